From an optimization exercise on the open Yosys and OpenROAD flow, aimed at small area; shortcuts taken in it are not production practice. The RTL was checked by simulation tests, not by an equivalence proof against the original design. Order is by start time. A run may have started before the one above it ended, and the first run may already hold edits. The series may have gaps, and a smaller design here may also do less where the tests do not look. Power is estimated from default activity; no workload was simulated.

--- flow/design.v ---
localparam XLEN = 32;
localparam REG_ADDR_LEN = 5;
localparam PC_SEL_LEN   = 3,
           PC_PLUS_FOUR = 3'd0,
           PC_BRANCH    = 3'd1,
           PC_JAL       = 3'd2,
           PC_JALR      = 3'd3;
localparam ALU_OP_LEN = 4,
           ALU_ADD    = 4'd0,
           ALU_SLL    = 4'd1,
           ALU_XOR    = 4'd2,
           ALU_OR     = 4'd3,
           ALU_AND    = 4'd4,
           ALU_SRL    = 4'd5,
           ALU_SEQ    = 4'd6,
           ALU_SNE    = 4'd7,
           ALU_SUB    = 4'd8,
           ALU_SRA    = 4'd9,
           ALU_SLT    = 4'd10,
           ALU_SGE    = 4'd11,
           ALU_SLTU   = 4'd12,
           ALU_SGEU   = 4'd13;
localparam SRCA_SEL_LEN = 2,
           SRCA_RS1     = 2'd0,
           SRCA_PC      = 2'd1,
           SRCA_ZERO    = 2'd2;
localparam SRCB_SEL_LEN = 3,
           SRCB_RS2     = 3'd0,
           SRCB_IMM_I   = 3'd1,
           SRCB_IMM_S   = 3'd2,
           SRCB_IMM_U   = 3'd3,
           SRCB_IMM_J   = 3'd4,
           SRCB_FOUR    = 3'd5,
           SRCB_ZERO    = 3'd6;
localparam MEM_TYPE_LEN = 3,
           MEM_B        = 3'b000,
           MEM_H        = 3'b001,
           MEM_W        = 3'b010,
           MEM_D        = 3'b011,
           MEM_BU       = 3'b100,
           MEM_HU       = 3'b101,
           MEM_WU       = 3'b110;
localparam WB_SEL_LEN = 2,
           WB_ALU     = 2'd0,
           WB_MEM     = 2'd1,
           WB_CSR     = 2'd2;
localparam RV_NOP     = 32'b0010011,
           RV_INVALID = 32'b0;
localparam CSR_SEL_LEN     = 1,
           CSR_SEL_RS1     = 1'd0,
           CSR_SEL_IMM     = 1'd1;
localparam CSR_COUNTER_LEN   = 64,
           CSR_ADDR_LEN      = 12,
           CSR_ADDR_CYCLE    = 12'hC00,
           CSR_ADDR_TIME     = 12'hC01,
           CSR_ADDR_INSTRET  = 12'hC02,
           CSR_ADDR_CYCLEH   = 12'hC80,
           CSR_ADDR_TIMEH    = 12'hC81,
           CSR_ADDR_INSTRETH = 12'hC82;
localparam CSR_CMD_LEN = 2,
           CSR_READ    = 2'd0,
           CSR_WRITE   = 2'd1,
           CSR_SET     = 2'd2,
           CSR_CLEAR   = 2'd3;
localparam RV_LOAD     = 7'b0000011,
           RV_STORE    = 7'b0100011,
           RV_MADD     = 7'b1000011,
           RV_BRANCH   = 7'b1100011,
           RV_LOAD_FP  = 7'b0000111,
           RV_STORE_FP = 7'b0100111,
           RV_MSUB     = 7'b1000111,
           RV_JALR     = 7'b1100111,
           RV_CUSTOM_0 = 7'b0001011,
           RV_CUSTOM_1 = 7'b0101011,
           RV_NMSUB    = 7'b1001011,
           RV_MISC_MEM = 7'b0001111,
           RV_AMO      = 7'b0101111,
           RV_NMADD    = 7'b1001111,
           RV_JAL      = 7'b1101111,
           RV_OP_IMM   = 7'b0010011,
           RV_OP       = 7'b0110011,
           RV_OP_FP    = 7'b1010011,
           RV_SYSTEM   = 7'b1110011,
           RV_AUIPC    = 7'b0010111,
           RV_LUI      = 7'b0110111,
           RV_CUSTOM_2 = 7'b1011011,
           RV_CUSTOM_3 = 7'b1111011;
localparam RV_FUNCT3_ADD_SUB = 0,
           RV_FUNCT3_SLL = 1,
           RV_FUNCT3_SLT = 2,
           RV_FUNCT3_SLTU = 3,
           RV_FUNCT3_XOR = 4,
           RV_FUNCT3_SRA_SRL = 5,
           RV_FUNCT3_OR = 6,
           RV_FUNCT3_AND = 7;
localparam RV_FUNCT3_BEQ = 0,
           RV_FUNCT3_BNE = 1,
           RV_FUNCT3_BLT = 4,
           RV_FUNCT3_BGE = 5,
           RV_FUNCT3_BLTU = 6,
           RV_FUNCT3_BGEU = 7;
localparam RV_FUNCT3_FENCE = 0,
           RV_FUNCT3_FENCE_I = 1;
localparam RV_FUNCT3_PRIV = 0,
           RV_FUNCT3_CSRRW = 1,
           RV_FUNCT3_CSRRS = 2,
           RV_FUNCT3_CSRRC = 3,
           RV_FUNCT3_CSRRWI = 5,
           RV_FUNCT3_CSRRSI = 6,
           RV_FUNCT3_CSRRCI = 7;
localparam RV_FUNCT12_ECALL = 12'b000000000000,
           RV_FUNCT12_EBREAK = 12'b000000000001,
           RV_FUNCT12_ERET = 12'b000100000000,
           RV_FUNCT12_WFI = 12'b000100000010;
localparam RV_FUNCT7_MUL_DIV = 7'd1,
           RV_FUNCT3_MUL = 3'd0,
           RV_FUNCT3_MULH = 3'd1,
           RV_FUNCT3_MULHSU = 3'd2,
           RV_FUNCT3_MULHU = 3'd3,
           RV_FUNCT3_DIV = 3'd4,
           RV_FUNCT3_DIVU = 3'd5,
           RV_FUNCT3_REM = 3'd6,
           RV_FUNCT3_REMU = 3'd7;
module control (
  input reset,
  input [XLEN-1:0] inst,
  output reg [ALU_OP_LEN-1:0] alu_op,
  output reg [SRCA_SEL_LEN-1:0] alu_srca,
  output reg [SRCB_SEL_LEN-1:0] alu_srcb,
  output wire [MEM_TYPE_LEN-1:0] dmem_type,
  output reg dmem_we,
  output reg reg_we,
  output reg [WB_SEL_LEN-1:0] wb_sel,
  output reg [CSR_CMD_LEN-1:0] csr_cmd,
  output reg [CSR_SEL_LEN-1:0] csr_sel,
  output reg [PC_SEL_LEN-1:0] pc_sel,
  output reg error
);
localparam XLEN = 32;
localparam REG_ADDR_LEN = 5;
localparam PC_SEL_LEN   = 3,
           PC_PLUS_FOUR = 3'd0,
           PC_BRANCH    = 3'd1,
           PC_JAL       = 3'd2,
           PC_JALR      = 3'd3;
localparam ALU_OP_LEN = 4,
           ALU_ADD    = 4'd0,
           ALU_SLL    = 4'd1,
           ALU_XOR    = 4'd2,
           ALU_OR     = 4'd3,
           ALU_AND    = 4'd4,
           ALU_SRL    = 4'd5,
           ALU_SEQ    = 4'd6,
           ALU_SNE    = 4'd7,
           ALU_SUB    = 4'd8,
           ALU_SRA    = 4'd9,
           ALU_SLT    = 4'd10,
           ALU_SGE    = 4'd11,
           ALU_SLTU   = 4'd12,
           ALU_SGEU   = 4'd13;
localparam SRCA_SEL_LEN = 2,
           SRCA_RS1     = 2'd0,
           SRCA_PC      = 2'd1,
           SRCA_ZERO    = 2'd2;
localparam SRCB_SEL_LEN = 3,
           SRCB_RS2     = 3'd0,
           SRCB_IMM_I   = 3'd1,
           SRCB_IMM_S   = 3'd2,
           SRCB_IMM_U   = 3'd3,
           SRCB_IMM_J   = 3'd4,
           SRCB_FOUR    = 3'd5,
           SRCB_ZERO    = 3'd6;
localparam MEM_TYPE_LEN = 3,
           MEM_B        = 3'b000,
           MEM_H        = 3'b001,
           MEM_W        = 3'b010,
           MEM_D        = 3'b011,
           MEM_BU       = 3'b100,
           MEM_HU       = 3'b101,
           MEM_WU       = 3'b110;
localparam WB_SEL_LEN = 2,
           WB_ALU     = 2'd0,
           WB_MEM     = 2'd1,
           WB_CSR     = 2'd2;
localparam RV_NOP     = 32'b0010011,
           RV_INVALID = 32'b0;
localparam CSR_SEL_LEN     = 1,
           CSR_SEL_RS1     = 1'd0,
           CSR_SEL_IMM     = 1'd1;
localparam CSR_COUNTER_LEN   = 64,
           CSR_ADDR_LEN      = 12,
           CSR_ADDR_CYCLE    = 12'hC00,
           CSR_ADDR_TIME     = 12'hC01,
           CSR_ADDR_INSTRET  = 12'hC02,
           CSR_ADDR_CYCLEH   = 12'hC80,
           CSR_ADDR_TIMEH    = 12'hC81,
           CSR_ADDR_INSTRETH = 12'hC82;
localparam CSR_CMD_LEN = 2,
           CSR_READ    = 2'd0,
           CSR_WRITE   = 2'd1,
           CSR_SET     = 2'd2,
           CSR_CLEAR   = 2'd3;
localparam RV_LOAD     = 7'b0000011,
           RV_STORE    = 7'b0100011,
           RV_MADD     = 7'b1000011,
           RV_BRANCH   = 7'b1100011,
           RV_LOAD_FP  = 7'b0000111,
           RV_STORE_FP = 7'b0100111,
           RV_MSUB     = 7'b1000111,
           RV_JALR     = 7'b1100111,
           RV_CUSTOM_0 = 7'b0001011,
           RV_CUSTOM_1 = 7'b0101011,
           RV_NMSUB    = 7'b1001011,
           RV_MISC_MEM = 7'b0001111,
           RV_AMO      = 7'b0101111,
           RV_NMADD    = 7'b1001111,
           RV_JAL      = 7'b1101111,
           RV_OP_IMM   = 7'b0010011,
           RV_OP       = 7'b0110011,
           RV_OP_FP    = 7'b1010011,
           RV_SYSTEM   = 7'b1110011,
           RV_AUIPC    = 7'b0010111,
           RV_LUI      = 7'b0110111,
           RV_CUSTOM_2 = 7'b1011011,
           RV_CUSTOM_3 = 7'b1111011;
localparam RV_FUNCT3_ADD_SUB = 0,
           RV_FUNCT3_SLL = 1,
           RV_FUNCT3_SLT = 2,
           RV_FUNCT3_SLTU = 3,
           RV_FUNCT3_XOR = 4,
           RV_FUNCT3_SRA_SRL = 5,
           RV_FUNCT3_OR = 6,
           RV_FUNCT3_AND = 7;
localparam RV_FUNCT3_BEQ = 0,
           RV_FUNCT3_BNE = 1,
           RV_FUNCT3_BLT = 4,
           RV_FUNCT3_BGE = 5,
           RV_FUNCT3_BLTU = 6,
           RV_FUNCT3_BGEU = 7;
localparam RV_FUNCT3_FENCE = 0,
           RV_FUNCT3_FENCE_I = 1;
localparam RV_FUNCT3_PRIV = 0,
           RV_FUNCT3_CSRRW = 1,
           RV_FUNCT3_CSRRS = 2,
           RV_FUNCT3_CSRRC = 3,
           RV_FUNCT3_CSRRWI = 5,
           RV_FUNCT3_CSRRSI = 6,
           RV_FUNCT3_CSRRCI = 7;
localparam RV_FUNCT12_ECALL = 12'b000000000000,
           RV_FUNCT12_EBREAK = 12'b000000000001,
           RV_FUNCT12_ERET = 12'b000100000000,
           RV_FUNCT12_WFI = 12'b000100000010;
localparam RV_FUNCT7_MUL_DIV = 7'd1,
           RV_FUNCT3_MUL = 3'd0,
           RV_FUNCT3_MULH = 3'd1,
           RV_FUNCT3_MULHSU = 3'd2,
           RV_FUNCT3_MULHU = 3'd3,
           RV_FUNCT3_DIV = 3'd4,
           RV_FUNCT3_DIVU = 3'd5,
           RV_FUNCT3_REM = 3'd6,
           RV_FUNCT3_REMU = 3'd7;
  wire [6:0] opcode = inst[6:0];
  wire [2:0] funct3 = inst[14:12];
  wire [6:0] funct7 = inst[31:25];
  wire [REG_ADDR_LEN-1:0] rs1_addr = inst[19:15];
  reg [ALU_OP_LEN-1:0] alu_op_arith;
  always @(*) begin
    alu_op = ALU_ADD;
    alu_srca = SRCA_RS1;
    alu_srcb = SRCB_IMM_I;
    dmem_we = 1'b0;
    reg_we = 1'b0;
    wb_sel = WB_ALU;
    csr_sel = CSR_SEL_RS1;
    csr_cmd = CSR_READ;
    pc_sel = PC_PLUS_FOUR;
    error = 1'b0;
    case (opcode)
      RV_LOAD: begin
        reg_we = 1'b1;
        wb_sel = WB_MEM;
      end
      RV_STORE: begin
        alu_srcb = SRCB_IMM_S;
        dmem_we = 1'b1;
      end
      RV_BRANCH: begin
        alu_srcb = SRCB_RS2;
        pc_sel = PC_BRANCH;
        case (funct3)
          RV_FUNCT3_BEQ: alu_op = ALU_SEQ;
          RV_FUNCT3_BNE: alu_op = ALU_SNE;
          RV_FUNCT3_BLT: alu_op = ALU_SLT;
          RV_FUNCT3_BLTU: alu_op = ALU_SLTU;
          RV_FUNCT3_BGE: alu_op = ALU_SGE;
          RV_FUNCT3_BGEU: alu_op = ALU_SGEU;
          default: begin
            error = 1'b1;
          end
        endcase
      end
      RV_JAL: begin
        pc_sel = PC_JAL;
        alu_srca = SRCA_PC;
        alu_srcb = SRCB_FOUR;
        reg_we = 1'b1;
      end
      RV_JALR: begin
        if (funct3 != 0) begin
          error = 1'b1;
        end
        pc_sel = PC_JALR;
        alu_srca = SRCA_PC;
        alu_srcb = SRCB_FOUR;
        reg_we = 1'b1;
      end
      RV_OP_IMM: begin
        alu_op = alu_op_arith;
        reg_we = 1'b1;
      end
      RV_OP: begin
        alu_op = alu_op_arith;
        alu_srcb = SRCB_RS2;
        reg_we = 1'b1;
      end
      RV_SYSTEM: begin
        wb_sel = WB_CSR;
        reg_we = 1'b1;
        case (funct3)
          RV_FUNCT3_CSRRW: begin
            csr_cmd = CSR_WRITE;
          end
          RV_FUNCT3_CSRRS: begin
            csr_cmd = CSR_SET;
          end
          RV_FUNCT3_CSRRC: begin
            csr_cmd = CSR_CLEAR;
          end
          RV_FUNCT3_CSRRWI: begin
            csr_cmd = CSR_WRITE;
            csr_sel = CSR_SEL_IMM;
          end
          RV_FUNCT3_CSRRSI: begin
            csr_cmd = CSR_SET;
            csr_sel = CSR_SEL_IMM;
          end
          RV_FUNCT3_CSRRCI: begin
            csr_cmd = CSR_CLEAR;
            csr_sel = CSR_SEL_IMM;
          end
          default: error = 1'b1;
        endcase
        if (rs1_addr == 0) csr_cmd = CSR_READ;
      end
      RV_AUIPC: begin
        alu_srca = SRCA_PC;
        alu_srcb = SRCB_IMM_U;
        reg_we = 1'b1;
      end
      RV_LUI: begin
        alu_srca = SRCA_ZERO;
        alu_srcb = SRCB_IMM_U;
        reg_we = 1'b1;
      end
      default: begin
        error = 1'b1;
      end
    endcase
  end
  always @(*) begin
    case (funct3)
      RV_FUNCT3_ADD_SUB: begin
        if ((opcode == RV_OP) && (funct7[5] != 0)) begin
          alu_op_arith = ALU_SUB;
        end else begin
          alu_op_arith = ALU_ADD;
        end
      end
      RV_FUNCT3_SLL: alu_op_arith = ALU_SLL;
      RV_FUNCT3_SLT: alu_op_arith = ALU_SLT;
      RV_FUNCT3_SLTU: alu_op_arith = ALU_SLTU;
      RV_FUNCT3_XOR: alu_op_arith = ALU_XOR;
      RV_FUNCT3_OR: alu_op_arith = ALU_OR;
      RV_FUNCT3_AND: alu_op_arith = ALU_AND;
      RV_FUNCT3_SRA_SRL: begin
        if (funct7[5] != 0) alu_op_arith = ALU_SRA;
        else alu_op_arith = ALU_SRL;
      end
      default: alu_op_arith = ALU_ADD;
    endcase
  end
  assign dmem_type = funct3;
endmodule
module alu (
  input [ALU_OP_LEN-1:0] op,
  input [XLEN-1:0] srca,
  input [XLEN-1:0] srcb,
  output reg [XLEN-1:0] out
);
localparam XLEN = 32;
localparam REG_ADDR_LEN = 5;
localparam PC_SEL_LEN   = 3,
           PC_PLUS_FOUR = 3'd0,
           PC_BRANCH    = 3'd1,
           PC_JAL       = 3'd2,
           PC_JALR      = 3'd3;
localparam ALU_OP_LEN = 4,
           ALU_ADD    = 4'd0,
           ALU_SLL    = 4'd1,
           ALU_XOR    = 4'd2,
           ALU_OR     = 4'd3,
           ALU_AND    = 4'd4,
           ALU_SRL    = 4'd5,
           ALU_SEQ    = 4'd6,
           ALU_SNE    = 4'd7,
           ALU_SUB    = 4'd8,
           ALU_SRA    = 4'd9,
           ALU_SLT    = 4'd10,
           ALU_SGE    = 4'd11,
           ALU_SLTU   = 4'd12,
           ALU_SGEU   = 4'd13;
localparam SRCA_SEL_LEN = 2,
           SRCA_RS1     = 2'd0,
           SRCA_PC      = 2'd1,
           SRCA_ZERO    = 2'd2;
localparam SRCB_SEL_LEN = 3,
           SRCB_RS2     = 3'd0,
           SRCB_IMM_I   = 3'd1,
           SRCB_IMM_S   = 3'd2,
           SRCB_IMM_U   = 3'd3,
           SRCB_IMM_J   = 3'd4,
           SRCB_FOUR    = 3'd5,
           SRCB_ZERO    = 3'd6;
localparam MEM_TYPE_LEN = 3,
           MEM_B        = 3'b000,
           MEM_H        = 3'b001,
           MEM_W        = 3'b010,
           MEM_D        = 3'b011,
           MEM_BU       = 3'b100,
           MEM_HU       = 3'b101,
           MEM_WU       = 3'b110;
localparam WB_SEL_LEN = 2,
           WB_ALU     = 2'd0,
           WB_MEM     = 2'd1,
           WB_CSR     = 2'd2;
localparam RV_NOP     = 32'b0010011,
           RV_INVALID = 32'b0;
localparam CSR_SEL_LEN     = 1,
           CSR_SEL_RS1     = 1'd0,
           CSR_SEL_IMM     = 1'd1;
localparam CSR_COUNTER_LEN   = 64,
           CSR_ADDR_LEN      = 12,
           CSR_ADDR_CYCLE    = 12'hC00,
           CSR_ADDR_TIME     = 12'hC01,
           CSR_ADDR_INSTRET  = 12'hC02,
           CSR_ADDR_CYCLEH   = 12'hC80,
           CSR_ADDR_TIMEH    = 12'hC81,
           CSR_ADDR_INSTRETH = 12'hC82;
localparam CSR_CMD_LEN = 2,
           CSR_READ    = 2'd0,
           CSR_WRITE   = 2'd1,
           CSR_SET     = 2'd2,
           CSR_CLEAR   = 2'd3;
  localparam SHAMT_WIDTH = 5;
  wire [SHAMT_WIDTH-1:0] shamt;
  assign shamt = srcb[SHAMT_WIDTH-1:0];
  always @(*) begin
    case (op)
      ALU_ADD : out = srca + srcb;
      ALU_SLL : out = srca << shamt;
      ALU_XOR : out = srca ^ srcb;
      ALU_OR : out = srca | srcb;
      ALU_AND : out = srca & srcb;
      ALU_SRL : out = srca >> shamt;
      ALU_SEQ : out = {31'b0, srca == srcb};
      ALU_SNE : out = {31'b0, srca != srcb};
      ALU_SUB : out = srca - srcb;
      ALU_SRA : out = $signed(srca) >>> shamt;
      ALU_SLT : out = {31'b0, $signed(srca) < $signed(srcb)};
      ALU_SGE : out = {31'b0, $signed(srca) >= $signed(srcb)};
      ALU_SLTU : out = {31'b0, srca < srcb};
      ALU_SGEU : out = {31'b0, srca >= srcb};
      default : out = 0;
    endcase
  end
endmodule
module alu_src_mux (
  input [SRCA_SEL_LEN-1:0] srca_sel,
  input [SRCB_SEL_LEN-1:0] srcb_sel,
  input [XLEN-1:0] rs1,
  input [XLEN-1:0] rs2,
  input [XLEN-1:0] pc,
  input [XLEN-1:0] imm_i,
  input [XLEN-1:0] imm_s,
  input [XLEN-1:0] imm_u,
  input [XLEN-1:0] imm_j,
  output reg [XLEN-1:0] srca,
  output reg [XLEN-1:0] srcb
);
localparam XLEN = 32;
localparam REG_ADDR_LEN = 5;
localparam PC_SEL_LEN   = 3,
           PC_PLUS_FOUR = 3'd0,
           PC_BRANCH    = 3'd1,
           PC_JAL       = 3'd2,
           PC_JALR      = 3'd3;
localparam ALU_OP_LEN = 4,
           ALU_ADD    = 4'd0,
           ALU_SLL    = 4'd1,
           ALU_XOR    = 4'd2,
           ALU_OR     = 4'd3,
           ALU_AND    = 4'd4,
           ALU_SRL    = 4'd5,
           ALU_SEQ    = 4'd6,
           ALU_SNE    = 4'd7,
           ALU_SUB    = 4'd8,
           ALU_SRA    = 4'd9,
           ALU_SLT    = 4'd10,
           ALU_SGE    = 4'd11,
           ALU_SLTU   = 4'd12,
           ALU_SGEU   = 4'd13;
localparam SRCA_SEL_LEN = 2,
           SRCA_RS1     = 2'd0,
           SRCA_PC      = 2'd1,
           SRCA_ZERO    = 2'd2;
localparam SRCB_SEL_LEN = 3,
           SRCB_RS2     = 3'd0,
           SRCB_IMM_I   = 3'd1,
           SRCB_IMM_S   = 3'd2,
           SRCB_IMM_U   = 3'd3,
           SRCB_IMM_J   = 3'd4,
           SRCB_FOUR    = 3'd5,
           SRCB_ZERO    = 3'd6;
localparam MEM_TYPE_LEN = 3,
           MEM_B        = 3'b000,
           MEM_H        = 3'b001,
           MEM_W        = 3'b010,
           MEM_D        = 3'b011,
           MEM_BU       = 3'b100,
           MEM_HU       = 3'b101,
           MEM_WU       = 3'b110;
localparam WB_SEL_LEN = 2,
           WB_ALU     = 2'd0,
           WB_MEM     = 2'd1,
           WB_CSR     = 2'd2;
localparam RV_NOP     = 32'b0010011,
           RV_INVALID = 32'b0;
localparam CSR_SEL_LEN     = 1,
           CSR_SEL_RS1     = 1'd0,
           CSR_SEL_IMM     = 1'd1;
localparam CSR_COUNTER_LEN   = 64,
           CSR_ADDR_LEN      = 12,
           CSR_ADDR_CYCLE    = 12'hC00,
           CSR_ADDR_TIME     = 12'hC01,
           CSR_ADDR_INSTRET  = 12'hC02,
           CSR_ADDR_CYCLEH   = 12'hC80,
           CSR_ADDR_TIMEH    = 12'hC81,
           CSR_ADDR_INSTRETH = 12'hC82;
localparam CSR_CMD_LEN = 2,
           CSR_READ    = 2'd0,
           CSR_WRITE   = 2'd1,
           CSR_SET     = 2'd2,
           CSR_CLEAR   = 2'd3;
  always @(*) begin
    case (srca_sel)
      SRCA_RS1: srca = rs1;
      SRCA_PC: srca = pc;
      default: srca = 0;
    endcase
  end
  always @(*) begin
    case (srcb_sel)
      SRCB_RS2: srcb = rs2;
      SRCB_IMM_I: srcb = imm_i;
      SRCB_IMM_S: srcb = imm_s;
      SRCB_IMM_U: srcb = imm_u;
      SRCB_IMM_J: srcb = imm_j;
      SRCB_FOUR: srcb = 4;
      default: srcb = 0;
    endcase
  end
endmodule
module csr (
  input clk,
  input reset,
  input [CSR_CMD_LEN-1:0] cmd,
  input [CSR_ADDR_LEN-1:0] addr,
  input [XLEN-1:0] wdata,
  output reg [XLEN-1:0] rdata
);
localparam XLEN = 32;
localparam REG_ADDR_LEN = 5;
localparam PC_SEL_LEN   = 3,
           PC_PLUS_FOUR = 3'd0,
           PC_BRANCH    = 3'd1,
           PC_JAL       = 3'd2,
           PC_JALR      = 3'd3;
localparam ALU_OP_LEN = 4,
           ALU_ADD    = 4'd0,
           ALU_SLL    = 4'd1,
           ALU_XOR    = 4'd2,
           ALU_OR     = 4'd3,
           ALU_AND    = 4'd4,
           ALU_SRL    = 4'd5,
           ALU_SEQ    = 4'd6,
           ALU_SNE    = 4'd7,
           ALU_SUB    = 4'd8,
           ALU_SRA    = 4'd9,
           ALU_SLT    = 4'd10,
           ALU_SGE    = 4'd11,
           ALU_SLTU   = 4'd12,
           ALU_SGEU   = 4'd13;
localparam SRCA_SEL_LEN = 2,
           SRCA_RS1     = 2'd0,
           SRCA_PC      = 2'd1,
           SRCA_ZERO    = 2'd2;
localparam SRCB_SEL_LEN = 3,
           SRCB_RS2     = 3'd0,
           SRCB_IMM_I   = 3'd1,
           SRCB_IMM_S   = 3'd2,
           SRCB_IMM_U   = 3'd3,
           SRCB_IMM_J   = 3'd4,
           SRCB_FOUR    = 3'd5,
           SRCB_ZERO    = 3'd6;
localparam MEM_TYPE_LEN = 3,
           MEM_B        = 3'b000,
           MEM_H        = 3'b001,
           MEM_W        = 3'b010,
           MEM_D        = 3'b011,
           MEM_BU       = 3'b100,
           MEM_HU       = 3'b101,
           MEM_WU       = 3'b110;
localparam WB_SEL_LEN = 2,
           WB_ALU     = 2'd0,
           WB_MEM     = 2'd1,
           WB_CSR     = 2'd2;
localparam RV_NOP     = 32'b0010011,
           RV_INVALID = 32'b0;
localparam CSR_SEL_LEN     = 1,
           CSR_SEL_RS1     = 1'd0,
           CSR_SEL_IMM     = 1'd1;
localparam CSR_COUNTER_LEN   = 64,
           CSR_ADDR_LEN      = 12,
           CSR_ADDR_CYCLE    = 12'hC00,
           CSR_ADDR_TIME     = 12'hC01,
           CSR_ADDR_INSTRET  = 12'hC02,
           CSR_ADDR_CYCLEH   = 12'hC80,
           CSR_ADDR_TIMEH    = 12'hC81,
           CSR_ADDR_INSTRETH = 12'hC82;
localparam CSR_CMD_LEN = 2,
           CSR_READ    = 2'd0,
           CSR_WRITE   = 2'd1,
           CSR_SET     = 2'd2,
           CSR_CLEAR   = 2'd3;
  reg [CSR_COUNTER_LEN-1:0] cycle_cnt;
  reg [CSR_COUNTER_LEN-1:0] time_cnt;
  reg [CSR_COUNTER_LEN-1:0] instret;
  reg [XLEN-1:0] to_write;
  reg we;
  always @(*) begin
    case (cmd)
      CSR_WRITE: begin
        we = 1'b1;
        to_write = wdata;
      end
      CSR_SET: begin
        we = 1'b1;
        to_write = rdata | wdata;
      end
      CSR_CLEAR: begin
        we = 1'b1;
        to_write = rdata & ~wdata;
      end
      default: begin
        we = 1'b0;
        to_write = wdata;
      end
    endcase
  end
  always @(*) begin
    case (addr)
      CSR_ADDR_CYCLE: rdata = cycle_cnt[0 +: XLEN];
      CSR_ADDR_TIME: rdata = time_cnt[0 +: XLEN];
      CSR_ADDR_INSTRET: rdata = instret[0 +: XLEN];
      CSR_ADDR_CYCLEH: rdata = cycle_cnt[XLEN +: XLEN];
      CSR_ADDR_TIMEH: rdata = time_cnt[XLEN +: XLEN];
      CSR_ADDR_INSTRETH: rdata = instret[XLEN +: XLEN];
      default: rdata = 0;
    endcase
  end
  always @(posedge clk) begin
    if (reset) begin
      cycle_cnt <= 0;
      time_cnt <= 0;
      instret <= 0;
    end else begin
      cycle_cnt <= cycle_cnt + 1;
      time_cnt <= time_cnt + 1;
      instret <= instret + 1;
      if (we) begin
        case (addr)
          CSR_ADDR_CYCLE: cycle_cnt[0 +: XLEN] <= to_write;
          CSR_ADDR_TIME: time_cnt[0 +: XLEN] <= to_write;
          CSR_ADDR_INSTRET: instret[0 +: XLEN] <= to_write;
          CSR_ADDR_CYCLEH: cycle_cnt[XLEN +: XLEN] <= to_write;
          CSR_ADDR_TIMEH: time_cnt[XLEN +: XLEN] <= to_write;
          CSR_ADDR_INSTRETH: instret[XLEN +: XLEN] <= to_write;
          default: ;
        endcase
      end  
    end  
  end  
endmodule
module mem_load (
  input [XLEN-1:0] addr,
  input [XLEN-1:0] data,
  input [MEM_TYPE_LEN-1:0] load_type,
  output reg [XLEN-1:0] to_load
);
localparam XLEN = 32;
localparam REG_ADDR_LEN = 5;
localparam PC_SEL_LEN   = 3,
           PC_PLUS_FOUR = 3'd0,
           PC_BRANCH    = 3'd1,
           PC_JAL       = 3'd2,
           PC_JALR      = 3'd3;
localparam ALU_OP_LEN = 4,
           ALU_ADD    = 4'd0,
           ALU_SLL    = 4'd1,
           ALU_XOR    = 4'd2,
           ALU_OR     = 4'd3,
           ALU_AND    = 4'd4,
           ALU_SRL    = 4'd5,
           ALU_SEQ    = 4'd6,
           ALU_SNE    = 4'd7,
           ALU_SUB    = 4'd8,
           ALU_SRA    = 4'd9,
           ALU_SLT    = 4'd10,
           ALU_SGE    = 4'd11,
           ALU_SLTU   = 4'd12,
           ALU_SGEU   = 4'd13;
localparam SRCA_SEL_LEN = 2,
           SRCA_RS1     = 2'd0,
           SRCA_PC      = 2'd1,
           SRCA_ZERO    = 2'd2;
localparam SRCB_SEL_LEN = 3,
           SRCB_RS2     = 3'd0,
           SRCB_IMM_I   = 3'd1,
           SRCB_IMM_S   = 3'd2,
           SRCB_IMM_U   = 3'd3,
           SRCB_IMM_J   = 3'd4,
           SRCB_FOUR    = 3'd5,
           SRCB_ZERO    = 3'd6;
localparam MEM_TYPE_LEN = 3,
           MEM_B        = 3'b000,
           MEM_H        = 3'b001,
           MEM_W        = 3'b010,
           MEM_D        = 3'b011,
           MEM_BU       = 3'b100,
           MEM_HU       = 3'b101,
           MEM_WU       = 3'b110;
localparam WB_SEL_LEN = 2,
           WB_ALU     = 2'd0,
           WB_MEM     = 2'd1,
           WB_CSR     = 2'd2;
localparam RV_NOP     = 32'b0010011,
           RV_INVALID = 32'b0;
localparam CSR_SEL_LEN     = 1,
           CSR_SEL_RS1     = 1'd0,
           CSR_SEL_IMM     = 1'd1;
localparam CSR_COUNTER_LEN   = 64,
           CSR_ADDR_LEN      = 12,
           CSR_ADDR_CYCLE    = 12'hC00,
           CSR_ADDR_TIME     = 12'hC01,
           CSR_ADDR_INSTRET  = 12'hC02,
           CSR_ADDR_CYCLEH   = 12'hC80,
           CSR_ADDR_TIMEH    = 12'hC81,
           CSR_ADDR_INSTRETH = 12'hC82;
localparam CSR_CMD_LEN = 2,
           CSR_READ    = 2'd0,
           CSR_WRITE   = 2'd1,
           CSR_SET     = 2'd2,
           CSR_CLEAR   = 2'd3;
  wire [XLEN-1:0] shifted_data = data >> {addr[1:0], 3'b0};
  wire [XLEN-1:0] b_data = (shifted_data & 32'hFF);
  wire [XLEN-1:0] h_data = (shifted_data & 32'hFFFF);
  wire [XLEN-1:0] b_extend = ({{32{shifted_data[7]}}} & ~(32'hFF));
  wire [XLEN-1:0] h_extend = ({{32{shifted_data[15]}}} & ~(32'hFFFF));
  always @(*) begin
    case (load_type)
      MEM_B: to_load = b_data | b_extend;
      MEM_H: to_load = h_data | h_extend;
      MEM_BU: to_load = b_data;
      MEM_HU: to_load = h_data;
      default : to_load = shifted_data;
    endcase
  end
endmodule
module pc_mux (
  input [XLEN-1:0] pc_in,
  input [PC_SEL_LEN-1:0] sel,
  input branch,
  input [XLEN-1:0] imm_i,
  input [XLEN-1:0] imm_b,
  input [XLEN-1:0] imm_j,
  input [XLEN-1:0] rs1_data,
  output [XLEN-1:0] pc_out
);
localparam XLEN = 32;
localparam REG_ADDR_LEN = 5;
localparam PC_SEL_LEN   = 3,
           PC_PLUS_FOUR = 3'd0,
           PC_BRANCH    = 3'd1,
           PC_JAL       = 3'd2,
           PC_JALR      = 3'd3;
localparam ALU_OP_LEN = 4,
           ALU_ADD    = 4'd0,
           ALU_SLL    = 4'd1,
           ALU_XOR    = 4'd2,
           ALU_OR     = 4'd3,
           ALU_AND    = 4'd4,
           ALU_SRL    = 4'd5,
           ALU_SEQ    = 4'd6,
           ALU_SNE    = 4'd7,
           ALU_SUB    = 4'd8,
           ALU_SRA    = 4'd9,
           ALU_SLT    = 4'd10,
           ALU_SGE    = 4'd11,
           ALU_SLTU   = 4'd12,
           ALU_SGEU   = 4'd13;
localparam SRCA_SEL_LEN = 2,
           SRCA_RS1     = 2'd0,
           SRCA_PC      = 2'd1,
           SRCA_ZERO    = 2'd2;
localparam SRCB_SEL_LEN = 3,
           SRCB_RS2     = 3'd0,
           SRCB_IMM_I   = 3'd1,
           SRCB_IMM_S   = 3'd2,
           SRCB_IMM_U   = 3'd3,
           SRCB_IMM_J   = 3'd4,
           SRCB_FOUR    = 3'd5,
           SRCB_ZERO    = 3'd6;
localparam MEM_TYPE_LEN = 3,
           MEM_B        = 3'b000,
           MEM_H        = 3'b001,
           MEM_W        = 3'b010,
           MEM_D        = 3'b011,
           MEM_BU       = 3'b100,
           MEM_HU       = 3'b101,
           MEM_WU       = 3'b110;
localparam WB_SEL_LEN = 2,
           WB_ALU     = 2'd0,
           WB_MEM     = 2'd1,
           WB_CSR     = 2'd2;
localparam RV_NOP     = 32'b0010011,
           RV_INVALID = 32'b0;
localparam CSR_SEL_LEN     = 1,
           CSR_SEL_RS1     = 1'd0,
           CSR_SEL_IMM     = 1'd1;
localparam CSR_COUNTER_LEN   = 64,
           CSR_ADDR_LEN      = 12,
           CSR_ADDR_CYCLE    = 12'hC00,
           CSR_ADDR_TIME     = 12'hC01,
           CSR_ADDR_INSTRET  = 12'hC02,
           CSR_ADDR_CYCLEH   = 12'hC80,
           CSR_ADDR_TIMEH    = 12'hC81,
           CSR_ADDR_INSTRETH = 12'hC82;
localparam CSR_CMD_LEN = 2,
           CSR_READ    = 2'd0,
           CSR_WRITE   = 2'd1,
           CSR_SET     = 2'd2,
           CSR_CLEAR   = 2'd3;
  reg [XLEN-1:0] base;
  reg [XLEN-1:0] offset;
  always @(*) begin
    base = pc_in;
    offset = 32'h4;
    case (sel)
      PC_JAL: begin
        base = pc_in;
        offset = imm_j;
      end
      PC_JALR: begin
        base = rs1_data;
        offset = imm_i & ~(32'b1);
      end
      PC_BRANCH: begin
        if (branch) begin
          base = pc_in;
          offset = imm_b;
        end
      end
    endcase
  end
  assign pc_out = base + offset;
endmodule
module regfile #(
  parameter STACK_ADDR = ~(32'h0)
)(
  input clk,
  input reset,
  input[REG_ADDR_LEN-1:0] ra1, ra2, wa,
  input we,
  input [XLEN-1:0] wdata,
  output[XLEN-1:0] rd1,
  output[XLEN-1:0] rd2
);
localparam XLEN = 32;
localparam REG_ADDR_LEN = 5;
localparam PC_SEL_LEN   = 3,
           PC_PLUS_FOUR = 3'd0,
           PC_BRANCH    = 3'd1,
           PC_JAL       = 3'd2,
           PC_JALR      = 3'd3;
localparam ALU_OP_LEN = 4,
           ALU_ADD    = 4'd0,
           ALU_SLL    = 4'd1,
           ALU_XOR    = 4'd2,
           ALU_OR     = 4'd3,
           ALU_AND    = 4'd4,
           ALU_SRL    = 4'd5,
           ALU_SEQ    = 4'd6,
           ALU_SNE    = 4'd7,
           ALU_SUB    = 4'd8,
           ALU_SRA    = 4'd9,
           ALU_SLT    = 4'd10,
           ALU_SGE    = 4'd11,
           ALU_SLTU   = 4'd12,
           ALU_SGEU   = 4'd13;
localparam SRCA_SEL_LEN = 2,
           SRCA_RS1     = 2'd0,
           SRCA_PC      = 2'd1,
           SRCA_ZERO    = 2'd2;
localparam SRCB_SEL_LEN = 3,
           SRCB_RS2     = 3'd0,
           SRCB_IMM_I   = 3'd1,
           SRCB_IMM_S   = 3'd2,
           SRCB_IMM_U   = 3'd3,
           SRCB_IMM_J   = 3'd4,
           SRCB_FOUR    = 3'd5,
           SRCB_ZERO    = 3'd6;
localparam MEM_TYPE_LEN = 3,
           MEM_B        = 3'b000,
           MEM_H        = 3'b001,
           MEM_W        = 3'b010,
           MEM_D        = 3'b011,
           MEM_BU       = 3'b100,
           MEM_HU       = 3'b101,
           MEM_WU       = 3'b110;
localparam WB_SEL_LEN = 2,
           WB_ALU     = 2'd0,
           WB_MEM     = 2'd1,
           WB_CSR     = 2'd2;
localparam RV_NOP     = 32'b0010011,
           RV_INVALID = 32'b0;
localparam CSR_SEL_LEN     = 1,
           CSR_SEL_RS1     = 1'd0,
           CSR_SEL_IMM     = 1'd1;
localparam CSR_COUNTER_LEN   = 64,
           CSR_ADDR_LEN      = 12,
           CSR_ADDR_CYCLE    = 12'hC00,
           CSR_ADDR_TIME     = 12'hC01,
           CSR_ADDR_INSTRET  = 12'hC02,
           CSR_ADDR_CYCLEH   = 12'hC80,
           CSR_ADDR_TIMEH    = 12'hC81,
           CSR_ADDR_INSTRETH = 12'hC82;
localparam CSR_CMD_LEN = 2,
           CSR_READ    = 2'd0,
           CSR_WRITE   = 2'd1,
           CSR_SET     = 2'd2,
           CSR_CLEAR   = 2'd3;
  localparam REG_RA = 2;
  reg [XLEN-1:0] regs[XLEN-1:0];
  assign rd1 = (ra1 != 0) ? regs[ra1] : 0;
  assign rd2 = (ra2 != 0) ? regs[ra2] : 0;
  always @(posedge clk) begin
    if (reset) begin
      regs[REG_RA] <= STACK_ADDR;
    end else if (we && wa != 0) begin
      regs[wa] <= wdata;
    end
  end
endmodule
module datapath #(
  parameter ENABLE_COUNTERS = 1,
  parameter PC_START        = 32'h0,
  parameter STACK_ADDR      = ~(32'h0)
)(
  input clk,
  input reset,
  input [XLEN-1:0] imem_rdata,
  input [XLEN-1:0] dmem_rdata,
  output [XLEN-1:0] imem_addr,
  output [XLEN-1:0] dmem_addr,
  output [XLEN-1:0] dmem_wdata,
  output reg [XLEN-1:0] dmem_wmask,
  output dmem_we,
  output error
);
localparam XLEN = 32;
localparam REG_ADDR_LEN = 5;
localparam PC_SEL_LEN   = 3,
           PC_PLUS_FOUR = 3'd0,
           PC_BRANCH    = 3'd1,
           PC_JAL       = 3'd2,
           PC_JALR      = 3'd3;
localparam ALU_OP_LEN = 4,
           ALU_ADD    = 4'd0,
           ALU_SLL    = 4'd1,
           ALU_XOR    = 4'd2,
           ALU_OR     = 4'd3,
           ALU_AND    = 4'd4,
           ALU_SRL    = 4'd5,
           ALU_SEQ    = 4'd6,
           ALU_SNE    = 4'd7,
           ALU_SUB    = 4'd8,
           ALU_SRA    = 4'd9,
           ALU_SLT    = 4'd10,
           ALU_SGE    = 4'd11,
           ALU_SLTU   = 4'd12,
           ALU_SGEU   = 4'd13;
localparam SRCA_SEL_LEN = 2,
           SRCA_RS1     = 2'd0,
           SRCA_PC      = 2'd1,
           SRCA_ZERO    = 2'd2;
localparam SRCB_SEL_LEN = 3,
           SRCB_RS2     = 3'd0,
           SRCB_IMM_I   = 3'd1,
           SRCB_IMM_S   = 3'd2,
           SRCB_IMM_U   = 3'd3,
           SRCB_IMM_J   = 3'd4,
           SRCB_FOUR    = 3'd5,
           SRCB_ZERO    = 3'd6;
localparam MEM_TYPE_LEN = 3,
           MEM_B        = 3'b000,
           MEM_H        = 3'b001,
           MEM_W        = 3'b010,
           MEM_D        = 3'b011,
           MEM_BU       = 3'b100,
           MEM_HU       = 3'b101,
           MEM_WU       = 3'b110;
localparam WB_SEL_LEN = 2,
           WB_ALU     = 2'd0,
           WB_MEM     = 2'd1,
           WB_CSR     = 2'd2;
localparam RV_NOP     = 32'b0010011,
           RV_INVALID = 32'b0;
localparam CSR_SEL_LEN     = 1,
           CSR_SEL_RS1     = 1'd0,
           CSR_SEL_IMM     = 1'd1;
localparam CSR_COUNTER_LEN   = 64,
           CSR_ADDR_LEN      = 12,
           CSR_ADDR_CYCLE    = 12'hC00,
           CSR_ADDR_TIME     = 12'hC01,
           CSR_ADDR_INSTRET  = 12'hC02,
           CSR_ADDR_CYCLEH   = 12'hC80,
           CSR_ADDR_TIMEH    = 12'hC81,
           CSR_ADDR_INSTRETH = 12'hC82;
localparam CSR_CMD_LEN = 2,
           CSR_READ    = 2'd0,
           CSR_WRITE   = 2'd1,
           CSR_SET     = 2'd2,
           CSR_CLEAR   = 2'd3;
  wire branch;
  wire [PC_SEL_LEN-1:0] pc_sel;
  wire [XLEN-1:0] pc_next;
  reg [XLEN-1:0] pc;
  reg [XLEN-1:0] inst;
  wire [XLEN-1:0] imm_i = {{21{inst[31]}}, inst[30:20]};
  wire [XLEN-1:0] imm_s = {{21{inst[31]}}, inst[30:25], inst[11:7]};
  wire [XLEN-1:0] imm_b = {{20{inst[31]}}, inst[7], inst[30:25], inst[11:8], 1'b0};
  wire [XLEN-1:0] imm_u = {inst[31:12], 12'b0};
  wire [XLEN-1:0] imm_j = {{12{inst[31]}}, inst[19:12], inst[20], inst[30:21], 1'b0};
  wire [XLEN-1:0] rs1_data;
  wire [XLEN-1:0] rs2_data;
  wire [ALU_OP_LEN-1:0] alu_op;
  wire [SRCA_SEL_LEN-1:0] srca_sel;
  wire [SRCB_SEL_LEN-1:0] srcb_sel;
  wire [MEM_TYPE_LEN-1:0] dmem_type;
  wire reg_we;
  wire [WB_SEL_LEN-1:0] wb_sel;
  reg [XLEN-1:0] reg_wdata;
  wire [CSR_CMD_LEN-1:0] csr_cmd;
  wire [CSR_SEL_LEN-1:0] csr_sel;
  wire [XLEN-1:0] csr_rdata;
  control control (
    .reset(reset),
    .inst(inst),
    .alu_op(alu_op),
    .alu_srca(srca_sel),
    .alu_srcb(srcb_sel),
    .dmem_type(dmem_type),
    .dmem_we(dmem_we),
    .reg_we(reg_we),
    .wb_sel(wb_sel),
    .csr_cmd(csr_cmd),
    .csr_sel(csr_sel),
    .pc_sel(pc_sel),
    .error()
  );
  pc_mux pc_mux (
    .pc_in(pc),
    .sel(pc_sel),
    .branch(branch),
    .imm_i(imm_i),
    .imm_b(imm_b),
    .imm_j(imm_j),
    .rs1_data(rs1_data),
    .pc_out(pc_next)
  );
  assign imem_addr = pc;
  wire [XLEN-1:0] inst_raw = reset ? RV_NOP : imem_rdata;
  wire dec_error;
  reg error_q;
  control decode_check (
    .reset(reset),
    .inst(inst_raw),
    .alu_op(),
    .alu_srca(),
    .alu_srcb(),
    .dmem_type(),
    .dmem_we(),
    .reg_we(),
    .wb_sel(),
    .csr_cmd(),
    .csr_sel(),
    .pc_sel(),
    .error(dec_error)
  );
  assign error = ~reset & (error_q | dec_error);
  always @(posedge clk) begin
    if (reset) error_q <= 1'b0;
    else error_q <= error;
  end
  always @(*) begin
    if (reset) inst = RV_NOP;
    else if (error) inst = RV_INVALID;
    else inst = imem_rdata;
  end
  always @(posedge clk) begin
    if (reset) pc <= PC_START;
    else if (~error) pc <= pc_next;
  end
  wire [REG_ADDR_LEN-1:0] rs1_addr = inst[19:15];
  wire [REG_ADDR_LEN-1:0] rs2_addr = inst[24:20];
  wire [REG_ADDR_LEN-1:0] rd_addr = inst[11:7];
  regfile #(
    .STACK_ADDR(STACK_ADDR)
  ) regfile (
    .clk(clk),
    .reset(reset),
    .ra1(rs1_addr),
    .ra2(rs2_addr),
    .wa(rd_addr),
    .we(reg_we),
    .wdata(reg_wdata),
    .rd1(rs1_data),
    .rd2(rs2_data)
  );
  wire [XLEN-1:0] alu_srca;
  wire [XLEN-1:0] alu_srcb;
  alu_src_mux alu_src_mux (
    .srca_sel(srca_sel),
    .srcb_sel(srcb_sel),
    .rs1(rs1_data),
    .rs2(rs2_data),
    .pc(pc),
    .imm_i(imm_i),
    .imm_s(imm_s),
    .imm_u(imm_u),
    .imm_j(imm_j),
    .srca(alu_srca),
    .srcb(alu_srcb)
  );
  wire [XLEN-1:0] alu_out;
  assign branch = alu_out[0];
  alu alu (
    .op(alu_op),
    .srca(alu_srca),
    .srcb(alu_srcb),
    .out(alu_out)
  );
  wire [XLEN-1:0] load_data;
  mem_load mem_load (
    .addr(alu_out),
    .data(dmem_rdata),
    .load_type(dmem_type),
    .to_load(load_data)
  );
  assign dmem_addr = alu_out;
  assign dmem_wdata = rs2_data;
  always @(*) begin
    case (dmem_type)
      MEM_B:   dmem_wmask = 32'hFF;
      MEM_H:   dmem_wmask = 32'hFFFF;
      default: dmem_wmask = ~(32'h0);
    endcase
  end
  always @(*) begin
    case (wb_sel)
      WB_MEM: reg_wdata = load_data;
      WB_CSR: reg_wdata = csr_rdata;
      default: reg_wdata = alu_out;
    endcase
  end
  generate
  if (ENABLE_COUNTERS) begin
    wire [CSR_ADDR_LEN-1:0] csr_addr = inst[31:20];
    wire [XLEN-1:0] csr_imm = {{(XLEN - 5){1'b0}}, inst[19:15]};
    wire [XLEN-1:0] csr_wdata = (csr_sel == CSR_SEL_IMM) ? csr_imm : rs1_data;
    csr csr (
      .clk(clk),
      .reset(reset),
      .cmd(csr_cmd),
      .addr(csr_addr),
      .wdata(csr_wdata),
      .rdata(csr_rdata)
    );
  end else begin
    assign csr_rdata = 0;
  end
  endgenerate
endmodule
--- flow/run.sh ---
#!/bin/bash
# synth_recipe.tcl (not shown) runs the flow's synth.tcl, then flattens the netlist and writes it again
# the make line also repeats each setting of config.mk as NAME=value (left out here)
make -C /OpenROAD-flow-scripts/flow DESIGN_CONFIG=/design/flow/config.mk WORK_HOME=/design/flow/orfs CLKGATE_MAP_FILE= SYNTH_SCRIPT=/design/flow/synth_recipe.tcl finish
--- flow/config.mk ---
export PLATFORM = sky130hd
export DESIGN_NAME = datapath
export DESIGN_NICKNAME = datapath
export VERILOG_FILES = /design/flow/design.v
export SDC_FILE = /design/flow/constraint.sdc
export NUM_CORES = 4
export LEC_CHECK = 0
export CAP_MARGIN = 20
export CORE_MARGIN = 2
export CORE_UTILIZATION = 45
export PLACE_DENSITY = 0.6
export SLEW_MARGIN = 20
--- flow/constraint.sdc ---
create_clock -name core_clock -period 13.0 [get_ports {clk}]
set_input_delay 2.6000 -clock core_clock [delete_from_list [all_inputs] [get_ports {clk}]]
set_output_delay 2.6000 -clock core_clock [all_outputs]
set_load 0.01 [all_outputs]
==> impl_metrics.env, run 1 <==
export IMPL_worstSetupEndpointType="output port"
export IMPL_crit_slowest_cell="clkdlybuf4s50_1"
export IMPL_r2r_end="pc[31]"
export IMPL_hold_violations=0
export IMPL_period_share_pct=98.2
export IMPL_clk_path_buf_depth=3
export IMPL_rr_worst_depth=43
export IMPL_finalNonFillerCells=11065
export IMPL_p_leak_nw=35.3
export IMPL_synth_edf_count=1001
export IMPL_antenna_found_initial=41
export IMPL_cts_buffers=139
export IMPL_hpwlAfterDp_um=300000
export IMPL_dr_pass1_iters=9
export IMPL_maxCapViolCount=0
export IMPL_first_global_vias=72286
export IMPL_met2_length_um=174000
export IMPL_grt_max_degree=88
export IMPL_path_common_cell="buf_4"
export IMPL_worstSetupStartpointType="primary input"
export IMPL_worst_pin_slew_ns=1.18
export IMPL_critPathKind="primary input to output port"
export IMPL_netlist_instances=7837
export IMPL_netlist_area_um2=74500
export IMPL_htreeDepth=4
export IMPL_hold_path_class="flip-flop to flip-flop"
export IMPL_ys_ff_latch=1226
export IMPL_met1_length_um=152000
export IMPL_port_buffers=187
export IMPL_p_total_mw=9.59
export IMPL_grt_pass1_wl_um=579000
export IMPL_min_period_ns=12.77
export IMPL_status="timing/DRC/antenna clean"
export IMPL_synth_area_per_cell_um2=9.51
export IMPL_route_met3_wl_um=63000
export IMPL_die_width_um=411
export IMPL_antenna_left=0
export IMPL_seq_area_frac_synth_pct=46.4
export IMPL_layout_drive_gt1_share_pct=20.1
export IMPL_cp_max_fo=10
export IMPL_endpoint="dmem_addr[27]"
export IMPL_critPathLaunch="imem_rdata[14]"
export IMPL_reg2reg_from="error_q"
export IMPL_synth_ff_type="edfxtp_1"
export IMPL_rsz0062_at_grt="true"
export IMPL_fin_skew_ns=0.0397
export IMPL_placed_cells=10777
export IMPL_cts_root_buf="clkbuf_16"
export IMPL_routabilityCongestion=1.11
export IMPL_die_area_um2=169000
export IMPL_async_reset_ff_share_pct=0
export IMPL_slew_headroom_pct=21.2
export IMPL_clk_latency_ns=0.84
export IMPL_p_per_area_nw_per_um2=104
export IMPL_synth_distinct_cells=119
export IMPL_post_drt_wl_per_cell_um=38.6
export IMPL_yosys_warnings=8
export IMPL_cts_tree="built"
export IMPL_area_delta_synth_final_pct=23.9
export IMPL_clkTransAtPathRegs_ns=0.06
export IMPL_cts_sinks=1226
export IMPL_num_io_pins=196
export IMPL_max_stage_delay_ns=0.49
export IMPL_fillers=14684
export IMPL_grt_overflow_total=0
export IMPL_dr_total_vias=78585
export IMPL_r2r_slack_ns=2.66
export IMPL_routed_top_layer="met5"
export IMPL_via_per_inst=7.10
export IMPL_slew_violations=0
export IMPL_max_freq_mhz=78.3
export IMPL_die_h_um=411
export IMPL_worstPathRequired_ns=10.40
export IMPL_initial_core_util_pct=45.2
export IMPL_drcViolationCount=0
export IMPL_wirelength_um=428000
export IMPL_core_rowCount=149
export IMPL_core_um2=165000
export IMPL_nets=8942
export IMPL_gr_usage_all_layers_pct=49.1
export IMPL_setup_violations=0
export IMPL_drtIter0Drc=14059
export IMPL_peakVddDrop_uv=158
export IMPL_arrival_ns=10.17
## worst max-delay path, delay by kind of cell
kind	cells	cell delay [ns]
AOI/OAI and AO/OA	12	3.01
adders and majority gates	1	0.34
buffers and inverters	12	2.94
and+or+nand+nor	8	1.25
## where the power goes
| group | switching, mW | internal, mW | leakage (nW) |
|---|---|---|---|
| clock network | 1.73 | 2.39 | 2.27 |
| logic | 0.835 | 0.415 | 19.8 |
| registers | 0.00936 | 4.21 | 13.2 |
## routing by layer
| layer | GRT usage (%) | vias to the layer above |
|---|---|---|
| met1 | 61.6 | 38065 |
| met5 | 0 | - |
| li1 | - | 31583 |
| met4 | 35.4 | 34 |
| met2 | 69.6 | 7076 |
| met3 | 17.6 | 1827 |
## layout make-up
cell class	instances	area, µm²	share of cell area [%]
Inverter	141	534	0.579
Sequential cell	1226	34600	37.4
Clock inverter	74	877	0.950
Antenna cell	24	60.1	0.0651
Timing Repair Buffer	1378	12100	13.1
Clock buffer	179	3790	4.11
Tap cell	2189	2740	2.97
Multi-Input combinational cell	5854	37700	40.8
## registers in the layout, indices dropped and copies added (netlist names)
signal,flops
regfile.regs,1001
genblk1.csr.cycle_cnt,64
genblk1.csr.instret,64
genblk1.csr.time_cnt,64
pc,32
error_q,1
## cells in the mapped netlist, drive strengths merged, types with 60 or more instances
master	count	area share, %
o22ai	133	1.1
xor2	79	0.93
nor2	891	4.5
dfxtp	225	6.0
o221ai	103	1.2
mux2	85	1.3
buf	222	1.6
edfxtp	1001	40
o21ai	456	3.1
and3	82	0.69
mux2i	273	3.7
clkbuf	409	2.1
nor3	157	1.1
nand2	932	4.7
ha	133	2.2
o211ai	118	1.2
a221oi	100	1.2
xnor2	144	1.7
nand4	60	0.52
a21oi	510	3.4
nand3	313	2.1
a211oi	261	2.7
inv	138	0.70
a22oi	111	1.1
## worst min-delay path by stage
stage           start     end  slack (ns)  cells after the start
2_1_floorplan  pc[21]  pc[21]        0.50                      2
3_3_place_gp   pc[11]  pc[11]        0.52                      2
4_1_cts        pc[11]  pc[11]        0.54                      2
6_report       pc[11]  pc[11]        0.55                      2
3_5_place_dp   pc[11]  pc[11]        0.53                      2
5_1_grt        pc[11]  pc[11]        0.58                      2
## per-stage QoR
stage	setup TNS (ns)	worst slack (ns)	instance area, µm²	util, %	hold slack (ns)
2_1_floorplan	0	0.578	74600	-	0.496
3_3_place_gp	-3.20	-0.733	87200	52.9	0.521
3_5_place_dp	-3.18	-0.600	87200	52.9	0.530
4_1_cts	0	0.00663	91900	55.8	0.538
5_1_grt	-0.0512	-0.0512	92300	56.0	0.576
6_report	0	0.230	92300	56.0	0.551
## placed cells by master, fill, tap and decap left out, drive strengths merged, types with 36 or more instances in the layout
master         instances
a211oi               261
a21o                  44
a21oi                510
a221oi               100
a22oi                111
a311oi                38
a31oi                 55
and3                  82
buf                 1197
clkbuf               179
clkdlybuf4s50        170
clkinv                53
dfxtp                225
edfxtp              1001
ha                   133
inv                  143
mux2                  85
mux2i                273
mux4                  45
nand2                932
nand3                313
nand4                 60
nor2                 891
nor2b                 42
nor3                 157
o211ai               118
o21ai                456
o221ai               103
o22ai                133
o31ai                 36
or3                   54
xnor2                144
xor2                  79
## kinds of logic after synthesis
group	synth area share, %
multiplexers	6.32
flip-flops	46.4
XOR/XNOR	2.62
other	0.0101
AO/OA/AOI/OAI	22.2
buffers and inverters	4.36
AND/OR/NAND/NOR	15.8
adder cells (fa/ha/maj)	2.31
## what timing repair did
| action | 4_1_cts | 5_1_grt |
|---|---|---|
| gates resized for setup | 27 | 68 |
| pin swaps | 7 | 24 |
| endpoints found under the hold margin | 0 | 0 |
| endpoints found under the setup margin | 9 | 13 |
| setup buffers | 0 | 11 |
| hold buffers | 0 | 0 |
==> inputs of run 2 (changes only) <==
==> flow/design.v (replaced) <==
module csr (
  input clk,
  input reset,
  input [11:0] addr,
  input we,                
  input [1:0] op,          
  input [31:0] wdata,
  output [31:0] rdata
);
  reg [63:0] cnt0, cnt1, cnt2;
  wire base = (addr[11:8] == 4'hC) && (addr[6:2] == 5'b0);
  wire hi = addr[7];
  wire [5:0] s;
  assign s[0] = base & (addr[1:0] == 2'd0) & ~hi;
  assign s[1] = base & (addr[1:0] == 2'd0) &  hi;
  assign s[2] = base & (addr[1:0] == 2'd1) & ~hi;
  assign s[3] = base & (addr[1:0] == 2'd1) &  hi;
  assign s[4] = base & (addr[1:0] == 2'd2) & ~hi;
  assign s[5] = base & (addr[1:0] == 2'd2) &  hi;
  genvar i;
  generate
    for (i = 0; i < 32; i = i + 1) begin : rd
      wire nl, nh;
      aoi222 ul (.a0(cnt0[i]), .s0(s[0]), .a1(cnt1[i]), .s1(s[2]),
                 .a2(cnt2[i]), .s2(s[4]), .y(nl));
      aoi222 uh (.a0(cnt0[32 + i]), .s0(s[1]), .a1(cnt1[32 + i]), .s1(s[3]),
                 .a2(cnt2[32 + i]), .s2(s[5]), .y(nh));
      assign rdata[i] = ~(nl & nh);
    end
  endgenerate
  wire op_wr = (op == 2'd1);
  wire op_set = (op == 2'd2);
  wire op_clr = (op == 2'd3);
  wire [31:0] tw = ({32{op_wr}} & wdata) | ({32{op_set}} & (rdata | wdata))
                 | ({32{op_clr}} & rdata & ~wdata);
  wire [31:0] tw_r = tw & {32{~reset}};
  wire [5:0] ld = {6{reset}} | ({6{we}} & s);
  wire [63:0] inc0, inc1, inc2;
  cnt_inc i0 (.q(cnt0), .s(inc0));
  cnt_inc i1 (.q(cnt1), .s(inc1));
  cnt_inc i2 (.q(cnt2), .s(inc2));
  wire [63:0] d0, d1, d2;
  wire [5:0] nld = ~ld;
  generate
    for (i = 0; i < 32; i = i + 1) begin : m
      ao22 l0 (.a0(inc0[i]), .s0(nld[0]), .a1(tw_r[i]), .s1(ld[0]), .y(d0[i]));
      ao22 h0 (.a0(inc0[32 + i]), .s0(nld[1]), .a1(tw_r[i]), .s1(ld[1]), .y(d0[32 + i]));
      ao22 l1 (.a0(inc1[i]), .s0(nld[2]), .a1(tw_r[i]), .s1(ld[2]), .y(d1[i]));
      ao22 h1 (.a0(inc1[32 + i]), .s0(nld[3]), .a1(tw_r[i]), .s1(ld[3]), .y(d1[32 + i]));
      ao22 l2 (.a0(inc2[i]), .s0(nld[4]), .a1(tw_r[i]), .s1(ld[4]), .y(d2[i]));
      ao22 h2 (.a0(inc2[32 + i]), .s0(nld[5]), .a1(tw_r[i]), .s1(ld[5]), .y(d2[32 + i]));
    end
  endgenerate
  always @(posedge clk) begin
    cnt0 <= d0;
    cnt1 <= d1;
    cnt2 <= d2;
  end
endmodule
module cnt_inc (
  input [63:0] q,
  output [63:0] s
);
  wire [64:0] c;
  assign c[0] = 1'b1;
  assign c[32] = &q[31:0];
  genvar i;
  generate
    for (i = 0; i < 64; i = i + 1) begin : b
      assign s[i] = q[i] ^ c[i];
      if (i != 31) assign c[i + 1] = q[i] & c[i];
    end
  endgenerate
endmodule
module ao22 (
  input a0,
  input s0,
  input a1,
  input s1,
  output y
);
  assign y = (a0 & s0) | (a1 & s1);
endmodule
module regfile (
  input clk,
  input reset,
  input [4:0] ra1,
  input [4:0] ra2,
  input [31:0] wsel,       
  input [31:0] wdata,
  output [31:0] rd1,
  output [31:0] rd2
);
  wire [32*32-1:0] q;
  assign q[31:0] = 32'b0;
  genvar i;
  generate
    for (i = 1; i < 32; i = i + 1) begin : r
      reg [31:0] x;
      if (i == 2) begin : sp
        always @(posedge clk)
          if (reset) x <= 32'hFFFFFFFF;
          else if (wsel[i]) x <= wdata;
      end else begin : gp
        always @(posedge clk)
          if (wsel[i]) x <= wdata;
      end
      assign q[32*i +: 32] = x;
    end
  endgenerate
  wire [31:0] s1, s2;
  generate
    for (i = 0; i < 32; i = i + 1) begin : dec
      assign s1[i] = (i != 0) && (ra1 == i);
      assign s2[i] = (i != 0) && (ra2 == i);
    end
  endgenerate
  rf_read p1 (.q(q), .s(s1), .y(rd1));
  rf_read p2 (.q(q), .s(s2), .y(rd2));
endmodule
module rf_read (
  input [32*32-1:0] q,
  input [31:0] s,
  output [31:0] y
);
  genvar b, g;
  generate
    for (b = 0; b < 32; b = b + 1) begin : bt
      wire [10:0] n;
      for (g = 0; g < 10; g = g + 1) begin : grp
        aoi222 u (.a0(q[32*(3*g+1)+b]), .s0(s[3*g+1]),
                  .a1(q[32*(3*g+2)+b]), .s1(s[3*g+2]),
                  .a2(q[32*(3*g+3)+b]), .s2(s[3*g+3]), .y(n[g]));
      end
      assign n[10] = ~(q[32*31+b] & s[31]);
      assign y[b] = ~(n[0] & n[1] & n[2] & n[3]) | ~(n[4] & n[5] & n[6] & n[7]) |
                    ~(n[8] & n[9] & n[10]);
    end
  endgenerate
endmodule
module aoi222 (
  input a0, s0, a1, s1, a2, s2,
  output y
);
  assign y = ~((a0 & s0) | (a1 & s1) | (a2 & s2));
endmodule
module datapath (
  input clk,
  input reset,
  input [31:0] imem_rdata,
  input [31:0] dmem_rdata,
  output [31:0] imem_addr,
  output [31:0] dmem_addr,
  output [31:0] dmem_wdata,
  output [31:0] dmem_wmask,
  output dmem_we,
  output error
);
  wire [31:0] inst = imem_rdata;
  wire [4:0] o = inst[6:2];
  wire [2:0] f3 = inst[14:12];
  wire opc_ok = (inst[1:0] == 2'b11) && (
                (o == 5'b00000) || (o == 5'b01000) || (o == 5'b11000) ||
                (o == 5'b11011) || (o == 5'b11001) || (o == 5'b00100) ||
                (o == 5'b01100) || (o == 5'b11100) || (o == 5'b00101) ||
                (o == 5'b01101));
  wire illegal = ~opc_ok
               | ((o == 5'b11000) & (f3[2:1] == 2'b01))
               | ((o == 5'b11001) & (f3 != 3'd0))
               | ((o == 5'b11100) & (f3[1:0] == 2'b00));
  reg error_q;
  assign error = ~reset & (error_q | illegal);
  always @(posedge clk) begin
    if (reset) error_q <= 1'b0;
    else error_q <= error;
  end
  wire valid = ~reset & ~error_q & ~illegal;
  wire d_branch = o[4] & ~o[2] & ~o[0];
  wire d_jal    = o[4] & o[1];
  wire d_jalr   = o[4] & ~o[1] & o[0];
  wire d_system = o[4] & o[2];
  wire d_load   = ~o[4] & ~o[2] & ~o[3];
  wire d_store  = ~o[4] & ~o[2] & o[3];
  wire d_op     = ~o[4] & o[2] & ~o[0] & o[3];
  wire d_auipc  = ~o[4] & o[0] & ~o[3];
  wire d_lui    = ~o[4] & o[0] & o[3];
  wire d_arith  = ~o[4] & o[2] & ~o[0];        
  wire d_jump   = o[4] & o[0];                 
  wire [4:0] rs1 = inst[19:15];
  wire [4:0] rs2 = inst[24:20];
  wire [4:0] rd  = inst[11:7];
  wire rd_we = valid & ~d_branch & ~d_store;
  wire [31:0] wsel;
  genvar gi;
  generate
    for (gi = 0; gi < 32; gi = gi + 1) begin : wdec
      assign wsel[gi] = (gi != 0) && rd_we && (rd == gi);
    end
  endgenerate
  wire [31:0] rs1_data, rs2_data;
  wire [31:0] wb;
  regfile regfile (
    .clk(clk), .reset(reset),
    .ra1(rs1), .ra2(rs2),
    .wsel(wsel), .wdata(wb),
    .rd1(rs1_data), .rd2(rs2_data)
  );
  reg [31:0] pc;
  assign imem_addr = pc;
  wire a_pc = d_auipc | d_jal;
  wire a_rs1 = ~a_pc;
  wire sign = inst[31];
  wire imm_u = d_auipc | d_lui;
  wire [31:0] imm;
  assign imm[31:20] = imm_u ? inst[31:20] : {12{sign}};
  assign imm[19:12] = (imm_u | d_jal) ? inst[19:12] : {8{sign}};
  assign imm[11]    = imm_u ? 1'b0 : (d_jal ? inst[20] : sign);
  assign imm[10:5]  = imm_u ? 6'b0 : inst[30:25];
  assign imm[4:1]   = imm_u ? 4'b0 : (d_store ? inst[11:8] : inst[24:21]);
  assign imm[0]     = (imm_u | d_jal | d_jalr) ? 1'b0 : (d_store ? inst[7] : inst[20]);
  wire b_rs2 = d_op | d_branch;
  wire b_imm = ~b_rs2;
  wire [31:0] a, b;
  generate
    for (gi = 0; gi < 32; gi = gi + 1) begin : opnd
      ao22 ua (.a0(rs1_data[gi]), .s0(a_rs1), .a1(pc[gi]), .s1(a_pc), .y(a[gi]));
      ao22 ub (.a0(rs2_data[gi]), .s0(b_rs2), .a1(imm[gi]), .s1(b_imm), .y(b[gi]));
    end
  endgenerate
  wire sub = d_branch | (d_arith & (f3[2:1] == 2'b01)) | (d_op & (f3 == 3'd0) & inst[30]);
  wire [31:0] sum, p, g;
  wire cout;
  alu_add alu_add (.a(a), .b(b), .sub(sub), .sum(sum), .cout(cout), .p(p), .g(g));
  wire ltu = ~cout;
  wire lts = (a[31] ^ b[31]) ? a[31] : ltu;
  wire eq = &p;
  wire [31:0] sh_r, sh_l;
  shifter shifter (.a(a), .shamt(b[4:0]), .left(~f3[2]), .arith(inst[30]),
                   .r(sh_r), .l(sh_l));
  wire cond = f3[2] ? (f3[1] ? ltu : lts) : eq;
  wire taken = d_branch & (cond ^ f3[0]);
  wire [31:0] pc4, target;
  pc_inc pc_inc (.pc(pc), .y(pc4));
  br_target br_target (.pc(pc), .off({inst[31], inst[7], inst[30:25], inst[11:8]}), .y(target));
  wire s_j = d_jump;
  wire s_t = ~d_jump & taken;
  wire s_4 = ~d_jump & ~taken;
  wire [31:0] pc_d;
  generate
    for (gi = 0; gi < 32; gi = gi + 1) begin : npc
      wire n;
      aoi222 u (.a0(sum[gi]), .s0(s_j), .a1(target[gi]), .s1(s_t), .a2(pc4[gi]), .s2(s_4), .y(n));
      assign pc_d[gi] = ~(n | reset);
    end
  endgenerate
  always @(posedge clk) begin
    if (reset | valid) pc <= pc_d;
  end
  assign dmem_addr = sum;
  assign dmem_wdata = rs2_data;
  assign dmem_we = valid & d_store;
  assign dmem_wmask = {{16{f3[1] | f3[2]}}, {8{f3[1] | f3[2] | f3[0]}}, 8'hFF};
  wire [31:0] ld;
  ld_align ld_align (.d(dmem_rdata), .ba(sum[1:0]), .f3(f3), .y(ld));
  wire [31:0] csr_rdata;
  csr csr (
    .clk(clk), .reset(reset),
    .addr(inst[31:20]),
    .we(valid & d_system & (rs1 != 5'd0)),
    .op(f3[1:0]),
    .wdata(f3[2] ? {27'b0, rs1} : rs1_data),
    .rdata(csr_rdata)
  );
  wire w_sum  = d_auipc | (d_arith & (f3 == 3'd0));
  wire w_imm  = d_lui;
  wire w_p    = d_arith & ((f3 == 3'd4) | (f3 == 3'd6));    
  wire w_g    = d_arith & ((f3 == 3'd7) | (f3 == 3'd6));    
  wire w_shr  = d_arith & (f3 == 3'd5);
  wire w_shl  = d_arith & (f3 == 3'd1);
  wire w_link = d_jump;
  wire w_ld   = d_load;
  wire w_csr  = d_system;
  wire slt    = (f3 == 3'd2) ? lts : (f3 == 3'd3) ? ltu : 1'b0;
  generate
    for (gi = 0; gi < 32; gi = gi + 1) begin : wbm
      wire n0, n1, n2;
      aoi222 u0 (.a0(sum[gi]), .s0(w_sum), .a1(p[gi]), .s1(w_p), .a2(g[gi]), .s2(w_g), .y(n0));
      aoi222 u1 (.a0(sh_r[gi]), .s0(w_shr), .a1(sh_l[gi]), .s1(w_shl), .a2(pc4[gi]), .s2(w_link), .y(n1));
      if (gi == 0) begin : b0
        aoi222 u2 (.a0(ld[gi]), .s0(w_ld), .a1(csr_rdata[gi]), .s1(w_csr), .a2(slt), .s2(d_arith), .y(n2));
      end else begin : bn
        aoi222 u2 (.a0(ld[gi]), .s0(w_ld), .a1(csr_rdata[gi]), .s1(w_csr), .a2(b[gi]), .s2(w_imm), .y(n2));
      end
      assign wb[gi] = ~(n0 & n1 & n2);
    end
  endgenerate
endmodule
module alu_add (
  input [31:0] a,
  input [31:0] b,
  input sub,
  output [31:0] sum,
  output cout,
  output [31:0] p,
  output [31:0] g
);
  wire [31:0] bx = b ^ {32{sub}};
  assign p = a ^ bx;
  assign g = a & bx;
  wire [31:0] G [0:9];
  wire [31:0] P [0:9];
  assign G[0] = {g[31:1], g[0] | (p[0] & sub)};
  assign P[0] = p;
  genvar l, i;
  generate
    for (l = 1; l <= 5; l = l + 1) begin : up
      for (i = 0; i < 32; i = i + 1) begin : n
        if (((i + 1) % (1 << l)) == 0) begin : c
          assign G[l][i] = G[l-1][i] | (P[l-1][i] & G[l-1][i - (1 << (l-1))]);
          assign P[l][i] = P[l-1][i] & P[l-1][i - (1 << (l-1))];
        end else begin : t
          assign G[l][i] = G[l-1][i];
          assign P[l][i] = P[l-1][i];
        end
      end
    end
    for (l = 4; l >= 1; l = l - 1) begin : dn
      for (i = 0; i < 32; i = i + 1) begin : n
        if ((((i + 1) % (1 << l)) == (1 << (l-1))) && (i >= (1 << l))) begin : c
          assign G[10-l][i] = G[9-l][i] | (P[9-l][i] & G[9-l][i - (1 << (l-1))]);
          assign P[10-l][i] = P[9-l][i] & P[9-l][i - (1 << (l-1))];
        end else begin : t
          assign G[10-l][i] = G[9-l][i];
          assign P[10-l][i] = P[9-l][i];
        end
      end
    end
  endgenerate
  wire [31:0] c = {G[9][30:0], sub};
  assign sum = p ^ c;
  assign cout = G[9][31];
endmodule
module pc_inc (
  input [31:0] pc,
  output [31:0] y
);
  wire [32:0] c;
  assign c[2] = 1'b1;
  assign y[1:0] = pc[1:0];
  genvar i;
  generate
    for (i = 2; i < 32; i = i + 1) begin : b
      assign y[i] = pc[i] ^ c[i];
      assign c[i + 1] = pc[i] & c[i];
    end
  endgenerate
endmodule
module br_target (
  input [31:0] pc,
  input [11:0] off,
  output [31:0] y
);
  wire s = off[11];
  wire [13:0] c;
  assign c[1] = 1'b0;
  assign y[0] = pc[0];
  genvar i;
  generate
    for (i = 1; i <= 12; i = i + 1) begin : lo
      wire x = pc[i] ^ off[i - 1];
      assign y[i] = x ^ c[i];
      assign c[i + 1] = (pc[i] & off[i - 1]) | (x & c[i]);
    end
  endgenerate
  wire up = c[13] & ~s;
  wire dn = ~c[13] & s;
  wire [19:0] im, dm;
  assign im[0] = 1'b1;
  assign dm[0] = 1'b1;
  generate
    for (i = 0; i < 19; i = i + 1) begin : hi
      assign y[13 + i] = pc[13 + i] ^ ((up & im[i]) | (dn & dm[i]));
      assign im[i + 1] = im[i] & pc[13 + i];
      assign dm[i + 1] = dm[i] & ~pc[13 + i];
    end
  endgenerate
endmodule
module shifter (
  input [31:0] a,
  input [4:0] shamt,
  input left,
  input arith,
  output [31:0] r,
  output [31:0] l
);
  wire fill = ~left & arith & a[31];
  wire [31:0] s0, s1, s2, s3, s4, s5;
  genvar i;
  generate
    for (i = 0; i < 32; i = i + 1) begin : lv
      mxi m0 (.a(a[i]), .b(a[31 - i]), .s(left), .y(s0[i]));
      if (i < 16) begin : g1
        mxi m1 (.a(s0[i]), .b(s0[i + 16]), .s(shamt[4]), .y(s1[i]));
      end else begin : f1
        mxi m1 (.a(s0[i]), .b(~fill), .s(shamt[4]), .y(s1[i]));
      end
      if (i < 24) begin : g2
        mxi m2 (.a(s1[i]), .b(s1[i + 8]), .s(shamt[3]), .y(s2[i]));
      end else begin : f2
        mxi m2 (.a(s1[i]), .b(fill), .s(shamt[3]), .y(s2[i]));
      end
      if (i < 28) begin : g3
        mxi m3 (.a(s2[i]), .b(s2[i + 4]), .s(shamt[2]), .y(s3[i]));
      end else begin : f3
        mxi m3 (.a(s2[i]), .b(~fill), .s(shamt[2]), .y(s3[i]));
      end
      if (i < 30) begin : g4
        mxi m4 (.a(s3[i]), .b(s3[i + 2]), .s(shamt[1]), .y(s4[i]));
      end else begin : f4
        mxi m4 (.a(s3[i]), .b(fill), .s(shamt[1]), .y(s4[i]));
      end
      if (i < 31) begin : g5
        mxi m5 (.a(s4[i]), .b(s4[i + 1]), .s(shamt[0]), .y(s5[i]));
      end else begin : f5
        mxi m5 (.a(s4[i]), .b(~fill), .s(shamt[0]), .y(s5[i]));
      end
      assign l[i] = s5[31 - i];
    end
  endgenerate
  assign r = s5;
endmodule
module mxi (
  input a,
  input b,
  input s,
  output y
);
  assign y = ~(s ? b : a);
endmodule
module ld_align (
  input [31:0] d,
  input [1:0] ba,
  input [2:0] f3,
  output [31:0] y
);
  wire [31:0] sh = d >> {ba, 3'b0};
  wire ld_b = (f3[1:0] == 2'b00);
  wire ld_h = (f3[1:0] == 2'b01);
  wire ld_s = ~f3[2];
  assign y[7:0] = sh[7:0];
  assign y[15:8] = ld_b ? {8{ld_s & sh[7]}} : sh[15:8];
  assign y[31:16] = ld_b ? {16{ld_s & sh[7]}} :
                    ld_h ? {16{ld_s & sh[15]}} : sh[31:16];
endmodule
==> flow/flow/run.sh (new file) <==
#!/bin/bash
# Standard ORFS layout (standard.sh, standard synthesis unchanged) with
# small port buffers and no CTS dummy loads. Full tool output goes to
# flow_make.log here; ORFS's per-step logs stay under orfs/logs.
set -euo pipefail
export BUFFER_PORTS_ARGS="-buffer_cell sky130_fd_sc_hd__buf_2"
export CTS_ARGS="-sink_clustering_enable -repair_clock_nets -dont_use_dummy_load -sink_clustering_size 16 -sink_clustering_max_diameter 50 -buf_list sky130_fd_sc_hd__clkbuf_8"
bash standard.sh > flow_make.log 2>&1
==> flow/standard.sh (new file) <==
#!/bin/bash
# synth_recipe.tcl (not shown) runs the flow's synth.tcl, then flattens the netlist and writes it again
# the make line also repeats each setting of config.mk as NAME=value (left out here)
make -C /OpenROAD-flow-scripts/flow DESIGN_CONFIG=/design/flow/config.mk WORK_HOME=/design/flow/orfs CLKGATE_MAP_FILE= SYNTH_SCRIPT=/design/flow/synth_recipe.tcl "${@:-finish}"
--- a/flow/config.mk
+++ b/flow/config.mk
@@ -6,7 +6,14 @@
 export NUM_CORES = 4
 export LEC_CHECK = 0
 export CAP_MARGIN = 20
+export CELL_PAD_IN_SITES_DETAIL_PLACEMENT = 1
+export CELL_PAD_IN_SITES_GLOBAL_PLACEMENT = 1
 export CORE_MARGIN = 2
-export CORE_UTILIZATION = 45
-export PLACE_DENSITY = 0.6
+export CORE_UTILIZATION = 50
+export CTS_BUF_LIST = sky130_fd_sc_hd__clkbuf_8
+export CTS_CLUSTER_DIAMETER = 50
+export CTS_CLUSTER_SIZE = 16
+export PLACE_DENSITY = 0.62
 export SLEW_MARGIN = 20
+export SYNTH_HIERARCHICAL = 1
+export SYNTH_MINIMUM_KEEP_SIZE = 0
removed: flow/run.sh
==> run 2 against run 1 <==
Against the previous run:
- still clean on timing, DRC and antenna
- cell count down 46%
- combinational power grew 63%
- die area decreased by 28%
- highest routed layer unchanged
==> impl_metrics.env, run 2 <==
export IMPL_status="timing/DRC/antenna clean"
export IMPL_via_per_inst=7.98
export IMPL_cts_tree="built"
export IMPL_worstSetupEndpointType="output port"
export IMPL_min_period_ns=11.81
export IMPL_cts_buffers=117
export IMPL_cts_repair_resized=0
export IMPL_gr_max_usage_layer="met2"
export IMPL_num_io_pins=196
export IMPL_port_buffers=187
export IMPL_first_global_vias=46485
export IMPL_min_from="csr.cnt1[0]"
export IMPL_drtIter0Drc=10443
export IMPL_max_freq_mhz=84.7
export IMPL_antenna_found_initial=11
export IMPL_path_cells="buf_2 -> nand2b_1 -> nor2_4 -> buf_4 -> a222oi_1 -> nand4_1 -> a2111o_1 -> a22o_2 -> mux2i_1 -> fa_1 -> nand2b_1 -> a21oi_2 -> o2111ai_2 -> o22ai_2 -> a21oi_2 -> o21a_1 -> fa_1 -> xnor2_1 -> buf_2"
export IMPL_seq_power_share_pct=52.5
export IMPL_crit_slowest_cell="nand2b_1"
export IMPL_dr_pass1_iters=14
export IMPL_grt_overflow_total=0
export IMPL_worstPathRequired_ns=10.40
export IMPL_area_delta_synth_final_pct=9.20
export IMPL_met1_usage_pct=52.8
export IMPL_reg2reg_from="csr.cnt2[0]"
export IMPL_grt_use_met2_pct=63.2
export IMPL_yosys_warnings=10
export IMPL_cp_max_fo=34
export IMPL_core_um2=118000
export IMPL_gr_usage_all_layers_pct=41.2
export IMPL_die_width_um=348
export IMPL_netlist_area_um2=59300
export IMPL_gr_usage_met3_pct=9.66
export IMPL_cts_sinks=1217
export IMPL_pre_cts_ws_ns=1.37
export IMPL_die_h_um=348
export IMPL_final_area_um2=64800
export IMPL_nets=4803
export IMPL_hold_violations=0
export IMPL_finalWorstSetupSlack_ns=1.19
export IMPL_max_stage_delay_ns=0.76
export IMPL_clk_latency_ns=0.88
export IMPL_largest_reg_flops=992
export IMPL_layout_common_cells="edfxtp_1 (992), a222oi_1 (832), a22o_1 (252), ha_1 (247), dfxtp_1 (225)"
export IMPL_rsz0062_at_grt="false"
export IMPL_grt_pass1_wl_um=356000
export IMPL_top_register="regfile.r.x"
export IMPL_final_common_cell="edfxtp_1"
export IMPL_p_sw_mw=2.80
export IMPL_period_share_pct=90.8
export IMPL_critPathLaunch="imem_rdata[21]"
export IMPL_clk_path_buf_depth=3
export IMPL_clkTransAtPathRegs_ns=0.07
export IMPL_p_total_mw=8.61
export IMPL_critPathKind="primary input to output port"
export IMPL_netlist_instances=4154
export IMPL_arrival_ns=9.21
export IMPL_slew_violations=0
export IMPL_hold_path_class="flip-flop to flip-flop"
export IMPL_dr_total_vias=47942
export IMPL_antenna_left=0
export IMPL_core_rowCount=126
export IMPL_wirelength_um=258000
export IMPL_initial_core_util_pct=50.3
export IMPL_r2r_end="csr.cnt2[63]"
export IMPL_worst_pin_slew_ns=1.24
export IMPL_endpoint="dmem_addr[31]"
export IMPL_grt_max_degree=78
export IMPL_min_path_cells=2
export IMPL_cts_root_buf="clkbuf_8"
export IMPL_worstSetupStartpointType="primary input"
export IMPL_utilization_pct=54.9
export IMPL_pwr_share_comb_pct=23.7
export IMPL_drcViolationCount=0
export IMPL_p_per_area_nw_per_um2=133
export IMPL_layout_drive_gt1_share_pct=15.0
export IMPL_setup_tns_ns=0
export IMPL_routabilityCongestion=1.02
export IMPL_maxCapViolCount=0
export IMPL_hpwlAfterDp_um=173000
export IMPL_setup_violations=0
export IMPL_r2r_slack_ns=4.78
export IMPL_synth_area_per_cell_um2=14.3
export IMPL_p_sw_share_pct=32.5
export IMPL_p_clk_share_pct=23.7
export IMPL_post_drt_wl_per_cell_um=42.9
export IMPL_slew_headroom_pct=17.2
export IMPL_rr_worst_depth=37
export IMPL_fin_skew_ns=0.137
export IMPL_placed_cell_area_um2=63100
export IMPL_ctsHoldBuffers=0
export IMPL_p_int_mw=5.81
export IMPL_post_cts_buffers=0
export IMPL_htreeDepth=3
export IMPL_peakVddDrop_uv=103
export IMPL_p_leak_nw=23.5
export IMPL_die_area_um2=121000
## run 2: changes by cell type in the layout (fill, tap and decap cells not counted), moves of 170 or more
| cell | change |
|---|---|
| a21oi_1 | -426 |
| a22o_1 | +223 |
| nand3_1 | -284 |
| buf_4 | -937 |
| nand2_1 | -741 |
| buf_2 | +183 |
| nor2_1 | -776 |
| a222oi_1 | +832 |
| a211oi_1 | -236 |
| o21ai_0 | -388 |
| clkdlybuf4s50_1 | -170 |
## run 2: layer usage
metal / wire (µm) / share of wire (%)
met1: 93200 / 36
met2: 114000 / 44
met3: 32000 / 12
met4: 18400 / 7.2
met5: 47 / 0.018
## run 2: worst max-delay path, delay by kind of cell
kind	cells	cell delay [ns]
mux	1	0.24
simple gates	4	1.52
compound gates	8	2.86
fa+ha+maj	2	0.83
xor+xnor	1	0.34
buf+inv	3	0.81
## run 2: how the worst min path moves through the flow
| stage | to |
|---|---|
| floorplan | csr.cnt1[0] |
| global placement | csr.cnt1[0] |
| detailed placement | csr.cnt1[0] |
| CTS | csr.cnt1[0] |
| global route | csr.cnt0[0] |
| finish | csr.cnt1[0] |
## run 2: through the flow
stage                     hold slack, ns  std cells
final                              0.529       6010
after global routing               0.560       6006
after CTS                          0.533       5995
after detailed placement           0.514       5878
after global placement             0.507       5878
after floorplan                    0.491       4161
## run 2: power groups by stage
stage	registers [mW]	clock network (mW)	logic, mW
global route	4.53	2.19	2.09
floorplan	4.59	0	1.09
global placement	4.61	0	1.92
CTS	4.52	2.07	1.95
finish	4.53	2.05	2.04
detailed placement	4.61	0	1.95
## run 2: layout make-up
cell class	instances	area [µm²]
Fill cell	11421	53100
Tap cell	1536	1920
Clock buffer	117	1610
Inverter	40	150
Multi-Input combinational cell	2751	24700
Sequential cell	1217	34300
Antenna cell	13	32.5
Timing Repair Buffer	336	2100
==> inputs of run 3 (changes only) <==
==> flow/run.sh (new file) <==
#!/bin/bash
# synth_recipe.tcl (not shown) runs the flow's synth.tcl, then flattens the netlist and writes it again
# the make line also repeats each setting of config.mk as NAME=value (left out here)
make -C /OpenROAD-flow-scripts/flow DESIGN_CONFIG=/design/flow/config.mk WORK_HOME=/design/flow/orfs CLKGATE_MAP_FILE= SYNTH_SCRIPT=/design/flow/synth_recipe.tcl finish
removed: flow/flow/run.sh
removed: flow/standard.sh
==> run 3 against run 2 <==
Against the previous run:
- synthesized area unchanged
- critical path type unchanged
- cell count is 2.4% higher
- highest routed layer unchanged
- die area is the same
- sequential power about the same
- largest cell class unchanged
- combinational power rose by 6%
- global-route usage is 0.25 points higher
- first-iteration DRC count down 1.3%
- critical endpoint is now dmem_addr[13]
- clock skew decreased by 0.065 ns
- register-to-register slack better by 0.06 ns
- setup slack got worse by 0.68 ns
==> impl_metrics.env, run 3 <==
export IMPL_status="timing/DRC/antenna clean"
export IMPL_core_um2=118000
export IMPL_utilization_pct=57.0
export IMPL_wirelength_um=259000
export IMPL_yosys_warnings=10
export IMPL_grt_max_degree=78
export IMPL_routabilityCongestion=1.04
export IMPL_cts_root_buf="clkbuf_8"
export IMPL_min_period_ns=12.49
export IMPL_pwr_share_comb_pct=23.1
export IMPL_p_leak_nw=24.3
export IMPL_synth_area_per_cell_um2=14.3
export IMPL_p_sw_share_pct=32.7
export IMPL_clk_path_buf_depth=3
export IMPL_initial_core_util_pct=50.3
export IMPL_antenna_left=0
export IMPL_worst_pin_slew_ns=1.26
export IMPL_hpwlAfterDp_um=174000
export IMPL_clkTransAtPathRegs_ns=0.09
export IMPL_fin_skew_ns=0.0724
export IMPL_cts_buffers=120
export IMPL_setup_tns_ns=0
export IMPL_layout_common_cells="edfxtp_1 (992), a222oi_1 (832), a22o_1 (252), ha_1 (247), dfxtp_1 (225)"
export IMPL_final_common_cell="edfxtp_1"
export IMPL_port_buffers=187
export IMPL_crit_slowest_cell="clkdlybuf4s50_1"
export IMPL_hold_violations=0
export IMPL_post_cts_buffers=0
export IMPL_hold_path_class="flip-flop to flip-flop"
export IMPL_p_per_area_nw_per_um2=140
export IMPL_drtIter0Drc=10305
export IMPL_num_io_pins=196
export IMPL_p_sw_mw=3.08
export IMPL_die_h_um=348
export IMPL_nets=4852
export IMPL_area_delta_synth_final_pct=13.2
export IMPL_antenna_found_initial=10
export IMPL_via_per_inst=7.91
export IMPL_gr_usage_all_layers_pct=41.4
export IMPL_worstPathRequired_ns=10.40
export IMPL_dr_total_vias=48683
export IMPL_period_share_pct=96.1
export IMPL_post_drt_wl_per_cell_um=42.1
export IMPL_rsz0062_at_grt="false"
export IMPL_worstSetupStartpointType="primary input"
export IMPL_cts_sinks=1217
export IMPL_dr_pass1_iters=15
export IMPL_p_int_mw=6.34
export IMPL_arrival_ns=9.89
export IMPL_first_global_vias=47330
export IMPL_setup_violations=0
export IMPL_grt_pass1_wl_um=358000
export IMPL_layout_drive_gt1_share_pct=13.1
export IMPL_worstSetupEndpointType="output port"
export IMPL_clk_latency_ns=0.91
export IMPL_htreeDepth=3
export IMPL_grt_overflow_total=0
export IMPL_peakVddDrop_uv=134
export IMPL_slew_headroom_pct=15.7
export IMPL_path_cells="clkdlybuf4s50_1 -> or3b_1 -> nor2_4 -> buf_4 -> a222oi_1 -> nand4_1 -> a2111o_1 -> a22o_2 -> xor2_1 -> ha_1 -> nand2b_1 -> a21oi_2 -> o2111ai_2 -> a21oi_1 -> nor2b_1 -> fa_1 -> xnor2_1 -> clkdlybuf4s50_1"
export IMPL_die_width_um=348
export IMPL_path_common_cell="clkdlybuf4s50_1"
export IMPL_largest_reg_flops=992
export IMPL_critPathKind="primary input to output port"
export IMPL_max_stage_delay_ns=1.05
export IMPL_drcViolationCount=0
export IMPL_seq_power_share_pct=48.1
export IMPL_p_clk_share_pct=28.9
export IMPL_max_freq_mhz=80.0
export IMPL_slew_violations=0
export IMPL_cts_repair_resized=0
export IMPL_ctsHoldBuffers=0
export IMPL_cp_max_fo=22
export IMPL_die_area_um2=121000
export IMPL_top_register="regfile.r.x"
export IMPL_cts_tree="built"
export IMPL_core_rowCount=126
export IMPL_netlist_instances=4154
export IMPL_fillers=11319
export IMPL_maxCapViolCount=0
export IMPL_netlist_area_um2=59300
==> run 3: final cells by class <==
type | count | area (µm²) | share of cell area [%]
diodes | 8 | 20.0 | 0.0298
repair buffers | 382 | 3450 | 5.13
flip-flops and latches | 1217 | 34300 | 51.0
inverters | 40 | 150 | 0.223
clock buffers | 126 | 1730 | 2.58
clock inverters | 97 | 992 | 1.48
well taps | 1536 | 1920 | 2.86
multi-input cells | 2751 | 24600 | 36.7
==> run 3: through the flow <==
| stage | hold slack, ns | cell area, µm² | std cells | total power [mW] | setup WS [ns] |
|---|---|---|---|---|---|
| finish | 0.545 | 67200 | 6157 | 9.41 | 0.507 |
| detailed placement | 0.513 | 64300 | 5922 | 6.69 | 0.895 |
| global placement | 0.509 | 64300 | 5922 | 6.66 | 0.975 |
| CTS | 0.535 | 67100 | 6145 | 9.35 | 0.833 |
| global route | 0.570 | 67200 | 6154 | 9.62 | 0.585 |
| floorplan | 0.491 | 59400 | 4161 | 5.68 | 2.20 |
==> run 3: critical path: cells and delay by family <==
kind / cells / cell delay [ns]
compound gates: 6 / 1.43
xor+xnor: 2 / 1.14
buf+inv: 3 / 2.13
simple gates: 5 / 1.95
fa+ha+maj: 2 / 0.62
==> run 3: worst paths after layout <==
check / start / endpoint / slack [ns] / cells after the start
hold reg to reg: csr.cnt2[0] / csr.cnt2[0] / 0.54 / 2
setup reg to reg: csr.cnt2[0] / csr.cnt2[63] / 4.84 / 37
hold / removal: csr.cnt2[0] / csr.cnt2[0] / 0.54 / 2
setup / recovery: imem_rdata[20] / dmem_addr[13] / 0.51 / 18
==> run 3: layer usage <==
metal  GRT usage (%)  part of all wire [%]  vias up
li1                -                     -    19593
met1            53.0                    36    24557
met2            62.9                    44     3758
met3            10.0                    12      769
met4            26.7                   7.8        6
met5            1.16                 0.076        -
==> run 3: power groups by stage <==
stage	combinational (mW)	sequential [mW]	clock (mW)
6_report	2.17	4.53	2.72
3_5_place_dp	2.08	4.61	0
2_1_floorplan	1.09	4.59	0
3_3_place_gp	2.05	4.61	0
4_1_cts	2.08	4.52	2.75
5_1_grt	2.22	4.53	2.87
==> inputs of run 4 (changes only) <==
--- a/flow/design.v
+++ b/flow/design.v
@@ -28,12 +28,14 @@
       assign rdata[i] = ~(nl & nh);
     end
   endgenerate
-  wire op_wr = (op == 2'd1);
-  wire op_set = (op == 2'd2);
-  wire op_clr = (op == 2'd3);
-  wire [31:0] tw = ({32{op_wr}} & wdata) | ({32{op_set}} & (rdata | wdata))
-                 | ({32{op_clr}} & rdata & ~wdata);
-  wire [31:0] tw_r = tw & {32{~reset}};
+  wire ne_w = reset | ~(op == 2'd1 | op == 2'd2);
+  wire e_r = ~reset & op[1];
+  wire [31:0] tw_r;
+  generate
+    for (i = 0; i < 32; i = i + 1) begin : t
+      mxi u (.a(~(rdata[i] & e_r)), .b(ne_w), .s(wdata[i]), .y(tw_r[i]));
+    end
+  endgenerate
   wire [5:0] ld = {6{reset}} | ({6{we}} & s);
   wire [63:0] inc0, inc1, inc2;
   cnt_inc i0 (.q(cnt0), .s(inc0));
@@ -443,12 +445,34 @@
   input [2:0] f3,
   output [31:0] y
 );
-  wire [31:0] sh = d >> {ba, 3'b0};
-  wire ld_b = (f3[1:0] == 2'b00);
-  wire ld_h = (f3[1:0] == 2'b01);
-  wire ld_s = ~f3[2];
-  assign y[7:0] = sh[7:0];
-  assign y[15:8] = ld_b ? {8{ld_s & sh[7]}} : sh[15:8];
-  assign y[31:16] = ld_b ? {16{ld_s & sh[7]}} :
-                    ld_h ? {16{ld_s & sh[15]}} : sh[31:16];
+  wire lb = (f3[1:0] == 2'b00);
+  wire lh = (f3[1:0] == 2'b01);
+  wire [3:0] o;                           
+  assign o[0] = (ba == 2'd0);
+  assign o[1] = (ba == 2'd1);
+  assign o[2] = (ba == 2'd2);
+  assign o[3] = (ba == 2'd3);
+  wire bsign = (o[0] & d[7]) | (o[1] & d[15]) | (o[2] & d[23]) | (o[3] & d[31]);
+  wire hsign = (o[0] & d[15]) | (o[1] & d[23]) | (o[2] & d[31]);
+  wire ext = ~f3[2] & (lb ? bsign : hsign);
+  wire x1 = lb;                           
+  wire x2 = lb | lh;                      
+  wire [2:0] m1 = o[2:0] & {3{~x1}};
+  wire [1:0] m2 = o[1:0] & {2{~x2}};
+  wire m3 = o[0] & ~x2;
+  wire e1 = ext & x1;
+  wire e2 = ext & x2;
+  genvar i;
+  generate
+    for (i = 0; i < 8; i = i + 1) begin : b
+      wire n0, n1, n2, n3;
+      aoi222 u0 (.a0(d[i]), .s0(o[0]), .a1(d[i + 8]), .s1(o[1]), .a2(d[i + 16]), .s2(o[2]), .y(n0));
+      assign y[i] = ~(n0 & ~(d[i + 24] & o[3]));
+      aoi222 u1 (.a0(d[i + 8]), .s0(m1[0]), .a1(d[i + 16]), .s1(m1[1]), .a2(d[i + 24]), .s2(m1[2]), .y(n1));
+      assign y[i + 8] = ~(n1 & ~e1);
+      aoi222 u2 (.a0(d[i + 16]), .s0(m2[0]), .a1(d[i + 24]), .s1(m2[1]), .a2(ext), .s2(x2), .y(n2));
+      assign y[i + 16] = ~n2;
+      assign y[i + 24] = (d[i + 24] & m3) | e2;
+    end
+  endgenerate
 endmodule
==> flow/flow/run.sh (new file) <==
#!/bin/bash
# Standard ORFS layout (standard.sh, standard synthesis unchanged) with
# small port buffers and no CTS dummy loads. Full tool output goes to
# flow_make.log here; ORFS's per-step logs stay under orfs/logs.
set -euo pipefail
export BUFFER_PORTS_ARGS="-buffer_cell sky130_fd_sc_hd__buf_1"
export CTS_ARGS="-sink_clustering_enable -repair_clock_nets -dont_use_dummy_load -sink_clustering_size 16 -sink_clustering_max_diameter 50 -buf_list sky130_fd_sc_hd__clkbuf_8"
bash standard.sh > flow_make.log 2>&1
==> flow/standard.sh (new file) <==
#!/bin/bash
# synth_recipe.tcl (not shown) runs the flow's synth.tcl, then flattens the netlist and writes it again
# the make line also repeats each setting of config.mk as NAME=value (left out here)
make -C /OpenROAD-flow-scripts/flow DESIGN_CONFIG=/design/flow/config.mk WORK_HOME=/design/flow/orfs CLKGATE_MAP_FILE= SYNTH_SCRIPT=/design/flow/synth_recipe.tcl "${@:-finish}"
removed: flow/run.sh
==> run 4 against run 3 <==
Against the previous run:
- sequential power hardly changed
- via count fell by 0.55%
- synthesized area shrank 0.69%
- register-to-register slack got worse by 0.09 ns
- clock power is 19% lower
- critical path depth rose by 1
- synthesized cell count shrank 2.2%
- cell area down 3.8%
- fmax rose by 1.8%
- cell count down 3.0%
- sequential share of layout area is 2.0 points higher
- routed wire length down 1.3%
==> impl_metrics.env, run 4 <==
export IMPL_path_buf_inv=3
export IMPL_num_io_pins=196
export IMPL_setup_tns_ns=0
export IMPL_cts_buffers=132
export IMPL_path_delay_family="compound AO/OA/AOI/OAI gates"
export IMPL_routabilityCongestion=1.06
export IMPL_layout_drive_gt1_share_pct=11.1
export IMPL_first_global_vias=46783
export IMPL_cts_repair_resized=0
export IMPL_grt_pass1_wl_um=356000
export IMPL_utilization_pct=55.5
export IMPL_worstSetupStartpointType="primary input"
export IMPL_min_from="csr.cnt2[0]"
export IMPL_netlist_instances=4063
export IMPL_via_per_inst=8.11
export IMPL_top_register="regfile.r.x"
export IMPL_final_common_cell="edfxtp_1"
export IMPL_critPathKind="primary input to output port"
export IMPL_wirelength_um=256000
export IMPL_p_leak_nw=23.2
export IMPL_fin_skew_ns=0.109
export IMPL_drtIter0Drc=11247
export IMPL_drcViolationCount=0
export IMPL_r2r_slack_ns=4.75
export IMPL_grt_overflow_total=0
export IMPL_hold_violations=0
export IMPL_dr_pass1_iters=15
export IMPL_rsz0062_at_grt="false"
export IMPL_area_delta_synth_final_pct=9.70
export IMPL_clk_path_buf_depth=3
export IMPL_ctsHoldBuffers=0
export IMPL_grt_max_degree=65
export IMPL_largest_reg_flops=992
export IMPL_yosys_warnings=10
export IMPL_slew_violations=0
export IMPL_antenna_found_initial=25
export IMPL_min_period_ns=12.27
export IMPL_cts_sinks=1217
export IMPL_dr_total_vias=48414
export IMPL_max_freq_mhz=81.5
export IMPL_min_path_cells=2
export IMPL_worst_pin_slew_ns=1.34
export IMPL_die_h_um=347
export IMPL_antenna_left=0
export IMPL_p_per_area_nw_per_um2=134
export IMPL_worstPathRequired_ns=10.40
export IMPL_rr_worst_depth=36
export IMPL_clkTransAtPathRegs_ns=0.08
export IMPL_peakVddDrop_uv=104
export IMPL_clk_latency_ns=0.91
export IMPL_path_cells="buf_1 -> nand2b_1 -> nor2_4 -> a222oi_1 -> nand4_1 -> a2111o_1 -> a22o_2 -> xor2_1 -> inv_1 -> fa_1 -> nand2b_1 -> a21oi_4 -> o2111ai_4 -> o41ai_4 -> a2bb2oi_2 -> a31oi_1 -> fa_1 -> xnor2_1 -> buf_1"
export IMPL_netlist_area_um2=58900
export IMPL_slew_headroom_pct=10.8
export IMPL_hold_path_class="flip-flop to flip-flop"
export IMPL_htreeDepth=4
export IMPL_max_stage_delay_ns=1.14
export IMPL_period_share_pct=94.4
export IMPL_crit_slowest_cell="nor2_4"
export IMPL_core_rowCount=125
export IMPL_status="timing/DRC/antenna clean"
export IMPL_reg2reg_from="csr.cnt2[0]"
export IMPL_hpwlAfterDp_um=176000
export IMPL_synth_area_per_cell_um2=14.5
export IMPL_port_buffers=187
export IMPL_nets=4773
export IMPL_post_drt_wl_per_cell_um=42.8
export IMPL_post_cts_buffers=0
export IMPL_die_width_um=347
export IMPL_r2r_end="csr.cnt2[63]"
export IMPL_cts_tree="built"
export IMPL_worstSetupEndpointType="output port"
export IMPL_min_to="csr.cnt2[0]"
export IMPL_layout_common_cells="edfxtp_1 (992), a222oi_1 (856), a22o_1 (252), ha_1 (247), mux2i_1 (231)"
export IMPL_core_um2=117000
export IMPL_arrival_ns=9.67
export IMPL_cts_root_buf="clkbuf_8"
export IMPL_cp_max_fo=34
export IMPL_setup_violations=0
export IMPL_fillers=11210
export IMPL_maxCapViolCount=0
export IMPL_die_area_um2=121000
export IMPL_gr_usage_all_layers_pct=41.3
export IMPL_initial_core_util_pct=50.6
run 4: metal layers:
layer  vias up  GRT usage, %  share of wire [%]
met5         -         0.440              0.093
met4        28          23.6                6.4
met3       692          11.4                 14
met1     24561          56.2                 38
met2      3902          59.2                 42
li1      19231             -                  -
run 4: layout make-up:
| class | instances | area [µm²] | area share, % |
|---|---|---|---|
| diodes | 15 | 37.5 | 0.0581 |
| well taps | 1524 | 1910 | 2.95 |
| flip-flops and latches | 1217 | 34300 | 53.0 |
| multi-input cells | 2668 | 24300 | 37.6 |
| inverters | 49 | 184 | 0.285 |
| clock buffers | 132 | 1820 | 2.81 |
| repair buffers | 365 | 2080 | 3.21 |
run 4: worst register-to-register path, delay by kind of cell, from the launching register on:
kind	cells	cell delay, ns
fa+ha+maj	32	7.13
flops	1	0.34
simple gates	2	0.25
xor+xnor	1	0.16
compound gates	1	0.22
run 4: worst max-delay path by stage:
| stage | startpoint | end | slack, ns | cells past startpoint |
|---|---|---|---|---|
| 2_1_floorplan | imem_rdata[20] | dmem_addr[31] | 2.06 | 17 |
| 3_3_place_gp | imem_rdata[20] | dmem_addr[23] | 1.14 | 19 |
| 3_5_place_dp | imem_rdata[24] | dmem_addr[23] | 0.98 | 19 |
| 4_1_cts | imem_rdata[24] | dmem_addr[23] | 0.96 | 19 |
| 5_1_grt | imem_rdata[24] | dmem_addr[23] | 0.65 | 19 |
| 6_report | imem_rdata[24] | dmem_addr[23] | 0.73 | 19 |
run 4: power breakdown:
part,total [mW],internal (mW),switching (mW)
clock network,2.19,0.901,1.29
logic,1.97,0.531,1.44
registers,4.52,4.45,0.0706
run 4: stage by stage:
stage	hold WS (ns)	power, mW	worst slack [ns]	instances	cell area, µm²
2_1_floorplan	0.491	5.64	2.06	4070	59000
3_3_place_gp	0.512	6.46	1.14	5821	62700
3_5_place_dp	0.521	6.48	0.976	5821	62700
4_1_cts	0.546	8.63	0.959	5953	64600
5_1_grt	0.569	8.88	0.645	5956	64600
6_report	0.543	8.68	0.732	5970	64600
==> inputs of run 5 (changes only) <==
--- a/flow/config.mk
+++ b/flow/config.mk
@@ -5,7 +5,7 @@
 export SDC_FILE = /design/flow/constraint.sdc
 export NUM_CORES = 4
 export LEC_CHECK = 0
-export CAP_MARGIN = 20
+export CAP_MARGIN = 10
 export CELL_PAD_IN_SITES_DETAIL_PLACEMENT = 1
 export CELL_PAD_IN_SITES_GLOBAL_PLACEMENT = 1
 export CORE_MARGIN = 2
@@ -14,6 +14,6 @@
 export CTS_CLUSTER_DIAMETER = 50
 export CTS_CLUSTER_SIZE = 16
 export PLACE_DENSITY = 0.62
-export SLEW_MARGIN = 20
+export SLEW_MARGIN = 10
 export SYNTH_HIERARCHICAL = 1
 export SYNTH_MINIMUM_KEEP_SIZE = 0
==> run 5 against run 4 <==
Against the previous run:
- clock power is essentially flat
- worst hold slack got worse by 0.0026 ns
- critical path depth unchanged
- largest power group unchanged
- cell area about the same
- die area is the same
- still clean
- fmax barely moved
- clock skew fell by 0.0048 ns
- register-to-register slack barely moved
==> impl_metrics.env, run 5 <==
export IMPL_maxCapViolCount=0
export IMPL_clkTransAtPathRegs_ns=0.09
export IMPL_post_cts_buffers=0
export IMPL_via_per_inst=8.11
export IMPL_die_h_um=347
export IMPL_min_to="csr.cnt1[0]"
export IMPL_drcViolationCount=0
export IMPL_hpwlAfterDp_um=176000
export IMPL_slew_violations=0
export IMPL_setup_tns_ns=0
export IMPL_grt_max_degree=65
export IMPL_max_freq_mhz=81.4
export IMPL_ctsHoldBuffers=0
export IMPL_die_area_um2=121000
export IMPL_first_global_vias=46844
export IMPL_pre_cts_ws_ns=0.976
export IMPL_rsz0062_at_grt="false"
export IMPL_cp_max_fo=34
export IMPL_post_drt_wl_per_cell_um=42.9
export IMPL_worstSetupEndpointType="output port"
export IMPL_htreeDepth=4
export IMPL_cts_buffers=132
export IMPL_slew_headroom_pct=10.6
export IMPL_core_rowCount=125
export IMPL_path_buf_inv=3
export IMPL_grt_pass1_wl_um=356000
export IMPL_rr_worst_depth=36
export IMPL_largest_reg_flops=992
export IMPL_setup_violations=0
export IMPL_worst_pin_slew_ns=1.34
export IMPL_hold_violations=0
export IMPL_nets=4772
export IMPL_path_cells="buf_1 -> nand2b_1 -> nor2_4 -> a222oi_1 -> nand4_1 -> a2111o_1 -> a22o_2 -> xor2_1 -> inv_1 -> fa_1 -> nand2b_1 -> a21oi_4 -> o2111ai_4 -> o41ai_4 -> a2bb2oi_2 -> a31oi_1 -> fa_1 -> xnor2_1 -> buf_1"
export IMPL_critPathLaunch="imem_rdata[24]"
export IMPL_dr_total_vias=48384
export IMPL_core_um2=117000
export IMPL_hold_path_class="flip-flop to flip-flop"
export IMPL_initial_core_util_pct=50.6
export IMPL_min_from="csr.cnt1[0]"
export IMPL_die_width_um=347
export IMPL_clk_path_buf_depth=3
export IMPL_area_delta_synth_final_pct=9.63
export IMPL_yosys_warnings=10
export IMPL_r2r_slack_ns=4.74
export IMPL_layout_common_cells="edfxtp_1 (992), a222oi_1 (856), a22o_1 (252), ha_1 (247), mux2i_1 (231)"
export IMPL_wirelength_um=256000
export IMPL_finalNonFillerCells=5966
export IMPL_p_per_area_nw_per_um2=134
export IMPL_num_io_pins=196
export IMPL_netlist_instances=4063
export IMPL_period_share_pct=94.5
export IMPL_r2r_end="csr.cnt2[63]"
export IMPL_fin_skew_ns=0.104
export IMPL_top_register="regfile.r.x"
export IMPL_final_common_cell="edfxtp_1"
export IMPL_arrival_ns=9.68
export IMPL_critPathKind="primary input to output port"
export IMPL_antenna_left=0
export IMPL_peakVddDrop_uv=104
export IMPL_netlist_area_um2=58900
export IMPL_path_delay_family="compound AO/OA/AOI/OAI gates"
export IMPL_cts_tree="built"
export IMPL_holdWs_ns=0.540
export IMPL_routabilityCongestion=1.06
export IMPL_min_period_ns=12.28
export IMPL_cts_repair_resized=0
export IMPL_status="timing/DRC/antenna clean"
export IMPL_clk_latency_ns=0.91
export IMPL_synth_area_per_cell_um2=14.5
export IMPL_antenna_found_initial=29
export IMPL_port_buffers=187
export IMPL_drtIter0Drc=11199
export IMPL_p_leak_nw=23.2
export IMPL_cts_sinks=1217
export IMPL_max_stage_delay_ns=1.12
export IMPL_min_path_cells=2
export IMPL_finalWorstSetupSlack_ns=0.720
export IMPL_dr_pass1_iters=15
export IMPL_placed_cells=5821
export IMPL_gr_usage_all_layers_pct=41.3
export IMPL_crit_slowest_cell="nor2_4"
export IMPL_layout_drive_gt1_share_pct=11.0
export IMPL_worstSetupStartpointType="primary input"
export IMPL_worstPathRequired_ns=10.40
export IMPL_reg2reg_from="csr.cnt2[0]"
export IMPL_grt_overflow_total=0
export IMPL_cts_root_buf="clkbuf_8"
## run 5: stage by stage
| step | util (%) | area [µm²] | power [mW] |
|---|---|---|---|
| final | 55.4 | 64600 | 8.69 |
| after global routing | 55.4 | 64600 | 8.89 |
| after CTS | 55.4 | 64500 | 8.63 |
| after detailed placement | 53.8 | 62700 | 6.49 |
| after global placement | 53.8 | 62700 | 6.46 |
| after floorplan | - | 59000 | 5.64 |
## run 5: area by class of cell
cell class | instances | area [µm²]
timing repair buffer | 364 | 2060
inverter | 49 | 184
tap | 1524 | 1910
sequential | 1217 | 34300
clock buffer | 132 | 1820
fill | 11209 | 51900
multi-input combinational | 2668 | 24300
antenna | 12 | 30.0
## run 5: worst reg2reg max path: cells and delay by family (launching register included)
kind | cells | cell delay (ns)
adder cells (fa/ha/maj) | 32 | 7.13
AO/OA/AOI/OAI | 1 | 0.22
flip-flops | 1 | 0.34
XOR/XNOR | 1 | 0.16
AND/OR/NAND/NOR | 2 | 0.25
## run 5: worst max path at each step
stage	cells past startpoint	to	slack, ns
after floorplan	17	dmem_addr[31]	2.06
after global placement	19	dmem_addr[23]	1.14
after detailed placement	19	dmem_addr[23]	0.98
after CTS	19	dmem_addr[23]	0.96
after global routing	19	dmem_addr[23]	0.63
final	19	dmem_addr[23]	0.72
## run 5: power by group
part	internal [mW]	leakage, nW	switching (mW)	total [mW]
logic	0.532	11.3	1.44	1.97
clock network	0.901	0.949	1.30	2.20
registers	4.45	11.0	0.0704	4.52
total	5.88	23.2	2.80	8.69
## run 5: routing by layer
metal / vias to the layer above / routed length [µm] / track usage, %
li1: 19211 / - / -
met1: 24582 / 95600 / 55.7
met2: 3853 / 108000 / 59.2
met3: 696 / 35300 / 12.0
met4: 42 / 16700 / 24.3
met5: - / 319 / 0.440
==> inputs of run 6 (changes only) <==
--- a/flow/config.mk
+++ b/flow/config.mk
@@ -5,7 +5,7 @@
 export SDC_FILE = /design/flow/constraint.sdc
 export NUM_CORES = 4
 export LEC_CHECK = 0
-export CAP_MARGIN = 10
+export CAP_MARGIN = 0
 export CELL_PAD_IN_SITES_DETAIL_PLACEMENT = 1
 export CELL_PAD_IN_SITES_GLOBAL_PLACEMENT = 1
 export CORE_MARGIN = 2
@@ -14,6 +14,6 @@
 export CTS_CLUSTER_DIAMETER = 50
 export CTS_CLUSTER_SIZE = 16
 export PLACE_DENSITY = 0.62
-export SLEW_MARGIN = 10
+export SLEW_MARGIN = 0
 export SYNTH_HIERARCHICAL = 1
 export SYNTH_MINIMUM_KEEP_SIZE = 0
==> run 6 against run 5 <==
Against the previous run:
- still clean
- global-route usage is the same
- sequential power about the same
- combinational power hardly changed
- largest power group unchanged
==> impl_metrics.env, run 6 <==
export IMPL_routed_top_layer="met5"
export IMPL_path_cells="buf_1 -> nand3_1 -> nor2_4 -> a222oi_1 -> nand4_1 -> a2111o_1 -> a22o_2 -> xor2_1 -> inv_1 -> fa_1 -> nand2b_1 -> a21oi_4 -> o2111ai_4 -> o41ai_4 -> a2bb2oi_2 -> a31oi_1 -> fa_1 -> xnor2_1 -> buf_1"
export IMPL_grt_pass1_wl_um=356000
export IMPL_critPathKind="primary input to output port"
export IMPL_die_width_um=347
export IMPL_worstSetupStartpointType="primary input"
export IMPL_maxCapViolCount=0
export IMPL_port_buffers=187
export IMPL_antenna_left=0
export IMPL_reg2reg_from="pc[2]"
export IMPL_routabilityCongestion=1.06
export IMPL_area_delta_synth_final_pct=9.62
export IMPL_worstPathRequired_ns=10.40
export IMPL_slew_violations=0
export IMPL_gr_usage_all_layers_pct=41.3
export IMPL_post_cts_buffers=0
export IMPL_first_global_vias=46844
export IMPL_min_period_ns=12.40
export IMPL_min_from="csr.cnt2[0]"
export IMPL_cts_sinks=1217
export IMPL_period_share_pct=95.4
export IMPL_antenna_found_initial=29
export IMPL_grt_overflow_total=0
export IMPL_final_common_cell="edfxtp_1"
export IMPL_worstSetupEndpointType="output port"
export IMPL_peakVddDrop_uv=105
export IMPL_wirelength_um=256000
export IMPL_status="timing/DRC/antenna clean"
export IMPL_netlist_instances=4063
export IMPL_register_area_um2=34300
export IMPL_cp_max_fo=34
export IMPL_die_area_um2=121000
export IMPL_clk_latency_ns=0.91
export IMPL_clkTransAtPathRegs_ns=0.08
export IMPL_yosys_warnings=10
export IMPL_r2r_slack_ns=4.73
export IMPL_drcViolationCount=0
export IMPL_num_io_pins=196
export IMPL_fin_skew_ns=0.106
export IMPL_crit_slowest_cell="nor2_4"
export IMPL_ctsHoldBuffers=0
export IMPL_cts_buffers=132
export IMPL_arrival_ns=9.80
export IMPL_netlist_area_um2=58900
export IMPL_nets=4771
export IMPL_drtIter0Drc=10839
export IMPL_setup_tns_ns=0
export IMPL_core_um2=117000
export IMPL_cts_repair_resized=0
export IMPL_max_stage_delay_ns=1.15
export IMPL_crit_cells=19
export IMPL_min_to="csr.cnt2[0]"
export IMPL_initial_core_util_pct=50.6
export IMPL_layout_drive_gt1_share_pct=11.0
export IMPL_p_per_area_nw_per_um2=134
export IMPL_grt_max_degree=65
export IMPL_post_drt_wl_per_cell_um=42.8
export IMPL_worst_pin_slew_ns=1.38
export IMPL_met2_length_um=108000
export IMPL_cts_root_buf="clkbuf_8"
export IMPL_core_rowCount=125
export IMPL_min_path_cells=2
export IMPL_clk_path_buf_depth=3
export IMPL_via_per_inst=8.07
export IMPL_synth_area_per_cell_um2=14.5
export IMPL_slew_headroom_pct=8.06
export IMPL_rsz0062_at_grt="false"
export IMPL_dr_total_vias=48193
export IMPL_top_register="regfile.r.x"
export IMPL_placed_cell_area_um2=62700
export IMPL_route_met3_wl_um=34800
export IMPL_path_buf_inv=3
export IMPL_path_delay_family="compound AO/OA/AOI/OAI gates"
export IMPL_hpwlAfterDp_um=176000
export IMPL_cts_tree="built"
export IMPL_p_leak_nw=23.2
export IMPL_layout_common_cells="edfxtp_1 (992), a222oi_1 (856), a22o_1 (252), ha_1 (247), mux2i_1 (231)"
export IMPL_htreeDepth=4
export IMPL_largest_reg_flops=992
export IMPL_hold_path_class="flip-flop to flip-flop"
export IMPL_setup_violations=0
export IMPL_met1_length_um=95800
export IMPL_die_h_um=347
export IMPL_final_area_um2=64600
export IMPL_fillers=11215
export IMPL_r2r_end="regfile.r[2].x[29]"
export IMPL_multiInputGateArea_um2=24300
export IMPL_max_freq_mhz=80.7
export IMPL_dr_pass1_iters=14
export IMPL_rr_worst_depth=30
export IMPL_hold_violations=0
## run 6: cell count changes in the layout (fill, tap and decap cells not counted)
cell / before / now
buf_8: 1 / 0
nand3_1: 36 / 37
nand3_2: 6 / 5
diode_2: 12 / 17
## run 6: per-stage QoR
step / utilization (%) / instances / hold WS (ns) / power [mW] / setup slack (ns)
after CTS: 55.4 / 5953 / 0.546 / 8.63 / 0.959
final: 55.4 / 5970 / 0.544 / 8.68 / 0.603
after floorplan: - / 4070 / 0.491 / 5.64 / 2.06
after global placement: 53.8 / 5821 / 0.512 / 6.46 / 1.14
after detailed placement: 53.8 / 5821 / 0.521 / 6.49 / 0.976
after global routing: 55.4 / 5954 / 0.569 / 8.88 / 0.634
## run 6: power breakdown
part           total (mW)  switching, mW  internal (mW)  leakage (nW)
combinational        1.97           1.44          0.530          11.3
clock                2.20           1.30          0.901         0.949
sequential           4.52         0.0703           4.45          11.0
total                8.68           2.80           5.88          23.2
## run 6: final cells by class
type,instances,area share [%]
inverter,49,0.285
sequential,1217,53.1
tap,1524,2.95
timing repair buffer,363,3.16
multi-input combinational,2668,37.6
antenna,17,0.0659
clock buffer,132,2.81
## run 6: metal layers
| layer | GRT usage [%] | up-vias |
|---|---|---|
| li1 | - | 19221 |
| met1 | 55.7 | 24451 |
| met2 | 59.2 | 3787 |
| met3 | 12.0 | 688 |
| met4 | 24.3 | 46 |
| met5 | 0.440 | - |
## run 6: worst max-delay path by stage
stage,startpoint,end,slack (ns)
finish,imem_rdata[20],dmem_addr[23],0.60
global route,imem_rdata[24],dmem_addr[23],0.63
CTS,imem_rdata[24],dmem_addr[23],0.96
detailed placement,imem_rdata[24],dmem_addr[23],0.98
global placement,imem_rdata[20],dmem_addr[23],1.14
floorplan,imem_rdata[20],dmem_addr[31],2.06
## run 6: worst register-to-register path, delay by kind of cell, from the launching register on
| kind | cells | cell delay (ns) |
|---|---|---|
| AOI/OAI and AO/OA | 2 | 1.27 |
| DFF | 1 | 0.58 |
| and+or+nand+nor | 1 | 0.89 |
| adders and majority gates | 27 | 5.53 |

==> afterwards: timing with drivers on the ports <==
Ports are ideal in the flow. The routed layouts listed here were re-timed in OpenROAD. Step 1 sets driving cells, clkbuf_16 on the clock port and buf_2 on the other inputs (assumed; they add their load-dependent delay and slew). Step 2, shift: input delay + t, output delay - t, t = (earliest + latest rising clock arrival at the registers) / 2. This alone moves slack from input paths to output paths. a / b / c = ideal / step 1 / step 2; a / b = the first two.
run | shift t [ns] | slack for setup (ns) | hold slack, ns
run 1 | 0.907 | 0.230 / 0.195 / -0.498 | 0.551 / 0.551 / 0.551
run 2 | 0.894 | 1.191 / 1.162 / 1.162 | 0.529 / 0.529 / 0.529
run 3 | 0.952 | 0.507 / 0.472 / 0.472 | 0.545 / 0.545 / 0.545
run 4 | 0.938 | 0.732 / 0.594 / 0.594 | 0.543 / 0.543 / 0.543
run 5 | 0.934 | 0.720 / 0.570 / 0.570 | 0.540 / 0.540 / 0.540
run 6 | 0.932 | 0.603 / 0.508 / 0.508 | 0.544 / 0.544 / 0.544
With both steps, setup timing fails in run 1, where it was met with ideal ports. The setup slack of run 1, which loses most, moves by -0.035 ns with the drivers and by -0.728 ns with both steps.
